This is an optimization exercise on Yosys and OpenROAD, whose aim is small area, not a production implementation. RTL that was checked went through simulation tests only; none was proved equivalent to the original. The runs stand in the order in which they began. Some may have run side by side, so a run need not build on the results above it, and the first need not be the original design. Some runs may be left out. An edit can pass the tests and still lose a function that they never use. Function not checked in runs 4 and 5: the RTL went through the layout flow alone. The clock cells of runs 8 to 15 come from the design's own scripts or RTL, not from TritonCTS. The flow treats the clock pin as an ideal source. Dropping or thinning the clock tree relies on that and would not hold on a real chip. Power and IR drop assume default switching activity.

==> design.v <==
module contr_play_game(vga_clk,resetn,key_move,addr_x,addr_y,vga_r1,vga_g1,vga_b1);
parameter RESOLUTION = "160x120";
input vga_clk;
input resetn;
input key_move;
input [((RESOLUTION == "320x240") ? (8) : (7)):0] addr_x; 
input [((RESOLUTION == "320x240") ? (7) : (6)):0] addr_y;	
output [9:0] vga_r1;
output [9:0] vga_g1;
output [9:0] vga_b1;
reg [23:0] key_move_v;
reg move_sig;
reg[6:0] row_data_h0;
reg[6:0] row_data_l0;
reg[6:0] row_data_h1;
reg[6:0] row_data_l1;
reg[6:0] row_data_h2;
reg[6:0] row_data_l2;
reg[6:0] row_data_h3;
reg[6:0] row_data_l3;
reg [4:0] data_con;
reg up_sig0;
reg up_sig1;
reg up_sig2;
reg up_sig3;
reg en_sig;
reg [9:0] vga_r1r;
reg [9:0] vga_g1r;
reg [9:0] vga_b1r;
reg [9:0] vga_r1rr;
reg [9:0] vga_g1rr;
reg [9:0] vga_b1rr;
reg [7:0] targ_addr;
reg hit_sig0;
reg hit_sig1;
reg hit_sig2;
reg hit_sig3;
reg hit_sig;
always@(posedge vga_clk)
begin
  if(addr_x =='d1 && addr_y =='d0)
    data_con <= data_con +1'b1;
  else
    data_con <= data_con ;
  if(!resetn) begin
    data_con <= 5'd0;
  end
end
always@(posedge vga_clk)
begin
  if(addr_x =='d1 && addr_y =='d0 && data_con ==5'd30) 
     en_sig <= 1'b1;
  else
     en_sig <= 1'b0; 
  if(!resetn) begin
    en_sig <= 1'b0;
  end
end
always@(posedge vga_clk)
begin
   if(en_sig ==1'b1) begin
	  if(row_data_h0 ==7'd118 && up_sig0 ==1'b1)
	    up_sig0 <= 1'b0;
	  else if(row_data_h0 ==7'd10 & up_sig0 ==1'b0)
	    up_sig0 <= 1'b1;
	  else
	    up_sig0 <= up_sig0;
	end
	else
	  up_sig0 <= up_sig0;
  if(!resetn) begin
    up_sig0 <= 1'b0;
  end
end
always@(posedge vga_clk)
begin
   if(en_sig ==1'b1 && up_sig0 ==1'b1) begin
	  row_data_h0 <= row_data_h0 +1'b1;
	  row_data_l0 <= row_data_l0 +1'b1;
	end
	else if(en_sig ==1'b1 && up_sig0 ==1'b0) begin
	  row_data_h0 <= row_data_h0 -1'b1;
	  row_data_l0 <= row_data_l0 -1'b1;
	end
  if(!resetn) begin
    row_data_h0 <= 7'd9;
    row_data_l0 <= 7'd0;
  end
end
always@(posedge vga_clk)
begin
   if(en_sig ==1'b1) begin
	  if(row_data_h1 ==7'd118 && up_sig1 ==1'b1)
	    up_sig1 <= 1'b0;
	  else if(row_data_h1 ==7'd10 & up_sig1 ==1'b0)
	    up_sig1 <= 1'b1;
	  else
	    up_sig1 <= up_sig1;
	end
	else
	  up_sig1 <= up_sig1;
  if(!resetn) begin
    up_sig1 <= 1'b0;
  end
end
always@(posedge vga_clk)
begin
   if(en_sig ==1'b1 && up_sig1 ==1'b1) begin
	  row_data_h1 <= row_data_h1 +1'b1;
	  row_data_l1 <= row_data_l1 +1'b1;
	end
	else if(en_sig ==1'b1 && up_sig1 ==1'b0) begin
	  row_data_h1 <= row_data_h1 -1'b1;
	  row_data_l1 <= row_data_l1 -1'b1;
	end
  if(!resetn) begin
    row_data_h1 <= 7'd69;
    row_data_l1 <= 7'd60;
  end
end
always@(posedge vga_clk)
begin
   if(en_sig ==1'b1) begin
	  if(row_data_h2 ==7'd118 && up_sig2 ==1'b1)
	    up_sig2 <= 1'b0;
	  else if(row_data_h2 ==7'd10 & up_sig2 ==1'b0)
	    up_sig2 <= 1'b1;
	  else
	    up_sig2 <= up_sig2;
	end
	else
	  up_sig2 <= up_sig2;
  if(!resetn) begin
    up_sig2 <= 1'b0;
  end
end
always@(posedge vga_clk)
begin
   if(en_sig ==1'b1 && up_sig2 ==1'b1) begin
	  row_data_h2 <= row_data_h2 +1'b1;
	  row_data_l2 <= row_data_l2 +1'b1;
	end
	else if(en_sig ==1'b1 && up_sig2 ==1'b0) begin
	  row_data_h2 <= row_data_h2 -1'b1;
	  row_data_l2 <= row_data_l2 -1'b1;
	end
  if(!resetn) begin
    row_data_h2 <= 7'd49;
    row_data_l2 <= 7'd40;
  end
end
always@(posedge vga_clk)
begin
   if(en_sig ==1'b1) begin
	  if(row_data_h3 ==7'd118 && up_sig3 ==1'b1)
	    up_sig3 <= 1'b0;
	  else if(row_data_h3 ==7'd10 & up_sig3 ==1'b0)
	    up_sig3 <= 1'b1;
	  else
	    up_sig3 <= up_sig3;
	end
	else
	  up_sig3 <= up_sig3;
  if(!resetn) begin
    up_sig3 <= 1'b0;
  end
end
always@(posedge vga_clk)
begin
   if(en_sig ==1'b1 && up_sig3 ==1'b1) begin
	  row_data_h3 <= row_data_h3 +1'b1;
	  row_data_l3 <= row_data_l3 +1'b1;
	end
	else if(en_sig ==1'b1 && up_sig3 ==1'b0) begin
	  row_data_h3 <= row_data_h3 -1'b1;
	  row_data_l3 <= row_data_l3 -1'b1;
	end
  if(!resetn) begin
    row_data_h3 <= 7'd109;
    row_data_l3 <= 7'd100;
  end
end
reg col_sig;
always@(posedge vga_clk)
begin
  if(((addr_x >='d34 && addr_x <='d36) || (addr_x >='d69 && addr_x <='d71)) || 
    ((addr_x >='d99 && addr_x <='d101) || (addr_x >='d129 && addr_x <='d131)))
	   col_sig <= 1'b1;
  else 
      col_sig <= 1'b0;
  if(!resetn) begin
    col_sig <= 1'b0;
  end
end
always@(posedge vga_clk)
begin
  if(targ_addr >=8'd31 && targ_addr <=8'd36) begin
     if((row_data_h0 >=7'd58 && row_data_l0 <= 7'd58) ||(row_data_h0 >=7'd61 && row_data_l0 <=7'd61))
	    hit_sig0 <= 1'b1;
	  else
	    hit_sig0 <= 1'b0;
  end
  else
    hit_sig0 <= 1'b0;
  if(!resetn) begin
    hit_sig0 <= 1'b0;
  end
end
always@(posedge vga_clk)
begin
  if(targ_addr >=8'd66 && targ_addr <=8'd71) begin
     if((row_data_h1 >=7'd58 && row_data_l1 <= 7'd58) ||(row_data_h1 >=7'd61 && row_data_l1 <=7'd61))
	    hit_sig1 <= 1'b1;
	  else
	    hit_sig1 <= 1'b0;
  end
  else
    hit_sig1 <= 1'b0;
  if(!resetn) begin
    hit_sig1 <= 1'b0;
  end
end
always@(posedge vga_clk)
begin
  if(targ_addr >=8'd96 && targ_addr <=8'd101) begin
     if((row_data_h2 >=7'd58 && row_data_l2 <= 7'd58) ||(row_data_h2 >=7'd61 && row_data_l2 <=7'd61))
	    hit_sig2 <= 1'b1;
	  else
	    hit_sig2 <= 1'b0;
  end
  else
    hit_sig2 <= 1'b0;
  if(!resetn) begin
    hit_sig2 <= 1'b0;
  end
end
always@(posedge vga_clk)
begin
  if(targ_addr >=8'd126 && targ_addr <=8'd131) begin
     if((row_data_h3 >=7'd58 && row_data_l3 <= 7'd58) ||(row_data_h3 >=7'd61 && row_data_l3 <=7'd61))
	    hit_sig3 <= 1'b1;
	  else
	    hit_sig3 <= 1'b0;
  end
  else
    hit_sig3 <= 1'b0;
  if(!resetn) begin
    hit_sig3 <= 1'b0;
  end
end
always@(posedge vga_clk)
begin
  hit_sig <= (hit_sig0 | hit_sig1) | (hit_sig2 | hit_sig3);
  if(!resetn) begin
    hit_sig <= 1'b0;
  end
end
always@(posedge vga_clk)
begin
  if(col_sig) begin
    if((addr_y <=row_data_h0 && addr_y >=row_data_l0) || (addr_y <=row_data_h1 && addr_y >=row_data_l1) || 
	    (addr_y <=row_data_h2 && addr_y >=row_data_l2) || (addr_y <=row_data_h3 && addr_y >=row_data_l3) ) begin
	   vga_r1r <= 10'd1000;
		vga_g1r <= 10'd3;
		vga_b1r <= 10'd10;
	 end
    else begin
	   vga_r1r <= 10'd0;
		vga_g1r <= 10'd0;
		vga_b1r <= 10'd0;
	 end
  end
  if(!resetn) begin
    vga_r1r <= 10'd0;
    vga_g1r <= 10'd0;
    vga_b1r <= 10'd0;
  end
end
always@(posedge vga_clk)
begin
  key_move_v <={key_move_v[22:0],key_move};
  if(key_move_v ==24'h800000)
    move_sig <= 1'b1;
  else
    move_sig <= 1'b0;
  if(!resetn) begin
    key_move_v <= 24'hffffff;
    move_sig <= 1'b0;
  end
end
always@(posedge vga_clk)
begin
   if(!resetn)
	  targ_addr <= 8'd1;
	else if(hit_sig)
	  targ_addr <= 8'd1;
	else if(move_sig) begin
	  if(targ_addr >=8'd150)
	    targ_addr <= 8'd1;
	  else
	    targ_addr <= targ_addr +8'd4;
	end
end
always@(posedge vga_clk)
begin
  if(addr_y >='d58 && addr_y <='d61) begin
     if(addr_x >=targ_addr && addr_x <= targ_addr +8'd3) begin
	     vga_r1rr <= 10'd10;
		  vga_g1rr <= 10'd400;
		  vga_b1rr <= 10'd400;
     end	
	  else begin
	     vga_r1rr <= 10'd0;
		  vga_g1rr <= 10'd0;
		  vga_b1rr <= 10'd0;
     end	
  end
  if(!resetn) begin
    vga_r1rr <= 10'd0;
    vga_g1rr <= 10'd0;
    vga_b1rr <= 10'd0;
  end
end
assign vga_r1 = vga_r1r | vga_r1rr;
assign vga_g1 = vga_g1r | vga_g1rr;
assign vga_b1 = vga_b1r | vga_b1rr;
endmodule
==> run.sh <==
#!/bin/bash
# synth_recipe.tcl (not shown) runs the flow's synth.tcl, then flattens the netlist and writes it again
# the make line also repeats each setting of config.mk as NAME=value (left out here)
make -C /OpenROAD-flow-scripts/flow DESIGN_CONFIG=/design/flow/config.mk WORK_HOME=/design/flow/orfs CLKGATE_MAP_FILE= SYNTH_SCRIPT=/design/flow/synth_recipe.tcl finish
==> config.mk <==
export PLATFORM = sky130hd
export DESIGN_NAME = contr_play_game
export DESIGN_NICKNAME = contr_play_game
export VERILOG_FILES = /design/flow/design.v
export SDC_FILE = /design/flow/constraint.sdc
export NUM_CORES = 4
export LEC_CHECK = 0
export CAP_MARGIN = 20
export CORE_MARGIN = 2
export CORE_UTILIZATION = 40
export PLACE_DENSITY = 0.6
export SLEW_MARGIN = 20
==> constraint.sdc <==
create_clock -name core_clock -period 8.0 [get_ports {vga_clk}]
set_input_delay 1.6000 -clock core_clock [delete_from_list [all_inputs] [get_ports {vga_clk}]]
set_output_delay 1.6000 -clock core_clock [all_outputs]
set_load 0.01 [all_outputs]
==> impl_metrics.py, run 1 <==
metrics = {
    "sta": {
        "fmax_mhz": 290,
        "skew_ns": 0.0103,
        "setup-violations-final": 0,
        "drv_slew": 0,
        "holdWs_ns": 0.432,
        "period_minus_slack_ns": 3.45,
        "post-route-period-util": 0.431,
        "rsz0062_at_grt": "false",
        "worst_slack_ns": 4.55,
        "hold_violations": 0,
        "tightest_slew_ns": 0.725,
        "fin_setup_tns_ns": 0,
        "relSlewSlack": 0.516,
    },
    "worst_setup_path": {
        "timing.rr.end": "row_data_l3[6]",
        "crit_type": "input pin to flip-flop",
        "critical_path.reg2reg.startpoint": "en_sig",
        "cp-end-kind": "flip-flop",
        "cp.arrival_ns": 3.68,
        "crit_chain": "clkdlybuf4s50_1 > or4_1 > nor3_2 > and3_1 > a31o_2 > a21oi_1",
        "worst-r2r-setup-slack_ns": 4.56,
        "slowest_delay_ns": 0.68,
        "crit_required_ns": 8.23,
        "crit_path_top_delay_cell": "clkdlybuf4s50_1",
        "start_kind": "input pin",
        "reg2reg_depth": 8,
        "crit_fanout": 10,
    },
    "power": {
        "vdd_drop_max_uv": 126,
        "power.density_mw_per_mm2": 125,
        "p_leak_nw": 3.41,
    },
    "grt": {
        "grt_pass1_vias": 5949,
        "grt_pass1_wl_mm": 30.1,
        "grt_overflow_total": 0,
        "antenna_found_initial": 0,
        "grt_max_degree": 61,
        "track_usage": 0.172,
    },
    "floorplanning": {
        "initial_utilization": 0.409,
        "fp-row-count": 51,
        "coreArea_mm2": 0.0195,
        "die_area_mm2": 0.0210,
        "io_pins": 48,
        "die_h_um": 145,
        "die_x_um": 145,
    },
    "final_layout": {
        "diodes": 0,
        "final_util": 0.446,
        "drive_gt1_frac": 0.0317,
        "area_growth_syn_to_layout_pct": 9.10,
        "final_nets": 1084,
    },
    "clock_tree": {
        "cts_tree": "yes",
        "cts_sinks": 106,
        "numCtsBuffers": 9,
        "hold_buffers": 0,
        "cts.path.max_buffers": 2,
        "root_buffer": "clkbuf_16",
        "clock_latency_ns": 0.36,
        "clk_pin_slew_worst_paths_ns": 0.08,
        "post_cts_buffers": 0,
        "cts_resized": 0,
        "h-tree-depth": 3,
    },
    "route": {
        "detail_route.drc_violations": 0,
        "drt_wl_total_mm": 17.8,
        "antenna_left": 0,
        "via_count": 6417,
        "first_iter_violations": 300,
        "drtPass1Iterations": 4,
        "routedWlPerCell_um": 14.7,
        "viasPerCell": 5.30,
    },
    "yosys": {
        "synth_seq_area_share": 0.267,
        "synth_area_mm2": 0.00796,
        "ys_async_sr_fraction": 0,
        "ys_ff_latch": 106,
        "synth_edf_count": 0,
        "avgSynthCellArea_um2": 8.51,
        "ys_types": 58,
        "synth_cells": 935,
        "ys.flop_type": "dfxtp_1",
        "yosysWarnings": 1,
    },
    "hold_path": {
        "hp-start": "key_move_v[10]",
        "hold_depth": 1,
        "min_path_type": "flip-flop to flip-flop",
        "worstHoldEndpoint": "key_move_v[11]",
    },
    "placement": {
        "dp_slack_ns": 4.13,
        "gp_congestion": 0.831,
        "dpl.hpwl_mm": 13.1,
        "port_buffers": 34,
    },
    "status": {
        "status": "complete, no violations",
    },
    "run": {
        "max_cap_viol_count": 0,
    },
}
placed cells by master, fill, tap and decap left out, drive strengths merged, types with 4 or more instances in the layout:
master	n
a211oi	11
a21o	24
a21oi	53
a31oi	14
a41oi	5
buf	4
clkbuf	9
clkdlybuf4s50	33
clkinv	6
conb	13
dfxtp	106
fa	8
ha	118
inv	85
mux2i	26
nand2	59
nand2b	34
nand3	31
nand3b	10
nand4	27
nand4b	7
nor2	55
nor3	24
nor4	14
o211ai	14
o21ai	30
o21bai	7
o31ai	11
o32ai	4
or3	13
xnor2	39
xor2	6
where the power goes:
part	internal [W]	switching, W	total (W)
clock network	0.000227	0.000244	0.000471
logic	0.0000360	0.0000490	0.0000849
registers	0.000529	0.00000343	0.000533
worst max-delay path by stage:
stage,start,end,slack [ns]
2_1_floorplan,addr_y[4],data_con[4],5.12
3_3_place_gp,addr_y[4],data_con[3],4.14
3_5_place_dp,addr_y[4],data_con[3],4.13
4_1_cts,addr_y[4],data_con[3],4.51
5_1_grt,en_sig,row_data_h1[6],4.28
6_report,addr_y[4],data_con[3],4.55
per-layer routing:
metal	vias up	wire length, um	share of wire	global-route usage
met5	-	0	0	0
met4	0	161	0.0091	0.0294
met3	10	526	0.030	0.0321
met2	82	8120	0.46	0.284
met1	2969	8970	0.50	0.236
li1	3356	-	-	-
metrics by stage:
step | area, um^2 | instances | total power, W
after floorplan | 8000 | 947 | 0.000602
after global placement | 8360 | 1194 | 0.000630
after detailed placement | 8360 | 1194 | 0.000631
after CTS | 8680 | 1210 | 0.00110
after global routing | 8680 | 1210 | 0.00113
final | 8680 | 1210 | 0.00109
flip-flops by register name, indices dropped and copies added, names as in the netlist, 5 cells and up:
register and cells:
row_data_h3 7, targ_addr 7, data_con 5, row_data_l2 7, row_data_h0 7, row_data_h1 7, key_move_v 24, row_data_l0 7
row_data_l1 7, row_data_h2 7, row_data_l3 7
critical path: cells and delay by family:
family / cells / cell delay (ns)
AO/OA/AOI/OAI: 2 / 0.25
buffers and inverters: 1 / 0.68
AND/OR/NAND/NOR: 3 / 1.15
logic make-up after synthesis:
group,after synthesis,share of synthesized area
and+or+nand+nor,290,0.192
buffers and inverters,139,0.0821
AOI/OAI and AO/OA,200,0.168
xor gates and xnor gates,45,0.0495
muxes,28,0.0355
DFF,106,0.267
other,1,0.000471
adders and majority gates,126,0.206
final cells by class:
class                           instances  area [um^2]
Tap cell                              265          332
Timing Repair Buffer                   37          358
Multi-Input combinational cell        702         5230
Sequential cell                       106         2130
Clock buffer                            9          225
Inverter                               84          315
Fill cell                            1958        10800
Clock inverter                          7         98.8
cells in the mapped netlist, drive strengths merged, types with 3 or more instances:
cell     instances  share of area
clkbuf          16         0.0075
o2111ai          3         0.0033
nand3           31          0.019
o32ai            4         0.0044
ha             118           0.19
nand2b          34          0.027
o2111a           3         0.0042
nand2           59          0.028
o21bai           7         0.0066
mux2i           26          0.033
a2111o           3         0.0042
a31oi           14          0.011
xor2             6         0.0066
or3             13          0.010
a31o             3         0.0033
o311a            3         0.0038
a211oi          11          0.010
o211ai          14          0.013
or4              3         0.0028
nor2            55          0.026
a21oi           53          0.033
dfxtp          106           0.27
o31ai           11          0.010
fa               8          0.020
xnor2           39          0.043
nand4           27          0.023
nor3            24          0.016
nand4b           7         0.0077
buf             39          0.035
inv             84          0.040
a41oi            5         0.0055
a21o            24          0.023
nand3b          10         0.0094
o2bb2ai          3         0.0033
and2             3         0.0024
nor4b            3         0.0033
o21ai           30          0.019
nor4            14          0.011
==> run 2, diff against run 1 <==
==> design.v (replaced) <==
module contr_play_game(vga_clk,resetn,key_move,addr_x,addr_y,vga_r1,vga_g1,vga_b1);
parameter RESOLUTION = "160x120";
input vga_clk;
input resetn;
input key_move;
input [((RESOLUTION == "320x240") ? (8) : (7)):0] addr_x;
input [((RESOLUTION == "320x240") ? (7) : (6)):0] addr_y;
output [9:0] vga_r1;
output [9:0] vga_g1;
output [9:0] vga_b1;
reg [4:0] data_con;
reg en_sig;
wire frame_addr = (addr_x == 8'd1) && (addr_y == 7'd0);
always @(posedge vga_clk) begin
  if (!resetn) begin
    data_con <= 5'd0;
    en_sig <= 1'b0;
  end else begin
    if (frame_addr) data_con <= data_con + 1'b1;
    en_sig <= frame_addr && (data_con == 5'd30);
  end
end
reg [6:0] l0, l1, l2, l3;
reg up0, up1, up2, up3;
always @(posedge vga_clk) begin
  if (!resetn) begin
    l0 <= 7'd0;   up0 <= 1'b0;
    l1 <= 7'd60;  up1 <= 1'b0;
    l2 <= 7'd40;  up2 <= 1'b0;
    l3 <= 7'd100; up3 <= 1'b0;
  end else if (en_sig) begin
    l0 <= up0 ? l0 + 1'b1 : l0 - 1'b1;
    l1 <= up1 ? l1 + 1'b1 : l1 - 1'b1;
    l2 <= up2 ? l2 + 1'b1 : l2 - 1'b1;
    l3 <= up3 ? l3 + 1'b1 : l3 - 1'b1;
    if (up0 ? (l0 == 7'd109) : (l0 == 7'd1)) up0 <= ~up0;
    if (up1 ? (l1 == 7'd109) : (l1 == 7'd1)) up1 <= ~up1;
    if (up2 ? (l2 == 7'd109) : (l2 == 7'd1)) up2 <= ~up2;
    if (up3 ? (l3 == 7'd109) : (l3 == 7'd1)) up3 <= ~up3;
  end
end
reg col_sig;
always @(posedge vga_clk) begin
  if (!resetn) col_sig <= 1'b0;
  else col_sig <= (addr_x >= 8'd34 && addr_x <= 8'd36) || (addr_x >= 8'd69 && addr_x <= 8'd71) ||
                  (addr_x >= 8'd99 && addr_x <= 8'd101) || (addr_x >= 8'd129 && addr_x <= 8'd131);
end
wire [7:0] d0 = {1'b0, addr_y} - {1'b0, l0};
wire [7:0] d1 = {1'b0, addr_y} - {1'b0, l1};
wire [7:0] d2 = {1'b0, addr_y} - {1'b0, l2};
wire [7:0] d3 = {1'b0, addr_y} - {1'b0, l3};
wire in0 = (d0 <= 8'd9) && (l0 <= 7'd118);
wire in1 = (d1 <= 8'd9);
wire in2 = (d2 <= 8'd9);
wire in3 = (d3 <= 8'd9);
reg bar_on;
always @(posedge vga_clk) begin
  if (!resetn) bar_on <= 1'b0;
  else if (col_sig) bar_on <= in0 | in1 | in2 | in3;
end
reg [4:0] zc;
reg move_sig;
always @(posedge vga_clk) begin
  if (!resetn || key_move) zc <= 5'd0;
  else if (zc != 5'd24) zc <= zc + 1'b1;
  if (!resetn) move_sig <= 1'b0;
  else move_sig <= (zc == 5'd23);
end
reg [5:0] k;
reg hit_any, hit_sig;
always @(posedge vga_clk) begin
  if (!resetn || hit_sig) k <= 6'd0;
  else if (move_sig) k <= (k == 6'd38) ? 6'd0 : k + 1'b1;
end
wire cov0 = (l0 >= 7'd49) && (l0 <= 7'd61);
wire cov1 = (l1 >= 7'd49) && (l1 <= 7'd61);
wire cov2 = (l2 >= 7'd49) && (l2 <= 7'd61);
wire cov3 = (l3 >= 7'd49) && (l3 <= 7'd61);
always @(posedge vga_clk) begin
  if (!resetn) begin
    hit_any <= 1'b0;
    hit_sig <= 1'b0;
  end else begin
    hit_any <= ((k == 6'd8) && cov0) || ((k == 6'd17) && cov1) ||
               ((k == 6'd24 || k == 6'd25) && cov2) || ((k == 6'd32) && cov3);
    hit_sig <= hit_any;
  end
end
wire [7:0] xm1 = addr_x - 8'd1;
reg targ_on;
always @(posedge vga_clk) begin
  if (!resetn) targ_on <= 1'b0;
  else if (addr_y >= 7'd58 && addr_y <= 7'd61) targ_on <= (xm1[7:2] == k);
end
wire A = bar_on, B = targ_on;
assign vga_r1 = {A, A, A, A, A, 1'b0, A | B, 1'b0, B, 1'b0};
assign vga_g1 = {1'b0, B, B, 1'b0, 1'b0, B, 1'b0, 1'b0, A, A};
assign vga_b1 = {1'b0, B, B, 1'b0, 1'b0, B, A, 1'b0, A, 1'b0};
endmodule
==> run 2 against run 1 <==
Effect of this change: sequential power shrank 48%; critical path depth grew 3; clock skew grew 0.0020 ns; synthesized cell count shrank 36%; sequential share of layout area shrank 2.8 points; first-iteration DRC count shrank 11%; non-clock buffer count shrank 1; still clean on timing, DRC and antenna; power shrank 46%; maximum frequency shrank 14%.
==> impl_metrics.py, run 2 <==
metrics = {
    "final_layout": {
        "final_nets": 671,
        "final_common_cell": "dfxtp_1",
        "area_growth_syn_to_layout_pct": 9.42,
        "drive_gt1_frac": 0.0349,
        "layout_common_cells": "dfxtp_1, ha_1, o21ai_0",
        "final_util": 0.446,
        "diodes": 0,
        "instances_no_fill": 744,
        "stdcell_area_mm2": 0.00507,
    },
    "yosys": {
        "ys_async_sr_fraction": 0,
        "synth_edf_count": 0,
        "synth_cells": 594,
        "synth_commonest_cells": "dfxtp_1, ha_1, o21ai_0, inv_1, nand2_1",
        "ys_types": 56,
        "ys.flop_type": "dfxtp_1",
        "yosysWarnings": 1,
        "synth_most_common_cell": "dfxtp_1",
        "synth_seq_area_share": 0.238,
        "avgSynthCellArea_um2": 7.80,
        "yosys.area.top_type": "dfxtp_1",
        "ys_ff_latch": 55,
        "synth_top_area_frac": 0.238,
        "synth_area_mm2": 0.00464,
        "synth.area.top_cells": "dfxtp_1, ha_1, xnor2_1",
    },
    "placement": {
        "dp_slack_ns": 3.65,
        "dpl_cell_area_mm2": 0.00491,
        "dpl.cell_count": 736,
        "dpl.hpwl_mm": 7.72,
        "gp_congestion": 0.927,
        "port_buffers": 34,
    },
    "worst_setup_path": {
        "path_depth": 9,
        "start_kind": "input pin",
        "cp-end-kind": "flip-flop",
        "cp_num_buf_inv": 2,
        "crit_chain": "clkdlybuf4s50_1 > inv_1 > fa_1 > nor2b_4 > o21a_1 > o21ai_0 > a221o_1 > o311a_1 > a31oi_1",
        "crit_fanout": 10,
        "critical_path.reg2reg.startpoint": "l1[0]",
        "cp.arrival_ns": 4.27,
        "crit_required_ns": 8.25,
        "cp_top_family": "compound AO/OA/AOI/OAI gates",
        "worst-r2r-setup-slack_ns": 5.51,
        "crit_start": "addr_y[1]",
        "reg2reg_depth": 10,
        "crit_path_top_delay_cell": "clkdlybuf4s50_1",
        "slowest_delay_ns": 0.82,
        "crit_type": "input pin to flip-flop",
    },
    "clock_tree": {
        "numCtsBuffers": 5,
        "h-tree-depth": 2,
        "cts_sinks": 55,
        "root_buffer": "clkbuf_16",
        "cts_resized": 0,
        "clk_pin_slew_worst_paths_ns": 0.08,
        "hold_buffers": 0,
        "cts.path.max_buffers": 2,
        "clock_latency_ns": 0.31,
        "cts_tree": "yes",
        "post_cts_buffers": 0,
    },
    "floorplanning": {
        "initial_utilization": 0.408,
        "die_x_um": 112,
        "coreArea_mm2": 0.0114,
        "die_h_um": 112,
        "io_pins": 48,
        "fp-row-count": 39,
        "die_area_mm2": 0.0125,
    },
    "power": {
        "vdd_drop_max_uv": 187,
        "p_leak_nw": 1.98,
        "power.density_mw_per_mm2": 116,
    },
    "sta": {
        "hold_violations": 0,
        "period_minus_slack_ns": 4.02,
        "drv_slew": 0,
        "setup-violations-final": 0,
        "fin_setup_tns_ns": 0,
        "worst_slack_ns": 3.98,
        "post-route-period-util": 0.502,
        "relSlewSlack": 0.525,
        "tightest_slew_ns": 0.706,
        "fmax_mhz": 249,
        "rsz0062_at_grt": "false",
        "skew_ns": 0.0122,
    },
    "grt": {
        "track_usage": 0.172,
        "grt_pass1_wl_mm": 17.8,
        "grt_pass1_vias": 3833,
        "grt_max_degree": 47,
        "grt_overflow_total": 0,
        "antenna_found_initial": 0,
    },
    "route": {
        "viasPerCell": 5.36,
        "detail_route.drc_violations": 0,
        "drt_wl_total_mm": 10.5,
        "antenna_left": 0,
        "routedWlPerCell_um": 14.1,
        "via_count": 3988,
        "first_iter_violations": 268,
        "drtPass1Iterations": 4,
    },
    "hold_path": {
        "min_path_type": "flip-flop to flip-flop",
        "hold_depth": 1,
        "hp-start": "hit_any",
    },
    "run": {
        "max_cap_viol_count": 0,
    },
    "status": {
        "status": "complete, no violations",
    },
}
## run 2: cell types whose count changed after synthesis, sizes merged, moves of 19 or more
cell,delta
nand2b,-29
nand2,-19
ha,-69
dfxtp,-51
mux2i,-23
a21o,-21
nor2,-19
and2,+25
inv,-39
a21oi,-21
## run 2: layout make-up
cell class / instances / area, um^2
multi-input cells: 457 / 3110
clock inverters: 3 / 33.8
well taps: 143 / 179
clock buffers: 5 / 125
repair buffers: 36 / 355
inverters: 45 / 169
flip-flops and latches: 55 / 1100
fillers: 1126 / 6300
## run 2: where the power goes
group | internal, W | leakage (nW) | total, W | switching [W]
Sequential | 0.000274 | 0.444 | 0.000275 | 0.000000940
Combinational | 0.0000323 | 1.46 | 0.0000734 | 0.0000411
Clock | 0.000121 | 0.0772 | 0.000238 | 0.000117
Total | 0.000427 | 1.98 | 0.000586 | 0.000159
## run 2: cells by family after synthesis
| logic type | count (synthesis) | synth area share |
|---|---|---|
| and+or+nand+nor | 213 | 0.242 |
| AOI/OAI and AO/OA | 120 | 0.156 |
| buffers and inverters | 94 | 0.101 |
| DFF | 55 | 0.238 |
| adders and majority gates | 53 | 0.150 |
| xor gates and xnor gates | 51 | 0.0964 |
| muxes | 7 | 0.0162 |
| other | 1 | 0.000809 |
## run 2: per-layer routing
layer	wire, um	GRT usage	share of wire	up-vias
met5	0	0	0	-
met4	317	0.0741	0.030	0
met3	445	0.0463	0.042	24
met2	4820	0.284	0.46	88
met1	4910	0.212	0.47	1849
li1	-	-	-	2027
## run 2: stage by stage
stage | total power, W | hold slack [ns]
floorplan | 0.000334 | 0.406
detailed placement | 0.000354 | 0.429
CTS | 0.000596 | 0.444
global placement | 0.000352 | 0.420
finish | 0.000586 | 0.440
global route | 0.000615 | 0.457
## run 2: path summary, 6_finish.rpt
path / to
setup / recovery: bar_on
hold / removal: hit_sig
setup reg to reg: bar_on
hold reg to reg: hit_sig
==> run 3, diff against run 2 <==
==> flow/run.sh (new file) <==
#!/bin/bash
# Own layout flow: the standard synthesis, then an area-oriented re-mapping of the
# combinational logic between the (untouched) registers, then the standard ORFS layout.
set -euo pipefail
W=$(pwd)
R=$W/orfs/results/${FLOW_PLATFORM}/contr_play_game/base
LIB=$FLOW_HOME/platforms/sky130hd/lib/sky130_fd_sc_hd__tt_025C_1v80.lib

# 1. standard synthesis (unchanged)
bash standard.sh synth > $W/log_synth.txt 2>&1

# 2. re-map the logic for area; registers (dfxtp cells) are kept as black boxes
cp $R/1_2_yosys.v $W/std_synth.v
sed -e "s#@LIB@#$LIB#g" -e "s#@IN@#$W/std_synth.v#g" -e "s#@OUT@#$W/remapped.v#g" \
    -e "s#@ABC@#$W/flow/area.abc#g" $W/flow/remap.ys > $W/remap_run.ys
yosys -s $W/remap_run.ys > $W/log_remap.txt 2>&1
cp $W/remapped.v $R/1_2_yosys.v
rm -f $R/1_synth.odb $R/1_synth.sdc

# 3. standard layout on the re-mapped netlist
bash standard.sh \
  "BUFFER_PORTS_ARGS=-buffer_cell sky130_fd_sc_hd__buf_1" \
  finish > $W/log_layout.txt 2>&1
==> flow/area.abc (new file) <==
strash
&get -n
&deepsyn -T 30
&put
dch -f
amap
topo
dnsize
==> flow/remap.ys (new file) <==
read_liberty -ignore_miss_func @LIB@
read_verilog @IN@
hierarchy -top contr_play_game
setattr -mod -set blackbox 1 sky130_fd_sc_hd__dfxtp_1
flatten
hierarchy -top contr_play_game
read_liberty -lib -overwrite @LIB@
opt_clean
stat
abc -liberty @LIB@ -dont_use sky130_fd_sc_hd__probe_p_8 -dont_use sky130_fd_sc_hd__probec_p_8 -dont_use sky130_fd_sc_hd__lpflow_bleeder_1 -dont_use sky130_fd_sc_hd__lpflow_clkbufkapwr_1 -dont_use sky130_fd_sc_hd__lpflow_clkbufkapwr_16 -dont_use sky130_fd_sc_hd__lpflow_clkbufkapwr_2 -dont_use sky130_fd_sc_hd__lpflow_clkbufkapwr_4 -dont_use sky130_fd_sc_hd__lpflow_clkbufkapwr_8 -dont_use sky130_fd_sc_hd__lpflow_clkinvkapwr_1 -dont_use sky130_fd_sc_hd__lpflow_clkinvkapwr_16 -dont_use sky130_fd_sc_hd__lpflow_clkinvkapwr_2 -dont_use sky130_fd_sc_hd__lpflow_clkinvkapwr_4 -dont_use sky130_fd_sc_hd__lpflow_clkinvkapwr_8 -dont_use sky130_fd_sc_hd__lpflow_decapkapwr_12 -dont_use sky130_fd_sc_hd__lpflow_decapkapwr_3 -dont_use sky130_fd_sc_hd__lpflow_decapkapwr_4 -dont_use sky130_fd_sc_hd__lpflow_decapkapwr_6 -dont_use sky130_fd_sc_hd__lpflow_decapkapwr_8 -dont_use sky130_fd_sc_hd__lpflow_inputiso0n_1 -dont_use sky130_fd_sc_hd__lpflow_inputiso0p_1 -dont_use sky130_fd_sc_hd__lpflow_inputiso1n_1 -dont_use sky130_fd_sc_hd__lpflow_inputiso1p_1 -dont_use sky130_fd_sc_hd__lpflow_inputisolatch_1 -dont_use sky130_fd_sc_hd__lpflow_isobufsrc_1 -dont_use sky130_fd_sc_hd__lpflow_isobufsrc_16 -dont_use sky130_fd_sc_hd__lpflow_isobufsrc_2 -dont_use sky130_fd_sc_hd__lpflow_isobufsrc_4 -dont_use sky130_fd_sc_hd__lpflow_isobufsrc_8 -dont_use sky130_fd_sc_hd__lpflow_isobufsrckapwr_16 -dont_use sky130_fd_sc_hd__lpflow_lsbuf_lh_hl_isowell_tap_1 -dont_use sky130_fd_sc_hd__lpflow_lsbuf_lh_hl_isowell_tap_2 -dont_use sky130_fd_sc_hd__lpflow_lsbuf_lh_hl_isowell_tap_4 -dont_use sky130_fd_sc_hd__lpflow_lsbuf_lh_isowell_4 -dont_use sky130_fd_sc_hd__lpflow_lsbuf_lh_isowell_tap_1 -dont_use sky130_fd_sc_hd__lpflow_lsbuf_lh_isowell_tap_2 -dont_use sky130_fd_sc_hd__lpflow_lsbuf_lh_isowell_tap_4 -dont_use sky130_fd_sc_hd__fill_1 -dont_use sky130_fd_sc_hd__fill_2 -dont_use sky130_fd_sc_hd__fill_4 -dont_use sky130_fd_sc_hd__fill_8  -script @ABC@
opt_clean -purge
hilomap -singleton -hicell sky130_fd_sc_hd__conb_1 HI -locell sky130_fd_sc_hd__conb_1 LO
setundef -zero
splitnets
opt_clean -purge
insbuf -buf sky130_fd_sc_hd__buf_4 A X
check -assert
stat -liberty @LIB@
write_verilog -noattr -nohex -nodec @OUT@
==> standard.sh (new file) <==
#!/bin/bash
# synth_recipe.tcl (not shown) runs the flow's synth.tcl, then flattens the netlist and writes it again
# the make line also repeats each setting of config.mk as NAME=value (left out here)
make -C /OpenROAD-flow-scripts/flow DESIGN_CONFIG=/design/flow/config.mk WORK_HOME=/design/flow/orfs CLKGATE_MAP_FILE= SYNTH_SCRIPT=/design/flow/synth_recipe.tcl "${@:-finish}"
removed: run.sh
==> run 3 against run 2 <==
Effect of this change: sequential share of layout area increased by 9.1 points; register-to-register slack lost 0.30 ns; still clean; critical path depth up 2; critical path type unchanged.
==> impl_metrics.py, run 3 <==
metrics = {
    "clock_tree": {
        "numCtsBuffers": 5,
        "clk_pin_slew_worst_paths_ns": 0.11,
        "cts_resized": 0,
        "clock_latency_ns": 0.32,
        "hold_buffers": 0,
        "cts_tree": "yes",
        "h-tree-depth": 2,
        "cts.path.max_buffers": 2,
        "post_cts_buffers": 0,
        "cts_sinks": 55,
        "root_buffer": "clkbuf_8",
    },
    "power": {
        "vdd_drop_max_uv": 86.2,
        "p_leak_nw": 1.10,
        "power.density_mw_per_mm2": 144,
    },
    "floorplanning": {
        "initial_utilization": 0.412,
        "die_x_um": 95.8,
        "fp-row-count": 33,
        "io_pins": 48,
        "die_area_mm2": 0.00917,
        "die_h_um": 95.8,
        "coreArea_mm2": 0.00818,
    },
    "hold_path": {
        "min_path_type": "flip-flop to flip-flop",
    },
    "worst_setup_path": {
        "crit_required_ns": 8.26,
        "cp.arrival_ns": 3.73,
        "crit_fanout": 7,
        "start_kind": "input pin",
        "cp-end-kind": "flip-flop",
        "crit_path_top_delay_cell": "buf_1",
        "crit_chain": "buf_1 > clkinv_1 > nor2_1 > clkinv_1 > o21ai_0 > nor2_1 > o32ai_1 > o311ai_0 > a222oi_1 > nor3_1 > a31oi_1",
        "slowest_delay_ns": 0.31,
        "crit_type": "input pin to flip-flop",
    },
    "sta": {
        "period_minus_slack_ns": 3.47,
        "drv_slew": 0,
        "fin_setup_tns_ns": 0,
        "tightest_slew_ns": 0.910,
        "skew_ns": 0.0142,
        "hold_violations": 0,
        "rsz0062_at_grt": "false",
        "relSlewSlack": 0.386,
        "post-route-period-util": 0.434,
        "fmax_mhz": 288,
        "setup-violations-final": 0,
    },
    "yosys": {
        "synth_area_mm2": 0.00337,
        "avgSynthCellArea_um2": 6.86,
        "synth_cells": 491,
        "yosysWarnings": 1,
    },
    "final_layout": {
        "fillers": 852,
        "diodes": 0,
        "layout_common_cells": "nor2_1, clkinv_1, dfxtp_1",
        "final_nets": 533,
        "final_util": 0.437,
        "drive_gt1_frac": 0.0174,
        "area_growth_syn_to_layout_pct": 6.09,
        "final_common_cell": "nor2_1",
    },
    "grt": {
        "grt_max_degree": 38,
        "grt_pass1_vias": 3006,
        "track_usage": 0.191,
        "antenna_found_initial": 0,
        "grt_overflow_total": 0,
        "grt_pass1_wl_mm": 14.0,
    },
    "route": {
        "detail_route.drc_violations": 0,
        "antenna_left": 0,
        "drtPass1Iterations": 5,
        "viasPerCell": 5.54,
        "first_iter_violations": 227,
        "drt_wl_total_mm": 8.55,
        "via_count": 3440,
        "routedWlPerCell_um": 13.8,
    },
    "placement": {
        "gp_congestion": 0.908,
        "port_buffers": 34,
        "dpl.hpwl_mm": 6.46,
    },
    "status": {
        "status": "complete, no violations",
    },
    "run": {
        "max_cap_viol_count": 0,
    },
}
[run 3: worst max-delay path: cells and delay by family]
family | cells | cell delay [ns]
AND/OR/NAND/NOR | 3 | 0.43
buffers and inverters | 3 | 0.72
AO/OA/AOI/OAI | 5 | 0.98
[run 3: layout make-up]
cell class / instances / area (um^2) / share of cell area
Multi-Input combinational cell: 348 / 1830 / 0.512
Clock inverter: 3 / 50.0 / 0.0140
Tap cell: 105 / 131 / 0.0368
Timing Repair Buffer: 34 / 128 / 0.0357
Inverter: 71 / 267 / 0.0746
Clock buffer: 5 / 68.8 / 0.0193
Sequential cell: 55 / 1100 / 0.308
[run 3: path summary, 6_finish.rpt]
path,end,slack [ns],from,depth (start not counted)
min,move_sig,0.44,zc[3],1
max reg2reg,l3[6],5.21,en_sig,9
max,bar_on,4.53,addr_y[3],11
min reg2reg,move_sig,0.44,zc[3],1
[run 3: report_power, final]
part           leakage, nW  switching [W]  internal, W
clock network       0.0607       0.000100    0.0000967
registers            0.444     0.00000104     0.000275
logic                0.593      0.0000304    0.0000124
total                 1.10       0.000132     0.000384
[run 3: stage by stage]
| stage | cells | instance area (um^2) | power [W] | hold WS (ns) | setup slack [ns] |
|---|---|---|---|---|---|
| 2_1_floorplan | 503 | 3410 | 0.000314 | 0.406 | 4.83 |
| 3_5_place_dp | 613 | 3460 | 0.000324 | 0.428 | 3.98 |
| 6_report | 621 | 3570 | 0.000515 | 0.444 | 4.53 |
| 5_1_grt | 621 | 3570 | 0.000537 | 0.458 | 4.25 |
| 3_3_place_gp | 613 | 3460 | 0.000323 | 0.416 | 4.08 |
| 4_1_cts | 621 | 3570 | 0.000521 | 0.444 | 4.34 |
[run 3: routing by layer]
layer	wire length, um	GRT usage	vias to the layer above
li1	-	-	1780
met1	4070	0.253	1560
met2	3980	0.323	85
met3	335	0.0321	15
met4	153	0.0488	0
met5	0	0	-
==> run 4, diff against run 3 <==
--- a/design.v
+++ b/design.v
@@ -12,4 +12,5 @@
 reg en_sig;
 wire frame_addr = (addr_x == 8'd1) && (addr_y == 7'd0);
+wire dc_fb = data_con[4] ^ data_con[2] ^ (data_con[3:0] == 4'd0);
 always @(posedge vga_clk) begin
   if (!resetn) begin
@@ -17,21 +18,28 @@
     en_sig <= 1'b0;
   end else begin
-    if (frame_addr) data_con <= data_con + 1'b1;
-    en_sig <= frame_addr && (data_con == 5'd30);
+    if (frame_addr) data_con <= {data_con[3:0], dc_fb};
+    en_sig <= frame_addr && (data_con == 5'b01000);
   end
 end
-reg [6:0] l0, l1, l2, l3;
+reg b0;
+reg [5:0] u0, u1, u2, u3;
 reg up0, up1, up2, up3;
+wire [6:0] l0 = {u0, b0};
+wire [6:0] l1 = {u1, b0};
+wire [6:0] l2 = {u2, b0};
+wire [6:0] l3 = {u3, b0};
 always @(posedge vga_clk) begin
   if (!resetn) begin
-    l0 <= 7'd0;   up0 <= 1'b0;
-    l1 <= 7'd60;  up1 <= 1'b0;
-    l2 <= 7'd40;  up2 <= 1'b0;
-    l3 <= 7'd100; up3 <= 1'b0;
+    b0 <= 1'b0;
+    u0 <= 6'd0;  up0 <= 1'b0;
+    u1 <= 6'd30; up1 <= 1'b0;
+    u2 <= 6'd20; up2 <= 1'b0;
+    u3 <= 6'd50; up3 <= 1'b0;
   end else if (en_sig) begin
-    l0 <= up0 ? l0 + 1'b1 : l0 - 1'b1;
-    l1 <= up1 ? l1 + 1'b1 : l1 - 1'b1;
-    l2 <= up2 ? l2 + 1'b1 : l2 - 1'b1;
-    l3 <= up3 ? l3 + 1'b1 : l3 - 1'b1;
+    b0 <= ~b0;
+    u0 <= up0 ? u0 + b0 : u0 - !b0;
+    u1 <= up1 ? u1 + b0 : u1 - !b0;
+    u2 <= up2 ? u2 + b0 : u2 - !b0;
+    u3 <= up3 ? u3 + b0 : u3 - !b0;
     if (up0 ? (l0 == 7'd109) : (l0 == 7'd1)) up0 <= ~up0;
     if (up1 ? (l1 == 7'd109) : (l1 == 7'd1)) up1 <= ~up1;
@@ -61,9 +69,11 @@
 reg [4:0] zc;
 reg move_sig;
+wire [15:0] zc_tt = 16'b1000011011111001;
+wire zc_fb = zc_tt[{zc[4], zc[3], zc[1], zc[0]}];
 always @(posedge vga_clk) begin
   if (!resetn || key_move) zc <= 5'd0;
-  else if (zc != 5'd24) zc <= zc + 1'b1;
+  else zc <= {zc[3:0], zc_fb};
   if (!resetn) move_sig <= 1'b0;
-  else move_sig <= (zc == 5'd23);
+  else move_sig <= (zc == 5'b01111);
 end
 reg [5:0] k;
--- a/flow/run.sh
+++ b/flow/run.sh
@@ -21,3 +21,5 @@
 bash standard.sh \
   "BUFFER_PORTS_ARGS=-buffer_cell sky130_fd_sc_hd__buf_1" \
+  "SKIP_REPAIR_TIE_FANOUT=1" \
+  "CTS_ARGS=-sink_clustering_enable -repair_clock_nets -dont_use_dummy_load" \
   finish > $W/log_layout.txt 2>&1
==> flow/area.abc (replaced) <==
strash
&get -n
&deepsyn -T 60
&put
dch -f
amap
topo
dnsize
--- a/flow/remap.ys
+++ b/flow/remap.ys
@@ -4,4 +4,5 @@
 setattr -mod -set blackbox 1 sky130_fd_sc_hd__dfxtp_1
 flatten
+rename -hide w:*.*
 hierarchy -top contr_play_game
 read_liberty -lib -overwrite @LIB@
==> run 4 against run 3 <==
Effect of this change: highest routed layer unchanged; maximum frequency down 1.5%; combinational power about the same; critical endpoint is now up3; clock-buffer cell count unchanged; register-to-register slack worse by 0.74 ns.
==> impl_metrics.py, run 4 <==
metrics = {
    "sta": {
        "setup-violations-final": 0,
        "fin_setup_tns_ns": 0,
        "period_minus_slack_ns": 3.53,
        "hold_violations": 0,
        "relSlewSlack": 0.447,
        "post-route-period-util": 0.441,
        "rsz0062_at_grt": "false",
        "skew_ns": 0.0262,
        "fmax_mhz": 284,
        "drv_slew": 0,
        "tightest_slew_ns": 0.826,
    },
    "worst_setup_path": {
        "cp_top_family": "simple AND/OR/NAND/NOR gates",
        "cp.arrival_ns": 3.75,
        "critical_path.reg2reg.startpoint": "b0",
        "crit_type": "flip-flop to flip-flop",
        "reg2reg_depth": 12,
        "cp_num_buf_inv": 3,
        "start_kind": "flip-flop",
        "crit_required_ns": 8.23,
        "slowest_delay_ns": 0.73,
        "crit_path_top_delay_cell": "nor2_1",
        "crit_fanout": 10,
        "crit_chain": "clkinv_1 > nor2_1 > clkinv_1 > nor2_1 > o21ai_0 > nor2_1 > clkinv_1 > a211oi_1 > o21ai_0 > a21oi_1 > o21ai_0 > a21oi_1",
        "cp-end-kind": "flip-flop",
        "crit_start": "b0",
        "path_depth": 12,
    },
    "floorplanning": {
        "die_area_mm2": 0.00875,
        "die_h_um": 93.5,
        "io_pins": 48,
        "coreArea_mm2": 0.00777,
        "initial_utilization": 0.413,
        "die_x_um": 93.5,
        "fp-row-count": 32,
    },
    "power": {
        "vdd_drop_max_uv": 58.0,
        "p_leak_nw": 1.01,
        "power.density_mw_per_mm2": 132,
    },
    "clock_tree": {
        "post_cts_buffers": 0,
        "h-tree-depth": 2,
        "cts.path.max_buffers": 2,
        "hold_buffers": 0,
        "root_buffer": "clkbuf_8",
        "clock_latency_ns": 0.31,
        "clk_pin_slew_worst_paths_ns": 0.11,
        "numCtsBuffers": 5,
        "cts_tree": "yes",
        "cts_resized": 0,
        "cts_sinks": 52,
    },
    "yosys": {
        "synth_area_mm2": 0.00321,
        "synth_cells": 467,
        "yosysWarnings": 1,
        "avgSynthCellArea_um2": 6.87,
    },
    "grt": {
        "track_usage": 0.195,
        "grt_max_degree": 20,
        "grt_pass1_vias": 2848,
        "antenna_found_initial": 0,
        "grt_pass1_wl_mm": 13.6,
        "grt_overflow_total": 0,
    },
    "route": {
        "routedWlPerCell_um": 14.2,
        "detail_route.drc_violations": 0,
        "drtPass1Iterations": 5,
        "viasPerCell": 5.60,
        "antenna_left": 0,
        "drt_wl_total_mm": 8.26,
        "first_iter_violations": 193,
        "via_count": 3251,
    },
    "placement": {
        "port_buffers": 34,
        "gp_congestion": 0.899,
        "dpl_cell_area_mm2": 0.00326,
        "dpl.hpwl_mm": 6.29,
    },
    "status": {
        "status": "complete, no violations",
    },
    "final_layout": {
        "final_nets": 499,
        "layout_common_cells": "nor2_1, clkinv_1, dfxtp_1",
        "diodes": 0,
        "drive_gt1_frac": 0.0125,
        "stdcell_area_mm2": 0.00333,
        "final_common_cell": "nor2_1",
        "area_growth_syn_to_layout_pct": 3.78,
        "fillers": 822,
    },
    "run": {
        "max_cap_viol_count": 0,
    },
    "hold_path": {
        "min_path_type": "flip-flop to flip-flop",
        "hold_depth": 2,
        "hp-start": "zc[2]",
    },
}
[run 4: changes by cell type in the layout (fill, tap and decap cells not counted), sizes merged, moves of 5 or more]
cell,change
nor2,-21
conb,-12
a21oi,+12
o21ai,+8
clkinv,-5
[run 4: layout make-up]
class | instances | area, um^2 | area share
timing repair buffer | 35 | 135 | 0.0406
clock buffer | 5 | 68.8 | 0.0207
multi-input combinational | 322 | 1710 | 0.514
sequential | 52 | 1040 | 0.313
tap | 102 | 128 | 0.0383
inverter | 65 | 244 | 0.0733
[run 4: layer usage]
| layer | GRT usage | wire [um] | up-vias |
|---|---|---|---|
| li1 | - | - | 1683 |
| met1 | 0.271 | 4020 | 1481 |
| met2 | 0.319 | 3800 | 78 |
| met3 | 0.0274 | 346 | 9 |
| met4 | 0.0447 | 83 | 0 |
| met5 | 0 | 0 | - |
[run 4: power by group]
group | internal, W | switching (W)
Sequential | 0.000260 | 0.000000896
Combinational | 0.0000129 | 0.0000298
Clock | 0.0000567 | 0.0000781
Total | 0.000329 | 0.000109
[run 4: stage by stage]
step	std cells	utilization	worst slack, ns	hold slack, ns	power [W]
6_report	581	0.428	4.47	0.439	0.000438
5_1_grt	581	0.428	4.06	0.452	0.000461
4_1_cts	581	0.428	4.46	0.441	0.000447
3_5_place_dp	576	0.420	4.29	0.420	0.000309
3_3_place_gp	576	0.420	4.37	0.416	0.000308
2_1_floorplan	467	-	4.68	0.404	0.000298
[run 4: final timing paths]
path              slack [ns]  endpoint
hold reg to reg         0.44     zc[3]
setup / recovery        4.47       up3
hold / removal          0.44     zc[3]
setup reg to reg        4.47       up3
[run 4: worst reg2reg max path: cells and delay by family, from the launching register on]
kind                   cells  cell delay (ns)
buffers and inverters      3             0.94
AOI/OAI and AO/OA          6             1.04
DFF                        1             0.35
and+or+nand+nor            3             1.13
==> run 5, diff against run 4 <==
--- a/flow/run.sh
+++ b/flow/run.sh
@@ -22,4 +22,4 @@
   "BUFFER_PORTS_ARGS=-buffer_cell sky130_fd_sc_hd__buf_1" \
   "SKIP_REPAIR_TIE_FANOUT=1" \
-  "CTS_ARGS=-sink_clustering_enable -repair_clock_nets -dont_use_dummy_load" \
+  "CTS_ARGS=-sink_clustering_enable -repair_clock_nets -dont_use_dummy_load -sink_clustering_size 30 -buf_list {sky130_fd_sc_hd__clkbuf_4 sky130_fd_sc_hd__clkbuf_8} -root_buf sky130_fd_sc_hd__clkbuf_8" \
   finish > $W/log_layout.txt 2>&1
==> run 5 against run 4 <==
Effect of this change: critical endpoint unchanged; sequential power hardly changed; die area stayed put; clock power hardly changed; via count stayed put; highest routed layer unchanged; sequential share of layout area stayed put; sequential cell count stayed put; critical path type unchanged.
==> impl_metrics.py, run 5 <==
metrics = {
    "grt": {
        "grt_pass1_wl_mm": 13.6,
        "grt_overflow_total": 0,
        "grt_max_degree": 20,
        "antenna_found_initial": 0,
        "grt_pass1_vias": 2848,
        "track_usage": 0.195,
    },
    "clock_tree": {
        "root_buffer": "clkbuf_8",
        "cts_sinks": 52,
        "post_cts_buffers": 0,
        "cts_tree": "yes",
        "cts_resized": 0,
        "cts.path.max_buffers": 2,
        "hold_buffers": 0,
        "numCtsBuffers": 5,
        "clk_pin_slew_worst_paths_ns": 0.11,
        "clock_latency_ns": 0.31,
        "h-tree-depth": 2,
    },
    "power": {
        "power.density_mw_per_mm2": 132,
        "p_leak_nw": 1.01,
        "vdd_drop_max_uv": 58.0,
    },
    "floorplanning": {
        "coreArea_mm2": 0.00777,
        "die_x_um": 93.5,
        "io_pins": 48,
        "initial_utilization": 0.413,
        "die_h_um": 93.5,
        "fp-row-count": 32,
        "die_area_mm2": 0.00875,
    },
    "sta": {
        "drv_slew": 0,
        "period_minus_slack_ns": 3.53,
        "holdWs_ns": 0.439,
        "tightest_slew_ns": 0.826,
        "skew_ns": 0.0262,
        "fmax_mhz": 284,
        "setup-violations-final": 0,
        "post-route-period-util": 0.441,
        "fin_setup_tns_ns": 0,
        "rsz0062_at_grt": "false",
        "hold_violations": 0,
        "relSlewSlack": 0.447,
    },
    "route": {
        "via_count": 3251,
        "first_iter_violations": 193,
        "routedWlPerCell_um": 14.2,
        "detail_route.drc_violations": 0,
        "drtPass1Iterations": 5,
        "drt_wl_total_mm": 8.26,
        "antenna_left": 0,
        "viasPerCell": 5.60,
    },
    "final_layout": {
        "diodes": 0,
        "multi_input_area_mm2": 0.00171,
        "seq_area_mm2": 0.00104,
        "area_growth_syn_to_layout_pct": 3.78,
        "final_common_cell": "nor2_1",
        "fillers": 822,
        "layout_common_cells": "nor2_1, clkinv_1, dfxtp_1",
        "drive_gt1_frac": 0.0125,
        "final_nets": 499,
    },
    "worst_setup_path": {
        "crit_chain": "clkinv_1 > nor2_1 > clkinv_1 > nor2_1 > o21ai_0 > nor2_1 > clkinv_1 > a211oi_1 > o21ai_0 > a21oi_1 > o21ai_0 > a21oi_1",
        "start_kind": "flip-flop",
        "crit_type": "flip-flop to flip-flop",
        "crit_required_ns": 8.23,
        "crit_path_top_delay_cell": "nor2_1",
        "slowest_delay_ns": 0.73,
        "cp.arrival_ns": 3.75,
        "cp-end-kind": "flip-flop",
        "crit_fanout": 10,
    },
    "placement": {
        "port_buffers": 34,
        "dpl.hpwl_mm": 6.29,
        "gp_congestion": 0.899,
    },
    "yosys": {
        "synth_area_mm2": 0.00321,
        "yosysWarnings": 1,
        "avgSynthCellArea_um2": 6.87,
        "synth_cells": 467,
    },
    "hold_path": {
        "min_path_type": "flip-flop to flip-flop",
    },
    "run": {
        "max_cap_viol_count": 0,
    },
    "status": {
        "status": "complete, no violations",
    },
}
run 5: worst paths after layout:
check / startpoint / end / slack (ns) / depth (start not counted)
min reg2reg: zc[2] / zc[3] / 0.44 / 2
max: b0 / up3 / 4.47 / 12
min: zc[2] / zc[3] / 0.44 / 2
max reg2reg: b0 / up3 / 4.47 / 12
run 5: layer usage:
layer	global-route usage	vias up	share of wire
met1	0.271	1481	0.49
li1	-	1683	-
met2	0.319	78	0.46
met3	0.0274	9	0.042
met4	0.0447	0	0.010
met5	0	-	0
run 5: per-stage QoR:
step                 util  power [W]  cells  area [um^2]  setup slack, ns
global placement    0.420   0.000308    576         3260             4.37
floorplan               -   0.000298    467         3210             4.68
CTS                 0.428   0.000447    581         3330             4.46
finish              0.428   0.000438    581         3330             4.47
global route        0.428   0.000461    581         3330             4.06
detailed placement  0.420   0.000309    576         3260             4.29
run 5: area by class of cell:
class / count / area share
Multi-Input combinational cell: 322 / 0.514
Sequential cell: 52 / 0.313
Clock buffer: 5 / 0.0207
Timing Repair Buffer: 35 / 0.0406
Tap cell: 102 / 0.0383
Inverter: 65 / 0.0733
run 5: power by group:
group / internal, W / total [W] / switching, W
logic: 0.0000129 / 0.0000427 / 0.0000298
clock network: 0.0000567 / 0.000135 / 0.0000781
registers: 0.000260 / 0.000261 / 0.000000896
total: 0.000329 / 0.000438 / 0.000109
run 5: worst max-delay path, delay by kind of cell (launching register included):
kind | cells | cell delay [ns]
flip-flops | 1 | 0.35
buffers and inverters | 3 | 0.94
AO/OA/AOI/OAI | 6 | 1.04
AND/OR/NAND/NOR | 3 | 1.13
==> run 6, diff against run 5 <==
--- a/design.v
+++ b/design.v
@@ -42,8 +42,8 @@
     u2 <= up2 ? u2 + b0 : u2 - !b0;
     u3 <= up3 ? u3 + b0 : u3 - !b0;
-    if (up0 ? (l0 == 7'd109) : (l0 == 7'd1)) up0 <= ~up0;
-    if (up1 ? (l1 == 7'd109) : (l1 == 7'd1)) up1 <= ~up1;
-    if (up2 ? (l2 == 7'd109) : (l2 == 7'd1)) up2 <= ~up2;
-    if (up3 ? (l3 == 7'd109) : (l3 == 7'd1)) up3 <= ~up3;
+    if (b0 && (up0 ? (u0[5] & u0[4] & u0[2] & u0[1]) : (u0 == 6'd0))) up0 <= ~up0;
+    if (b0 && (up1 ? (u1[5] & u1[4] & u1[2] & u1[1]) : (u1 == 6'd0))) up1 <= ~up1;
+    if (b0 && (up2 ? (u2[5] & u2[4] & u2[2] & u2[1]) : (u2 == 6'd0))) up2 <= ~up2;
+    if (b0 && (up3 ? (u3[5] & u3[4] & u3[2] & u3[1]) : (u3 == 6'd0))) up3 <= ~up3;
   end
 end
@@ -81,5 +81,5 @@
 always @(posedge vga_clk) begin
   if (!resetn || hit_sig) k <= 6'd0;
-  else if (move_sig) k <= (k == 6'd38) ? 6'd0 : k + 1'b1;
+  else if (move_sig) k <= (k[5] & k[2] & k[1]) ? 6'd0 : k + 1'b1;   
 end
 wire cov0 = (l0 >= 7'd49) && (l0 <= 7'd61);
@@ -92,6 +92,8 @@
     hit_sig <= 1'b0;
   end else begin
-    hit_any <= ((k == 6'd8) && cov0) || ((k == 6'd17) && cov1) ||
-               ((k == 6'd24 || k == 6'd25) && cov2) || ((k == 6'd32) && cov3);
+    hit_any <= (k[3] & ~k[4] & (k[2:0] == 3'd0) & cov0) |
+               (k[4] & (k[3:1] == 3'd0) & k[0] & cov1) |
+               (k[4] & k[3] & (k[2:1] == 2'd0) & cov2) |
+               (k[5] & (k[2:0] == 3'd0) & cov3);
     hit_sig <= hit_any;
   end
--- a/flow/run.sh
+++ b/flow/run.sh
@@ -22,4 +22,4 @@
   "BUFFER_PORTS_ARGS=-buffer_cell sky130_fd_sc_hd__buf_1" \
   "SKIP_REPAIR_TIE_FANOUT=1" \
-  "CTS_ARGS=-sink_clustering_enable -repair_clock_nets -dont_use_dummy_load -sink_clustering_size 30 -buf_list {sky130_fd_sc_hd__clkbuf_4 sky130_fd_sc_hd__clkbuf_8} -root_buf sky130_fd_sc_hd__clkbuf_8" \
+  "CTS_ARGS=-sink_clustering_enable -repair_clock_nets -dont_use_dummy_load" \
   finish > $W/log_layout.txt 2>&1
==> flow/area.abc (replaced) <==
strash
&get -n
&deepsyn -T 120 -t
&put
dch -f
amap
topo
dnsize
==> run 6 against run 5 <==
Effect of this change: still clean; cell count fell by 2.6%; clock power barely moved; synthesized cell count down 3.2%; combinational power fell by 3%; global-route usage grew 0.14 points; worst hold slack better by 0.0053 ns; sequential power hardly changed; register-to-register slack improved by 1.2 ns; first-iteration DRC count is 19% lower; critical endpoint is now bar_on; largest cell class unchanged; highest routed layer unchanged.
==> impl_metrics.py, run 6 <==
metrics = {
    "final_layout": {
        "instances_no_fill": 566,
        "drive_gt1_frac": 0.0129,
        "multi_input_area_mm2": 0.00165,
        "diodes": 0,
        "layout_common_cells": "nor2_1, clkinv_1, dfxtp_1",
        "fillers": 815,
        "area_growth_syn_to_layout_pct": 3.84,
        "final_common_cell": "nor2_1",
        "final_nets": 484,
        "seq_area_mm2": 0.00104,
    },
    "floorplanning": {
        "initial_utilization": 0.411,
        "io_pins": 48,
        "die_x_um": 92.8,
        "fp-row-count": 32,
        "coreArea_mm2": 0.00769,
        "die_h_um": 92.8,
        "die_area_mm2": 0.00862,
    },
    "clock_tree": {
        "h-tree-depth": 2,
        "cts_sinks": 52,
        "cts.path.max_buffers": 2,
        "hold_buffers": 0,
        "cts_resized": 0,
        "numCtsBuffers": 5,
        "cts_tree": "yes",
        "clock_latency_ns": 0.31,
        "clk_pin_slew_worst_paths_ns": 0.11,
        "post_cts_buffers": 0,
        "root_buffer": "clkbuf_8",
    },
    "route": {
        "routedWlPerCell_um": 14.5,
        "viasPerCell": 5.65,
        "drtPass1Iterations": 4,
        "first_iter_violations": 157,
        "detail_route.drc_violations": 0,
        "antenna_left": 0,
        "via_count": 3200,
        "drt_wl_total_mm": 8.21,
    },
    "placement": {
        "dpl.cell_count": 561,
        "dpl.hpwl_mm": 6.32,
        "port_buffers": 34,
        "gp_congestion": 0.940,
    },
    "hold_path": {
        "min_path_type": "flip-flop to flip-flop",
        "hp-start": "zc[2]",
    },
    "sta": {
        "post-route-period-util": 0.422,
        "period_minus_slack_ns": 3.38,
        "fmax_mhz": 296,
        "relSlewSlack": 0.585,
        "fin_setup_tns_ns": 0,
        "rsz0062_at_grt": "false",
        "drv_slew": 0,
        "tightest_slew_ns": 0.623,
        "hold_violations": 0,
        "skew_ns": 0.0281,
        "setup-violations-final": 0,
    },
    "worst_setup_path": {
        "crit_chain": "buf_1 > clkinv_1 > nor2_1 > o21ai_0 > o221ai_1 > o211ai_1 > a2111o_1 > a31oi_1",
        "crit_fanout": 11,
        "crit_required_ns": 8.22,
        "slowest_delay_ns": 0.43,
        "crit_path_top_delay_cell": "a2111o_1",
        "crit_start": "addr_y[2]",
        "cp.arrival_ns": 3.60,
        "crit_type": "input pin to flip-flop",
        "critical_path.reg2reg.startpoint": "b0",
        "cp-end-kind": "flip-flop",
        "start_kind": "input pin",
    },
    "status": {
        "status": "complete, no violations",
    },
    "grt": {
        "grt_pass1_vias": 2893,
        "grt_overflow_total": 0,
        "grt_max_degree": 30,
        "antenna_found_initial": 0,
        "grt_pass1_wl_mm": 13.6,
        "track_usage": 0.196,
    },
    "power": {
        "power.density_mw_per_mm2": 133,
        "p_leak_nw": 0.986,
        "vdd_drop_max_uv": 76.5,
    },
    "run": {
        "max_cap_viol_count": 0,
    },
    "yosys": {
        "avgSynthCellArea_um2": 6.98,
        "yosysWarnings": 1,
        "synth_area_mm2": 0.00316,
        "synth_cells": 452,
    },
}
-- run 6: changes by cell type in the layout (fill, tap and decap cells not counted), sizes merged, moves of 4 or more --
cell    change
a21oi       -7
a22oi       +4
a31oi       +4
nor2       -11
o21ai       -5
o221ai      +5
o32ai       +4
or4         -4
-- run 6: final cells by class --
class                   instances  share of cell area
well taps                     102              0.0389
flip-flops and latches         52               0.318
inverters                      67              0.0767
clock buffers                   5              0.0210
multi-input cells             305               0.505
repair buffers                 35              0.0412
-- run 6: per-layer routing --
| metal | GRT usage | wire length [um] | up-vias |
|---|---|---|---|
| li1 | - | - | 1635 |
| met1 | 0.255 | 3720 | 1435 |
| met2 | 0.321 | 3880 | 114 |
| met3 | 0.0325 | 413 | 16 |
| met4 | 0.0821 | 201 | 0 |
| met5 | 0 | 0 | - |
-- run 6: critical path, delay by kind of cell --
family | cells | cell delay [ns]
buf+inv | 2 | 0.61
compound gates | 5 | 1.05
simple gates | 1 | 0.35
-- run 6: report_power, final --
group	total, W	internal (W)	switching (W)
logic	0.0000413	0.0000127	0.0000285
registers	0.000260	0.000259	0.000000499
clock network	0.000135	0.0000567	0.0000788
total	0.000437	0.000329	0.000108
-- run 6: final timing paths --
kind,end,slack (ns),cells past startpoint
hold / removal,zc[3],0.44,2
setup / recovery,bar_on,4.62,8
setup reg to reg,u0[5],5.65,8
hold reg to reg,zc[3],0.44,2
-- run 6: through the flow --
step	instance area, um^2	total power, W	setup WS, ns	hold WS (ns)	utilization
after floorplan	3160	0.000297	4.95	0.404	-
after global routing	3280	0.000459	4.41	0.474	0.426
after detailed placement	3210	0.000306	4.37	0.427	0.417
after CTS	3280	0.000443	4.67	0.445	0.426
after global placement	3210	0.000306	4.49	0.423	0.417
final	3280	0.000437	4.62	0.444	0.426
==> run 7, diff against run 6 <==
--- a/design.v
+++ b/design.v
@@ -54,12 +54,12 @@
                   (addr_x >= 8'd99 && addr_x <= 8'd101) || (addr_x >= 8'd129 && addr_x <= 8'd131);
 end
-wire [7:0] d0 = {1'b0, addr_y} - {1'b0, l0};
-wire [7:0] d1 = {1'b0, addr_y} - {1'b0, l1};
-wire [7:0] d2 = {1'b0, addr_y} - {1'b0, l2};
-wire [7:0] d3 = {1'b0, addr_y} - {1'b0, l3};
-wire in0 = (d0 <= 8'd9) && (l0 <= 7'd118);
-wire in1 = (d1 <= 8'd9);
-wire in2 = (d2 <= 8'd9);
-wire in3 = (d3 <= 8'd9);
+wire [6:0] yb = addr_y - b0;
+wire [3:0] zb = yb[6:3];
+wire [1:0] zo = yb[2:1];
+wire [3:0] zbm1 = zb - 1'b1;
+wire in0 = ((zb == u0[5:2] && zo >= u0[1:0]) || (zbm1 == u0[5:2] && zo <= u0[1:0])) && (l0 <= 7'd118);
+wire in1 = (zb == u1[5:2] && zo >= u1[1:0]) || (zbm1 == u1[5:2] && zo <= u1[1:0]);
+wire in2 = (zb == u2[5:2] && zo >= u2[1:0]) || (zbm1 == u2[5:2] && zo <= u2[1:0]);
+wire in3 = (zb == u3[5:2] && zo >= u3[1:0]) || (zbm1 == u3[5:2] && zo <= u3[1:0]);
 reg bar_on;
 always @(posedge vga_clk) begin
==> run 7 against run 6 <==
Effect of this change: largest power group unchanged; combinational power grew 1%; clock-buffer cell count unchanged; wire length shrank 0.23%; still clean; maximum frequency up 5.4%.
==> impl_metrics.py, run 7 <==
metrics = {
    "grt": {
        "grt_overflow_total": 0,
        "grt_pass1_vias": 2861,
        "grt_pass1_wl_mm": 13.4,
        "grt_max_degree": 30,
        "antenna_found_initial": 0,
        "track_usage": 0.191,
    },
    "placement": {
        "gp_congestion": 0.927,
        "dpl.hpwl_mm": 6.27,
        "port_buffers": 34,
        "dpl.cell_count": 563,
        "dpl_cell_area_mm2": 0.00322,
    },
    "clock_tree": {
        "clk_pin_slew_worst_paths_ns": 0.10,
        "clock_latency_ns": 0.31,
        "numCtsBuffers": 5,
        "post_cts_buffers": 0,
        "cts_tree": "yes",
        "cts.path.max_buffers": 2,
        "h-tree-depth": 2,
        "root_buffer": "clkbuf_8",
        "cts_sinks": 52,
        "hold_buffers": 0,
        "cts_resized": 0,
    },
    "floorplanning": {
        "coreArea_mm2": 0.00769,
        "die_x_um": 92.8,
        "die_area_mm2": 0.00862,
        "fp-row-count": 32,
        "io_pins": 48,
        "die_h_um": 92.8,
        "initial_utilization": 0.411,
    },
    "worst_setup_path": {
        "timing.rr.end": "u2[5]",
        "crit_fanout": 7,
        "cp_num_buf_inv": 2,
        "setup.worst_path.end": "bar_on",
        "slowest_delay_ns": 0.30,
        "start_kind": "input pin",
        "crit_type": "input pin to flip-flop",
        "path_depth": 9,
        "reg2reg_depth": 11,
        "cp-end-kind": "flip-flop",
        "crit_path_top_delay_cell": "buf_1",
        "crit_required_ns": 8.22,
        "worst-r2r-setup-slack_ns": 5.51,
        "cp_top_family": "compound AO/OA/AOI/OAI gates",
        "critical_path.reg2reg.startpoint": "b0",
        "crit_start": "addr_y[2]",
        "crit_chain": "buf_1 > clkinv_1 > nand2_1 > o22ai_1 > o21a_1 > o31a_1 > nor4_1 > nor3b_1 > a31oi_1",
        "cp.arrival_ns": 3.42,
    },
    "sta": {
        "skew_ns": 0.0199,
        "fmax_mhz": 312,
        "rsz0062_at_grt": "false",
        "hold_violations": 0,
        "relSlewSlack": 0.378,
        "fin_setup_tns_ns": 0,
        "period_minus_slack_ns": 3.21,
        "drv_slew": 0,
        "tightest_slew_ns": 0.921,
        "setup-violations-final": 0,
        "post-route-period-util": 0.401,
    },
    "final_layout": {
        "layout_common_cells": "nor2_1, clkinv_1, dfxtp_1",
        "stdcell_area_mm2": 0.00329,
        "instances_no_fill": 568,
        "area_growth_syn_to_layout_pct": 4.08,
        "diodes": 0,
        "final_nets": 486,
        "drive_gt1_frac": 0.0150,
        "final_common_cell": "nor2_1",
        "final_util": 0.427,
    },
    "route": {
        "first_iter_violations": 241,
        "viasPerCell": 5.65,
        "detail_route.drc_violations": 0,
        "drt_wl_total_mm": 8.19,
        "drtPass1Iterations": 5,
        "antenna_left": 0,
        "via_count": 3208,
        "routedWlPerCell_um": 14.4,
    },
    "status": {
        "status": "complete, no violations",
    },
    "yosys": {
        "synth_cells": 453,
        "yosysWarnings": 1,
        "synth_area_mm2": 0.00316,
        "avgSynthCellArea_um2": 6.97,
    },
    "power": {
        "p_leak_nw": 1.00,
        "p_total_w": 0.000439,
        "power.density_mw_per_mm2": 134,
        "vdd_drop_max_uv": 83.8,
    },
    "run": {
        "max_cap_viol_count": 0,
    },
    "hold_path": {
        "min_path_type": "flip-flop to flip-flop",
    },
}
-- run 7: metal layers --
metal  GRT usage  up-vias  share of wire  routed length [um]
met5           0        -              0                   0
met4      0.0588        0          0.022                 182
met3      0.0317       15          0.075                 618
met2       0.316      104           0.46                3780
met1       0.255     1461           0.44                3620
li1            -     1628              -                   -
-- run 7: worst min-delay path by stage --
stage | start | to | slack [ns] | cells after the start
floorplan | zc[2] | zc[3] | 0.40 | 2
global placement | hit_any | hit_sig | 0.42 | 1
detailed placement | zc[2] | zc[3] | 0.42 | 2
CTS | zc[2] | zc[3] | 0.44 | 2
global route | data_con[2] | en_sig | 0.46 | 1
finish | zc[2] | zc[3] | 0.43 | 2
-- run 7: worst register-to-register path: stages (launching register included) --
cell	delay (ns)
dfxtp_1	0.41
clkinv_1	0.26
nor2_1	0.15
buf_4	0.21
clkinv_1	0.31
nor2_1	0.16
o21ai_0	0.12
clkinv_1	0.11
o21ai_0	0.14
a211oi_1	0.31
nor2_1	0.07
a211oi_1	0.16
-- run 7: stage by stage --
stage	worst slack (ns)	hold slack, ns
floorplan	5.13	0.404
global placement	4.60	0.419
detailed placement	4.56	0.423
CTS	4.85	0.439
global route	4.71	0.457
finish	4.79	0.434
-- run 7: area by class of cell --
cell class	count	area [um^2]
inverter	72	270
clock buffer	5	68.8
fill	833	4400
sequential	52	1040
tap	102	128
timing repair buffer	36	143
multi-input combinational	301	1640
-- run 7: report_power, final --
part	leakage (nW)	total, W	internal (W)	switching, W
combinational	0.549	0.0000417	0.0000128	0.0000289
sequential	0.419	0.000260	0.000259	0.000000813
clock	0.0359	0.000137	0.0000567	0.0000802
total	1.00	0.000439	0.000329	0.000110
==> run 8, diff against run 7 <==
--- a/flow/run.sh
+++ b/flow/run.sh
@@ -18,8 +18,16 @@
 rm -f $R/1_synth.odb $R/1_synth.sdc
 
-# 3. standard layout on the re-mapped netlist
-bash standard.sh \
-  "BUFFER_PORTS_ARGS=-buffer_cell sky130_fd_sc_hd__buf_1" \
-  "SKIP_REPAIR_TIE_FANOUT=1" \
-  "CTS_ARGS=-sink_clustering_enable -repair_clock_nets -dont_use_dummy_load" \
-  finish > $W/log_layout.txt 2>&1
+# 3. standard layout on the re-mapped netlist up to clock tree synthesis
+VARS=("BUFFER_PORTS_ARGS=-buffer_cell sky130_fd_sc_hd__buf_1" "SKIP_REPAIR_TIE_FANOUT=1"
+      "CTS_ARGS=-sink_clustering_enable -repair_clock_nets -dont_use_dummy_load")
+bash standard.sh "${VARS[@]}" cts > $W/log_layout_cts.txt 2>&1
+
+# 4. replace the two-level clock tree by two clock buffers fed by the clock port
+ODB_IN=$R/4_cts.odb ODB_OUT=$R/4_cts_mod.odb SDC_IN=$R/4_cts.sdc LIB=$LIB \
+  PLATFORM_DIR=$FLOW_HOME/platforms/sky130hd NBUF=2 BUFCELL=sky130_fd_sc_hd__clkbuf_16 \
+  openroad -no_init -exit $W/flow/clk.tcl > $W/log_clk.txt 2>&1
+cp $R/4_cts_mod.odb $R/4_cts.odb
+touch $R/4_cts.sdc
+
+# 5. the rest of the standard layout
+bash standard.sh "${VARS[@]}" finish > $W/log_layout.txt 2>&1
==> flow/clk.tcl (new file) <==
# Rebuild the clock tree made by CTS as $::env(NBUF) buffers of type $::env(BUFCELL), each
# driving one cluster of the clock sinks straight from the clock port.
read_db $::env(ODB_IN)
read_liberty $::env(LIB)
read_sdc $::env(SDC_IN)
source $::env(PLATFORM_DIR)/setRC.tcl
set block [ord::get_db_block]
set db [ord::get_db]
set port_net [[$block findBTerm vga_clk] getNet]
set sinks {}
set bufs {}
proc walk {net} {
  global sinks bufs
  foreach it [$net getITerms] {
    if {[$it isOutputSignal]} { continue }
    set inst [$it getInst]
    set m [[$inst getMaster] getName]
    if {[string match "sky130_fd_sc_hd__clkbuf_*" $m] || [string match "sky130_fd_sc_hd__clkinv_*" $m]} {
      if {[lsearch $bufs $inst] < 0} {
        lappend bufs $inst
        walk [[$inst findITerm X] getNet]
      }
    } else {
      lappend sinks $it
    }
  }
}
walk $port_net
set n $::env(NBUF)
set pts {}
foreach it $sinks {
  set bb [[$it getInst] getBBox]
  lappend pts [list [expr {([$bb xMin] + [$bb xMax]) / 2.0}] [expr {([$bb yMin] + [$bb yMax]) / 2.0}]]
  $it disconnect
}
# k-means, seeded by sorting on x
set sorted [lsort -real -index 0 $pts]
set cs {}
for {set i 0} {$i < $n} {incr i} {
  lappend cs [lindex $sorted [expr {int(($i + 0.5) * [llength $sorted] / $n)}]]
}
for {set iter 0} {$iter < 50} {incr iter} {
  set asg {}
  foreach p $pts {
    set best 0; set bd 1e30
    for {set i 0} {$i < $n} {incr i} {
      set c [lindex $cs $i]
      set d [expr {abs([lindex $p 0] - [lindex $c 0]) + abs([lindex $p 1] - [lindex $c 1])}]
      if {$d < $bd} { set bd $d; set best $i }
    }
    lappend asg $best
  }
  set ncs {}
  for {set i 0} {$i < $n} {incr i} {
    set sx 0; set sy 0; set k 0
    foreach p $pts a $asg { if {$a == $i} { set sx [expr {$sx + [lindex $p 0]}]; set sy [expr {$sy + [lindex $p 1]}]; incr k } }
    if {$k > 0} { lappend ncs [list [expr {$sx / $k}] [expr {$sy / $k}]] } else { lappend ncs [lindex $cs $i] }
  }
  set cs $ncs
}
foreach inst $bufs {
  set onet [[$inst findITerm X] getNet]
  odb::dbInst_destroy $inst
  if {$onet != "NULL" && $onet != $port_net} { odb::dbNet_destroy $onet }
}
set master [$db findMaster $::env(BUFCELL)]
for {set i 0} {$i < $n} {incr i} {
  set buf [odb::dbInst_create $block $master clkbuf_leaf_${i}_vga_clk]
  set cnet [odb::dbNet_create $block clknet_leaf_${i}_vga_clk]
  $cnet setSigType CLOCK
  [$buf findITerm A] connect $port_net
  [$buf findITerm X] connect $cnet
  set k 0
  foreach it $sinks a $asg { if {$a == $i} { $it connect $cnet; incr k } }
  set c [lindex $cs $i]
  $buf setLocation [expr {int([lindex $c 0])}] [expr {int([lindex $c 1])}]
  $buf setPlacementStatus PLACED
  puts "buffer $i drives $k sinks"
}
detailed_placement
check_placement
estimate_parasitics -placement
set worst 0
foreach pin [get_pins -hierarchical */CLK] {
  set s [get_property $pin slew_max]
  if {$s > $worst} { set worst $s }
}
puts "worst estimated clock-pin slew $worst"
report_worst_slack -max
report_worst_slack -min
write_db $::env(ODB_OUT)
==> run 8 against run 7 <==
Effect of this change: utilization is 0.44 points lower; worst setup slack worse by 0.61 ns; synthesized area stayed put; clock skew is 0.0063 ns higher; wire length is 1.1% lower; sequential share of layout area is 0.33 points higher.
==> impl_metrics.py, run 8 <==
metrics = {
    "status": {
        "status": "complete, no violations",
    },
    "final_layout": {
        "layout_common_cells": "nor2_1, clkinv_1, dfxtp_1",
        "diodes": 0,
        "final_util": 0.423,
        "area_growth_syn_to_layout_pct": 3.01,
        "fillers": 834,
        "final_common_cell": "nor2_1",
        "final_nets": 489,
        "drive_gt1_frac": 0.00426,
    },
    "sta": {
        "hold_violations": 0,
        "drv_slew": 0,
        "tightest_slew_ns": 0.863,
        "rsz0062_at_grt": "false",
        "skew_ns": 0.0263,
        "post-route-period-util": 0.477,
        "worst_slack_ns": 4.18,
        "fin_setup_tns_ns": 0,
        "setup-violations-final": 0,
        "relSlewSlack": 0.421,
        "fmax_mhz": 262,
        "period_minus_slack_ns": 3.82,
    },
    "grt": {
        "track_usage": 0.194,
        "grt_pass1_vias": 2850,
        "grt_pass1_wl_mm": 13.6,
        "grt_overflow_total": 0,
        "grt_max_degree": 34,
        "antenna_found_initial": 0,
    },
    "clock_tree": {
        "post_cts_buffers": 0,
        "cts_resized": 0,
        "hold_buffers": 0,
        "cts_sinks": 52,
        "clk_pin_slew_worst_paths_ns": 0.12,
        "clock_latency_ns": 0.17,
    },
    "yosys": {
        "avgSynthCellArea_um2": 6.85,
        "synth_area_mm2": 0.00316,
        "synth_cells": 461,
        "yosysWarnings": 1,
    },
    "power": {
        "clkPwrFrac": 0.277,
        "p_leak_nw": 0.983,
        "combinationalPowerShare": 0.094,
        "p_total_w": 0.000413,
        "p_int_w": 0.000317,
        "sw_frac_of_total": 0.234,
        "p_seq_frac": 0.629,
        "power.density_mw_per_mm2": 127,
        "vdd_drop_max_uv": 105,
        "power.switching_w": 0.0000966,
    },
    "route": {
        "detail_route.drc_violations": 0,
        "routedWlPerCell_um": 14.2,
        "first_iter_violations": 170,
        "viasPerCell": 5.45,
        "antenna_left": 0,
        "drtPass1Iterations": 4,
        "via_count": 3113,
        "drt_wl_total_mm": 8.10,
    },
    "floorplanning": {
        "coreArea_mm2": 0.00769,
        "io_pins": 48,
        "die_x_um": 92.8,
        "initial_utilization": 0.411,
        "die_h_um": 92.8,
        "fp-row-count": 32,
        "die_area_mm2": 0.00862,
    },
    "worst_setup_path": {
        "crit_required_ns": 8.10,
        "critical_path.reg2reg.startpoint": "b0",
        "cp-end-kind": "flip-flop",
        "worst-r2r-setup-slack_ns": 5.32,
        "timing.rr.end": "bar_on",
        "crit_fanout": 28,
        "reg2reg_depth": 9,
        "cp.arrival_ns": 3.91,
        "start_kind": "input pin",
        "crit_type": "input pin to flip-flop",
    },
    "placement": {
        "gp_congestion": 0.899,
        "port_buffers": 34,
        "dpl.hpwl_mm": 6.21,
        "dp_slack_ns": 3.92,
    },
    "run": {
        "max_cap_viol_count": 0,
    },
    "hold_path": {
        "min_path_type": "flip-flop to flip-flop",
        "worstHoldEndpoint": "zc[3]",
        "hold_depth": 2,
        "hp-start": "zc[2]",
    },
}
-- run 8: worst max-delay path, stage by stage --
cell      delay, ns
buf_1          0.47
clkinv_1       0.89
a311o_1        0.69
a211oi_1       0.25
-- run 8: power groups by stage --
stage	combinational, W	sequential (W)	clock [W]
floorplan	0.0000296	0.000266	0
global placement	0.0000379	0.000266	0
detailed placement	0.0000384	0.000266	0
CTS	0.0000385	0.000260	0.000149
global route	0.0000431	0.000260	0.000132
finish	0.0000390	0.000260	0.000114
-- run 8: area by class of cell --
| type | count | area (um^2) | share of cell area |
|---|---|---|---|
| inverters | 74 | 278 | 0.0854 |
| multi-input cells | 307 | 1630 | 0.501 |
| flip-flops and latches | 52 | 1040 | 0.320 |
| plain buffers | 2 | 50.0 | 0.0154 |
| well taps | 102 | 128 | 0.0392 |
| repair buffers | 34 | 128 | 0.0392 |
-- run 8: per-layer routing --
metal / wire length, um / GRT usage / vias up / share of wire
li1: - / - / 1632 / -
met1: 3910 / 0.266 / 1402 / 0.48
met2: 3710 / 0.322 / 69 / 0.46
met3: 341 / 0.0244 / 10 / 0.042
met4: 141 / 0.0515 / 0 / 0.017
met5: 0 / 0 / - / 0
-- run 8: per-stage QoR --
step | hold slack (ns) | cells | cell area, um^2
after floorplan | 0.404 | 461 | 3160
after global placement | 0.411 | 569 | 3200
after detailed placement | 0.419 | 569 | 3200
after CTS | 0.433 | 574 | 3270
after global routing | 0.453 | 571 | 3250
final | 0.437 | 571 | 3250
-- run 8: how the worst max path moves through the flow --
stage,from,end,slack [ns],cells after the start
CTS,resetn,k[2],4.27,4
floorplan,addr_y[0],bar_on,4.95,8
finish,resetn,k[4],4.18,4
global route,resetn,k[4],3.96,4
global placement,resetn,k[0],4.05,4
detailed placement,resetn,k[2],3.92,4
==> run 9, diff against run 8 <==
--- a/flow/run.sh
+++ b/flow/run.sh
@@ -10,10 +10,28 @@
 bash standard.sh synth > $W/log_synth.txt 2>&1
 
-# 2. re-map the logic for area; registers (dfxtp cells) are kept as black boxes
+# 2. re-map the logic for area; registers (dfxtp cells) are kept as black boxes. ABC's
+# deepsyn is run with several random seeds in parallel and the smallest result is kept.
 cp $R/1_2_yosys.v $W/std_synth.v
-sed -e "s#@LIB@#$LIB#g" -e "s#@IN@#$W/std_synth.v#g" -e "s#@OUT@#$W/remapped.v#g" \
-    -e "s#@ABC@#$W/flow/area.abc#g" $W/flow/remap.ys > $W/remap_run.ys
-yosys -s $W/remap_run.ys > $W/log_remap.txt 2>&1
-cp $W/remapped.v $R/1_2_yosys.v
+remap() {
+  local s=$1
+  sed -e "s#@T@#${ABC_T:-90}#" -e "s#@S@#$s#" $W/flow/area.abc > $W/area_$s.abc
+  sed -e "s#@LIB@#$LIB#g" -e "s#@IN@#$W/std_synth.v#g" -e "s#@OUT@#$W/remapped_$s.v#g" \
+      -e "s#@ABC@#$W/area_$s.abc#g" $W/flow/remap.ys > $W/remap_run_$s.ys
+  yosys -s $W/remap_run_$s.ys > $W/log_remap_$s.txt 2>&1
+}
+for batch in "1 2 3 4" "5 6 7 8"; do
+  for s in $batch; do remap $s & done
+  wait
+done
+best=""; bestarea=""
+for s in 1 2 3 4 5 6 7 8; do
+  a=$(grep "Chip area" $W/log_remap_$s.txt | tail -1 | awk '{print $NF}')
+  echo "seed $s area $a" >> $W/log_remap_choice.txt
+  if [[ -n "$a" ]] && { [[ -z "$bestarea" ]] || awk "BEGIN{exit !($a < $bestarea)}"; }; then
+    best=$s; bestarea=$a
+  fi
+done
+echo "chosen seed $best area $bestarea" >> $W/log_remap_choice.txt
+cp $W/remapped_$best.v $R/1_2_yosys.v
 rm -f $R/1_synth.odb $R/1_synth.sdc
 
==> flow/area.abc (replaced) <==
strash
&get -n
&deepsyn -T @T@ -t -S @S@
&put
dch -f
amap
topo
dnsize
==> run 9 against run 8 <==
Effect of this change: synthesized area fell by 1.3%; via count rose by 0.77%; register-to-register slack got worse by 0.47 ns; sequential share of layout area rose by 0.41 points; cell count fell by 2.5%; combinational power rose by 7.9%; sequential power barely moved; largest power group unchanged; die area fell by 1.2%; wire length fell by 1.9%.
==> impl_metrics.py, run 9 <==
metrics = {
    "grt": {
        "grt_pass1_wl_mm": 13.1,
        "grt_overflow_total": 0,
        "grt_pass1_vias": 2766,
        "track_usage": 0.189,
        "antenna_found_initial": 0,
        "grt_max_degree": 32,
    },
    "sta": {
        "setup-violations-final": 0,
        "skew_ns": 0.0198,
        "fmax_mhz": 245,
        "post-route-period-util": 0.510,
        "hold_violations": 0,
        "drv_slew": 0,
        "fin_setup_tns_ns": 0,
        "rsz0062_at_grt": "false",
        "relSlewSlack": 0.315,
        "tightest_slew_ns": 1.01,
        "period_minus_slack_ns": 4.08,
    },
    "placement": {
        "dpl.cell_count": 555,
        "dpl.hpwl_mm": 6.10,
        "gp_congestion": 0.884,
        "port_buffers": 34,
    },
    "route": {
        "drt_wl_total_mm": 7.95,
        "detail_route.drc_violations": 0,
        "routedWlPerCell_um": 14.3,
        "via_count": 3137,
        "first_iter_violations": 212,
        "viasPerCell": 5.63,
        "drtPass1Iterations": 5,
        "antenna_left": 0,
    },
    "floorplanning": {
        "fp-row-count": 32,
        "io_pins": 48,
        "die_x_um": 92.3,
        "die_area_mm2": 0.00851,
        "coreArea_mm2": 0.00765,
        "die_h_um": 92.3,
        "initial_utilization": 0.407,
    },
    "run": {
        "max_cap_viol_count": 0,
    },
    "clock_tree": {
        "clk_pin_slew_worst_paths_ns": 0.11,
        "post_cts_buffers": 0,
        "cts_sinks": 52,
        "cts_resized": 0,
        "hold_buffers": 0,
        "clock_latency_ns": 0.17,
    },
    "worst_setup_path": {
        "start_kind": "input pin",
        "crit_type": "input pin to flip-flop",
        "crit_path_frequent_cell": "clkinv_1",
        "crit_fanout": 9,
        "slowest_delay_ns": 0.75,
        "crit_required_ns": 8.09,
        "crit_chain": "buf_1 > nor2_1 > nand2_1 > clkinv_1 > o21ai_0 > clkinv_1 > a22oi_1 > o311ai_0 > a222oi_1 > nor3_1 > a31oi_1",
        "worst-r2r-setup-slack_ns": 4.85,
        "cp.arrival_ns": 4.17,
        "cp-end-kind": "flip-flop",
        "crit_path_top_delay_cell": "o21ai_0",
    },
    "final_layout": {
        "layout_common_cells": "nor2_1, clkinv_1, dfxtp_1",
        "diodes": 0,
        "instances_no_fill": 557,
        "fillers": 812,
        "final_common_cell": "nor2_1",
        "area_growth_syn_to_layout_pct": 3.05,
        "multi_input_area_mm2": 0.00159,
        "drive_gt1_frac": 0.00440,
        "seq_area_mm2": 0.00104,
        "final_nets": 475,
    },
    "status": {
        "status": "complete, no violations",
    },
    "power": {
        "vdd_drop_max_uv": 151,
        "power.density_mw_per_mm2": 130,
        "p_leak_nw": 0.962,
    },
    "yosys": {
        "synth_cells": 447,
        "synth_area_mm2": 0.00312,
        "yosysWarnings": 1,
        "avgSynthCellArea_um2": 6.97,
    },
    "hold_path": {
        "min_path_type": "flip-flop to flip-flop",
    },
}
run 9: per-layer routing:
metal  up-vias  wire length (um)  global-route usage
met5         -                 0                   0
met4         0               123              0.0510
met3         9               331              0.0263
met2        80              3690               0.313
met1      1439              3800               0.257
li1       1609                 -                   -
run 9: critical path: cells and delay by family:
kind / cells / cell delay (ns)
AND/OR/NAND/NOR: 3 / 0.29
buffers and inverters: 3 / 0.55
AO/OA/AOI/OAI: 5 / 1.72
run 9: worst paths after layout:
path,cells after the start,end,start
setup / recovery,11,bar_on,addr_y[1]
setup reg to reg,12,bar_on,b0
hold reg to reg,1,en_sig,data_con[1]
hold / removal,1,en_sig,data_con[1]
run 9: metrics by stage:
step / cell area [um^2] / hold slack [ns] / worst slack [ns] / utilization / total power (W)
4_1_cts: 3230 / 0.434 / 4.11 / 0.422 / 0.000444
5_1_grt: 3210 / 0.462 / 3.53 / 0.420 / 0.000434
3_3_place_gp: 3160 / 0.420 / 3.99 / 0.413 / 0.000307
2_1_floorplan: 3120 / 0.404 / 4.48 / - / 0.000300
6_report: 3210 / 0.439 / 3.92 / 0.420 / 0.000417
3_5_place_dp: 3160 / 0.420 / 3.82 / 0.413 / 0.000308
run 9: cell type report:
type                            count  area share
Sequential cell                    52       0.324
Inverter                           73      0.0853
Buffer                              2      0.0156
Multi-Input combinational cell    294       0.495
Timing Repair Buffer               34      0.0398
Tap cell                          102      0.0398
run 9: power by group:
group | switching [W] | leakage [nW] | total [W] | internal [W]
Sequential | 0.00000106 | 0.419 | 0.000261 | 0.000260
Combinational | 0.0000293 | 0.518 | 0.0000421 | 0.0000128
Clock | 0.0000677 | 0.0246 | 0.000114 | 0.0000462
Total | 0.0000981 | 0.962 | 0.000417 | 0.000319
==> run 10, diff against run 9 <==
--- a/design.v
+++ b/design.v
@@ -23,29 +23,35 @@
 end
 reg b0;
-reg [5:0] u0, u1, u2, u3;
-reg up0, up1, up2, up3;
+reg [5:0] u0;
+reg up0;
+reg [6:0] ph;
+always @(posedge vga_clk) begin
+  if (!resetn) begin
+    b0 <= 1'b0;
+    u0 <= 6'd0;  up0 <= 1'b0;
+    ph <= 7'd80;
+  end else if (en_sig) begin
+    b0 <= ~b0;
+    u0 <= up0 ? u0 + b0 : u0 - !b0;
+    if (b0 && (up0 ? (u0[5] & u0[4] & u0[2] & u0[1]) : (u0 == 6'd0))) up0 <= ~up0;
+    if (b0) ph <= (ph == 7'd109) ? 7'd0 : ph + 1'b1;
+  end
+end
+wire [6:0] ph2 = (ph >= 7'd100) ? ph - 7'd100 : ph + 7'd10;
+wire [6:0] ph3 = (ph < 7'd20) ? ph + 7'd90 : ph - 7'd20;
+function [5:0] ufold; input [6:0] h; input b;
+  reg [6:0] f;
+  begin
+    f = 7'd110 - h - b;
+    ufold = (h <= 7'd54) ? h[5:0] : f[5:0];
+  end
+endfunction
+wire [5:0] u1 = ufold(ph, b0);
+wire [5:0] u2 = ufold(ph2, b0);
+wire [5:0] u3 = ufold(ph3, b0);
 wire [6:0] l0 = {u0, b0};
 wire [6:0] l1 = {u1, b0};
 wire [6:0] l2 = {u2, b0};
 wire [6:0] l3 = {u3, b0};
-always @(posedge vga_clk) begin
-  if (!resetn) begin
-    b0 <= 1'b0;
-    u0 <= 6'd0;  up0 <= 1'b0;
-    u1 <= 6'd30; up1 <= 1'b0;
-    u2 <= 6'd20; up2 <= 1'b0;
-    u3 <= 6'd50; up3 <= 1'b0;
-  end else if (en_sig) begin
-    b0 <= ~b0;
-    u0 <= up0 ? u0 + b0 : u0 - !b0;
-    u1 <= up1 ? u1 + b0 : u1 - !b0;
-    u2 <= up2 ? u2 + b0 : u2 - !b0;
-    u3 <= up3 ? u3 + b0 : u3 - !b0;
-    if (b0 && (up0 ? (u0[5] & u0[4] & u0[2] & u0[1]) : (u0 == 6'd0))) up0 <= ~up0;
-    if (b0 && (up1 ? (u1[5] & u1[4] & u1[2] & u1[1]) : (u1 == 6'd0))) up1 <= ~up1;
-    if (b0 && (up2 ? (u2[5] & u2[4] & u2[2] & u2[1]) : (u2 == 6'd0))) up2 <= ~up2;
-    if (b0 && (up3 ? (u3[5] & u3[4] & u3[2] & u3[1]) : (u3 == 6'd0))) up3 <= ~up3;
-  end
-end
 reg col_sig;
 always @(posedge vga_clk) begin
==> run 10 against run 9 <==
Effect of this change: clock skew is 0.017 ns lower; register-to-register slack worse by 0.79 ns; global-route usage is 2.5 points higher; utilization is 1.2 points higher; design area is 7.6% lower.
==> impl_metrics.py, run 10 <==
metrics = {
    "status": {
        "status": "complete, no violations",
    },
    "sta": {
        "skew_ns": 0.00321,
        "relSlewSlack": 0.369,
        "post-route-period-util": 0.515,
        "fin_setup_tns_ns": 0,
        "holdWs_ns": 0.436,
        "drv_slew": 0,
        "rsz0062_at_grt": "false",
        "setup-violations-final": 0,
        "hold_violations": 0,
        "fmax_mhz": 243,
        "tightest_slew_ns": 0.934,
        "period_minus_slack_ns": 4.12,
    },
    "power": {
        "power.density_mw_per_mm2": 111,
        "vdd_drop_max_uv": 128,
        "p_leak_nw": 0.931,
    },
    "route": {
        "drt_wl_total_mm": 8.11,
        "detail_route.drc_violations": 0,
        "via_count": 3071,
        "first_iter_violations": 191,
        "antenna_left": 0,
        "drtPass1Iterations": 5,
        "routedWlPerCell_um": 14.7,
        "viasPerCell": 5.56,
    },
    "final_layout": {
        "multi_input_area_mm2": 0.00165,
        "diodes": 0,
        "area_growth_syn_to_layout_pct": 3.04,
        "layout_common_cells": "nor2_1, clkinv_1, dfxtp_1",
        "drive_gt1_frac": 0.00439,
        "largest_register_ffs": 7,
        "final_nets": 476,
        "fillers": 741,
        "seq_area_um2": 761,
        "reg_top3": "ph (7), k (6), u0 (6)",
        "final_util": 0.432,
        "max_flop_register": "ph",
        "final_common_cell": "nor2_1",
    },
    "yosys": {
        "avgSynthCellArea_um2": 6.43,
        "yosysWarnings": 1,
        "synth_cells": 448,
        "synth_area_mm2": 0.00288,
    },
    "clock_tree": {
        "clock_latency_ns": 0.15,
        "cts_resized": 0,
        "post_cts_buffers": 0,
        "clk_pin_slew_worst_paths_ns": 0.08,
        "hold_buffers": 0,
        "cts_sinks": 38,
    },
    "placement": {
        "dpl.hpwl_mm": 6.55,
        "port_buffers": 34,
        "gp_congestion": 1.01,
    },
    "worst_setup_path": {
        "crit_type": "input pin to flip-flop",
        "cp-end-kind": "flip-flop",
        "cp.arrival_ns": 4.22,
        "timing.rr.end": "hit_any",
        "crit_fanout": 5,
        "setup.worst_path.end": "bar_on",
        "reg2reg_depth": 15,
        "worst-r2r-setup-slack_ns": 4.06,
        "critical_path.reg2reg.startpoint": "ph[6]",
        "start_kind": "input pin",
        "crit_start": "addr_y[0]",
        "crit_required_ns": 8.10,
    },
    "floorplanning": {
        "die_h_um": 88.8,
        "die_x_um": 88.8,
        "initial_utilization": 0.419,
        "die_area_mm2": 0.00789,
        "io_pins": 48,
        "fp-row-count": 30,
        "coreArea_mm2": 0.00687,
    },
    "grt": {
        "grt_overflow_total": 0,
        "antenna_found_initial": 0,
        "grt_pass1_vias": 2752,
        "grt_max_degree": 21,
        "grt_pass1_wl_mm": 13.2,
        "track_usage": 0.214,
    },
    "run": {
        "max_cap_viol_count": 0,
    },
    "hold_path": {
        "min_path_type": "flip-flop to flip-flop",
    },
}
## run 10: worst min path at each step
stage	from	end	slack, ns	depth (start not counted)
3_5_place_dp	data_con[4]	en_sig	0.42	1
3_3_place_gp	data_con[2]	en_sig	0.42	1
2_1_floorplan	zc[2]	zc[3]	0.40	2
4_1_cts	data_con[2]	en_sig	0.44	1
5_1_grt	zc[2]	zc[3]	0.47	2
6_report	data_con[4]	en_sig	0.44	1
## run 10: per-layer routing
layer | track usage | up-vias | routed length [um]
met5 | 0 | - | 0
met4 | 0.0785 | 0 | 289
met3 | 0.0252 | 23 | 498
met2 | 0.351 | 110 | 3680
met1 | 0.289 | 1365 | 3650
li1 | - | 1573 | -
## run 10: critical path: stages
cell	delay, ns
buf_1	0.08
nor2_1	0.11
nand2_1	0.09
nor2_1	0.16
clkinv_1	0.12
nor2_1	0.29
nor2_1	0.11
a21oi_1	0.28
nor2_1	0.07
a21oi_1	0.21
o311a_1	0.21
a21oi_1	0.05
a2111oi_0	0.36
o311ai_0	0.21
nand3_1	0.12
o211a_1	0.13
## run 10: stage by stage
stage          instance area [um^2]  total power, W  cells  setup slack, ns
2_1_floorplan                  2880        0.000230    448             4.23
3_3_place_gp                   2920        0.000238    550             3.85
3_5_place_dp                   2920        0.000238    550             3.77
4_1_cts                        2990        0.000358    555             4.07
5_1_grt                        2970        0.000347    552             3.38
6_report                       2970        0.000330    552             3.88
## run 10: final cells by class
type	count	share of cell area
multi-input cells	314	0.557
repair buffers	34	0.0430
well taps	96	0.0405
inverters	68	0.0860
flip-flops and latches	38	0.256
plain buffers	2	0.0169
## run 10: power breakdown
| part | internal (W) | total (W) | switching [W] | leakage [nW] |
|---|---|---|---|---|
| Combinational | 0.0000138 | 0.0000437 | 0.0000299 | 0.600 |
| Clock | 0.0000455 | 0.0000961 | 0.0000507 | 0.0246 |
| Sequential | 0.000190 | 0.000190 | 0.000000660 | 0.306 |
| Total | 0.000249 | 0.000330 | 0.0000812 | 0.931 |
==> run 11, diff against run 10 <==
--- a/design.v
+++ b/design.v
@@ -23,31 +23,31 @@
 end
 reg b0;
-reg [5:0] u0;
-reg up0;
+reg t0;
 reg [6:0] ph;
 always @(posedge vga_clk) begin
   if (!resetn) begin
     b0 <= 1'b0;
-    u0 <= 6'd0;  up0 <= 1'b0;
+    t0 <= 1'b1;
     ph <= 7'd80;
   end else if (en_sig) begin
     b0 <= ~b0;
-    u0 <= up0 ? u0 + b0 : u0 - !b0;
-    if (b0 && (up0 ? (u0[5] & u0[4] & u0[2] & u0[1]) : (u0 == 6'd0))) up0 <= ~up0;
     if (b0) ph <= (ph == 7'd109) ? 7'd0 : ph + 1'b1;
+    if (b0 && ph == 7'd88) t0 <= 1'b0;
   end
 end
+wire [6:0] ph0 = (ph >= 7'd34) ? ph - 7'd34 : ph + 7'd76;
 wire [6:0] ph2 = (ph >= 7'd100) ? ph - 7'd100 : ph + 7'd10;
 wire [6:0] ph3 = (ph < 7'd20) ? ph + 7'd90 : ph - 7'd20;
-function [5:0] ufold; input [6:0] h; input b;
+function [5:0] ufold; input [6:0] h; input b; input down;
   reg [6:0] f;
   begin
     f = 7'd110 - h - b;
-    ufold = (h <= 7'd54) ? h[5:0] : f[5:0];
+    ufold = (h <= 7'd54 && !down) ? h[5:0] : f[5:0];
   end
 endfunction
-wire [5:0] u1 = ufold(ph, b0);
-wire [5:0] u2 = ufold(ph2, b0);
-wire [5:0] u3 = ufold(ph3, b0);
+wire [5:0] u0 = ufold(ph0, b0, t0);
+wire [5:0] u1 = ufold(ph, b0, 1'b0);
+wire [5:0] u2 = ufold(ph2, b0, 1'b0);
+wire [5:0] u3 = ufold(ph3, b0, 1'b0);
 wire [6:0] l0 = {u0, b0};
 wire [6:0] l1 = {u1, b0};
==> run 11 against run 10 <==
Effect of this change: still clean; register-to-register slack hardly changed; cell count is 4.3% lower; worst setup slack better by 0.11 ns; critical endpoint unchanged; highest routed layer unchanged.
==> impl_metrics.py, run 11 <==
metrics = {
    "sta": {
        "holdWs_ns": 0.432,
        "rsz0062_at_grt": "false",
        "relSlewSlack": 0.504,
        "tightest_slew_ns": 0.736,
        "post-route-period-util": 0.501,
        "skew_ns": 0.0202,
        "hold_violations": 0,
        "setup-violations-final": 0,
        "worst_slack_ns": 3.99,
        "fin_setup_tns_ns": 0,
        "period_minus_slack_ns": 4.01,
        "drv_slew": 0,
        "fmax_mhz": 250,
    },
    "route": {
        "first_iter_violations": 429,
        "drtPass1Iterations": 6,
        "via_count": 3104,
        "viasPerCell": 5.88,
        "antenna_left": 0,
        "drt_wl_total_mm": 7.88,
        "routedWlPerCell_um": 14.9,
        "detail_route.drc_violations": 0,
    },
    "floorplanning": {
        "fp-row-count": 30,
        "die_area_mm2": 0.00755,
        "die_h_um": 86.9,
        "io_pins": 48,
        "die_x_um": 86.9,
        "coreArea_mm2": 0.00672,
        "initial_utilization": 0.409,
    },
    "worst_setup_path": {
        "crit_fanout": 5,
        "cp.arrival_ns": 4.08,
        "start_kind": "input pin",
        "cp-end-kind": "flip-flop",
        "reg2reg_depth": 18,
        "crit_required_ns": 8.08,
        "crit_type": "input pin to flip-flop",
    },
    "final_layout": {
        "seq_area_um2": 641,
        "final_nets": 468,
        "layout_common_cells": "nor2_1, clkinv_1, buf_1",
        "final_common_cell": "nor2_1",
        "stdcell_area_mm2": 0.00282,
        "multi_input_area_mm2": 0.00162,
        "drive_gt1_frac": 0.00446,
        "fillers": 748,
        "diodes": 0,
        "area_growth_syn_to_layout_pct": 2.46,
        "largest_register_ffs": 7,
        "max_flop_register": "ph",
        "reg_top3": "ph (7), k (6)",
    },
    "clock_tree": {
        "cts_resized": 0,
        "clk_pin_slew_worst_paths_ns": 0.08,
        "clock_latency_ns": 0.14,
        "post_cts_buffers": 0,
        "cts_sinks": 32,
        "hold_buffers": 0,
    },
    "run": {
        "max_cap_viol_count": 0,
    },
    "power": {
        "power.density_mw_per_mm2": 104,
        "p_total_w": 0.000293,
        "vdd_drop_max_uv": 140,
        "p_leak_nw": 0.901,
    },
    "grt": {
        "grt_pass1_wl_mm": 13.1,
        "antenna_found_initial": 0,
        "track_usage": 0.214,
        "grt_pass1_vias": 2768,
        "grt_max_degree": 21,
        "grt_overflow_total": 0,
    },
    "status": {
        "status": "complete, no violations",
    },
    "placement": {
        "dpl_cell_area_mm2": 0.00277,
        "dp_slack_ns": 3.85,
        "port_buffers": 34,
        "gp_congestion": 1.01,
        "dpl.hpwl_mm": 6.39,
    },
    "hold_path": {
        "min_path_type": "flip-flop to flip-flop",
        "hold_depth": 1,
    },
    "yosys": {
        "synth_area_mm2": 0.00275,
        "synth_cells": 440,
        "yosysWarnings": 1,
        "avgSynthCellArea_um2": 6.24,
    },
}
## run 11: power breakdown
part | switching (W) | internal (W) | total, W | leakage [nW]
logic | 0.0000327 | 0.0000150 | 0.0000477 | 0.618
clock network | 0.0000389 | 0.0000449 | 0.0000838 | 0.0246
registers | 0.000000993 | 0.000160 | 0.000161 | 0.258
## run 11: path summary, 6_finish.rpt
kind / start / slack, ns / end
worst max register to register: ph[3] / 4.06 / bar_on
worst max-delay path: addr_y[0] / 3.99 / bar_on
worst min register to register: zc[4] / 0.43 / move_sig
worst min-delay path: zc[4] / 0.43 / move_sig
## run 11: stage by stage
stage                     utilization  std cells
after global placement          0.412        526
after detailed placement        0.412        526
after floorplan                     -        440
final                           0.419        528
after CTS                       0.422        531
after global routing            0.419        528
## run 11: critical path, cell delays in order
cell	delay [ns]
buf_1	0.08
nor2_1	0.13
nand2_1	0.10
nor2_1	0.17
nor2_1	0.09
clkinv_1	0.07
nor2_1	0.05
o22ai_1	0.39
clkinv_1	0.27
a22oi_1	0.23
o2111ai_1	0.13
a221oi_1	0.23
a31oi_1	0.10
a2111o_1	0.31
a31oi_1	0.15
## run 11: layout make-up
cell class                      count  share of cell area
Buffer                              2              0.0178
Tap cell                           80              0.0356
Inverter                           75               0.100
Multi-Input combinational cell    305               0.574
Sequential cell                    32               0.228
Timing Repair Buffer               34              0.0453
## run 11: layer usage
layer / wire length (um) / global-route usage / part of all wire
met1: 3380 / 0.289 / 0.43
met2: 3540 / 0.347 / 0.45
met3: 630 / 0.0171 / 0.080
met4: 324 / 0.0966 / 0.041
met5: 0 / 0 / 0
==> run 12, diff against run 11 <==
--- a/design.v
+++ b/design.v
@@ -22,36 +22,28 @@
   end
 end
-reg b0;
+reg [7:0] p;
 reg t0;
-reg [6:0] ph;
 always @(posedge vga_clk) begin
   if (!resetn) begin
-    b0 <= 1'b0;
+    p <= 8'd160;
     t0 <= 1'b1;
-    ph <= 7'd80;
   end else if (en_sig) begin
-    b0 <= ~b0;
-    if (b0) ph <= (ph == 7'd109) ? 7'd0 : ph + 1'b1;
-    if (b0 && ph == 7'd88) t0 <= 1'b0;
+    p <= (p == 8'd219) ? 8'd0 : p + 1'b1;
+    if (p == 8'd177) t0 <= 1'b0;
   end
 end
-wire [6:0] ph0 = (ph >= 7'd34) ? ph - 7'd34 : ph + 7'd76;
-wire [6:0] ph2 = (ph >= 7'd100) ? ph - 7'd100 : ph + 7'd10;
-wire [6:0] ph3 = (ph < 7'd20) ? ph + 7'd90 : ph - 7'd20;
-function [5:0] ufold; input [6:0] h; input b; input down;
-  reg [6:0] f;
-  begin
-    f = 7'd110 - h - b;
-    ufold = (h <= 7'd54 && !down) ? h[5:0] : f[5:0];
-  end
+wire [8:0] xd = {1'b0, p} + 9'd128 - {2'b0, addr_y};
+wire [8:0] sd = {1'b0, p} + {2'b0, addr_y};
+function ins; input [8:0] v; input [8:0] lo, hi;
+  ins = (v >= lo) && (v <= hi);
 endfunction
-wire [5:0] u0 = ufold(ph0, b0, t0);
-wire [5:0] u1 = ufold(ph, b0, 1'b0);
-wire [5:0] u2 = ufold(ph2, b0, 1'b0);
-wire [5:0] u3 = ufold(ph3, b0, 1'b0);
-wire [6:0] l0 = {u0, b0};
-wire [6:0] l1 = {u1, b0};
-wire [6:0] l2 = {u2, b0};
-wire [6:0] l3 = {u3, b0};
+wire in1 = (p <= 8'd110) ? ins(xd, 9'd119, 9'd128) : ins(sd, 9'd220, 9'd229);
+wire in2 = (p <= 8'd90) ? ins(xd, 9'd99, 9'd108) :
+           (p >= 8'd200) ? ins(xd, 9'd319, 9'd328) : ins(sd, 9'd200, 9'd209);
+wire in3 = (p < 8'd40) ? ins(sd, 9'd40, 9'd49) :
+           (p <= 8'd150) ? ins(xd, 9'd159, 9'd168) : ins(sd, 9'd260, 9'd269);
+wire in0 = t0 ? ((p >= 8'd170 && ins(sd, 9'd288, 9'd297)) || (p == 8'd160 && addr_y <= 7'd9)) :
+           (p < 8'd68) ? ins(sd, 9'd68, 9'd77) :
+           (p <= 8'd178) ? ins(xd, 9'd187, 9'd196) : ins(sd, 9'd288, 9'd297);
 reg col_sig;
 always @(posedge vga_clk) begin
@@ -60,12 +52,4 @@
                   (addr_x >= 8'd99 && addr_x <= 8'd101) || (addr_x >= 8'd129 && addr_x <= 8'd131);
 end
-wire [6:0] yb = addr_y - b0;
-wire [3:0] zb = yb[6:3];
-wire [1:0] zo = yb[2:1];
-wire [3:0] zbm1 = zb - 1'b1;
-wire in0 = ((zb == u0[5:2] && zo >= u0[1:0]) || (zbm1 == u0[5:2] && zo <= u0[1:0])) && (l0 <= 7'd118);
-wire in1 = (zb == u1[5:2] && zo >= u1[1:0]) || (zbm1 == u1[5:2] && zo <= u1[1:0]);
-wire in2 = (zb == u2[5:2] && zo >= u2[1:0]) || (zbm1 == u2[5:2] && zo <= u2[1:0]);
-wire in3 = (zb == u3[5:2] && zo >= u3[1:0]) || (zbm1 == u3[5:2] && zo <= u3[1:0]);
 reg bar_on;
 always @(posedge vga_clk) begin
@@ -89,8 +73,8 @@
   else if (move_sig) k <= (k[5] & k[2] & k[1]) ? 6'd0 : k + 1'b1;   
 end
-wire cov0 = (l0 >= 7'd49) && (l0 <= 7'd61);
-wire cov1 = (l1 >= 7'd49) && (l1 <= 7'd61);
-wire cov2 = (l2 >= 7'd49) && (l2 <= 7'd61);
-wire cov3 = (l3 >= 7'd49) && (l3 <= 7'd61);
+wire cov0 = (p >= 8'd117 && p <= 8'd129) || (p >= 8'd7 && p <= 8'd19);
+wire cov1 = (p >= 8'd49 && p <= 8'd61) || (p >= 8'd159 && p <= 8'd171);
+wire cov2 = (p >= 8'd29 && p <= 8'd41) || (p >= 8'd139 && p <= 8'd151);
+wire cov3 = (p >= 8'd89 && p <= 8'd101) || (p >= 8'd199 && p <= 8'd211);
 always @(posedge vga_clk) begin
   if (!resetn) begin
--- a/flow/run.sh
+++ b/flow/run.sh
@@ -41,7 +41,7 @@
 bash standard.sh "${VARS[@]}" cts > $W/log_layout_cts.txt 2>&1
 
-# 4. replace the two-level clock tree by two clock buffers fed by the clock port
+# 4. replace the two-level clock tree by one clock buffer fed by the clock port
 ODB_IN=$R/4_cts.odb ODB_OUT=$R/4_cts_mod.odb SDC_IN=$R/4_cts.sdc LIB=$LIB \
-  PLATFORM_DIR=$FLOW_HOME/platforms/sky130hd NBUF=2 BUFCELL=sky130_fd_sc_hd__clkbuf_16 \
+  PLATFORM_DIR=$FLOW_HOME/platforms/sky130hd NBUF=1 BUFCELL=sky130_fd_sc_hd__clkbuf_16 \
   openroad -no_init -exit $W/flow/clk.tcl > $W/log_clk.txt 2>&1
 cp $R/4_cts_mod.odb $R/4_cts.odb
==> run 12 against run 11 <==
Effect of this change: sequential power is essentially flat; clock skew shrank 0.013 ns; synthesized cell count shrank 16%; clock power shrank 21%; utilization shrank 0.60 points; power shrank 5.6%; highest routed layer unchanged; first-iteration DRC count shrank 57%; largest cell class unchanged; sequential cell count is the same; worst setup slack lost 0.17 ns.
==> impl_metrics.py, run 12 <==
metrics = {
    "worst_setup_path": {
        "crit_fanout": 4,
        "crit_type": "input pin to flip-flop",
        "crit_start": "addr_y[1]",
        "cp-end-kind": "flip-flop",
        "critical_path.reg2reg.startpoint": "p[2]",
        "start_kind": "input pin",
        "cp.arrival_ns": 4.30,
        "crit_required_ns": 8.13,
    },
    "floorplanning": {
        "die_area_mm2": 0.00658,
        "initial_utilization": 0.407,
        "io_pins": 48,
        "coreArea_mm2": 0.00585,
        "die_h_um": 81.1,
        "die_x_um": 81.1,
        "fp-row-count": 28,
    },
    "power": {
        "vdd_drop_max_uv": 102,
        "p_leak_nw": 0.739,
        "power.switching_w": 0.0000766,
        "p_seq_frac": 0.581,
        "clkPwrFrac": 0.239,
        "power.density_mw_per_mm2": 114,
        "sw_frac_of_total": 0.277,
        "p_int_w": 0.000200,
        "combinationalPowerShare": 0.180,
        "p_total_w": 0.000277,
    },
    "final_layout": {
        "diodes": 0,
        "fillers": 641,
        "final_nets": 398,
        "reg_top3": "p (8), k (6)",
        "layout_common_cells": "nor2_1, clkinv_1, buf_1",
        "max_flop_register": "p",
        "area_growth_syn_to_layout_pct": 1.52,
        "stdcell_area_mm2": 0.00242,
        "drive_gt1_frac": 0.00265,
        "final_common_cell": "nor2_1",
        "largest_register_ffs": 8,
        "final_util": 0.413,
    },
    "sta": {
        "rsz0062_at_grt": "false",
        "drv_slew": 0,
        "fin_setup_tns_ns": 0,
        "tightest_slew_ns": 0.503,
        "worst_slack_ns": 3.82,
        "hold_violations": 0,
        "skew_ns": 0.00700,
        "fmax_mhz": 240,
        "relSlewSlack": 0.662,
        "period_minus_slack_ns": 4.18,
        "setup-violations-final": 0,
        "post-route-period-util": 0.522,
    },
    "route": {
        "drt_wl_total_mm": 6.15,
        "routedWlPerCell_um": 13.6,
        "antenna_left": 0,
        "viasPerCell": 5.45,
        "via_count": 2469,
        "drtPass1Iterations": 4,
        "detail_route.drc_violations": 0,
        "first_iter_violations": 183,
    },
    "yosys": {
        "avgSynthCellArea_um2": 6.41,
        "synth_cells": 371,
        "yosysWarnings": 1,
        "synth_area_mm2": 0.00238,
    },
    "grt": {
        "grt_max_degree": 33,
        "grt_pass1_wl_mm": 9.94,
        "antenna_found_initial": 0,
        "track_usage": 0.189,
        "grt_pass1_vias": 2167,
        "grt_overflow_total": 0,
    },
    "status": {
        "status": "complete, no violations",
    },
    "clock_tree": {
        "clk_pin_slew_worst_paths_ns": 0.12,
        "hold_buffers": 0,
        "cts_sinks": 32,
        "clock_latency_ns": 0.18,
        "cts_resized": 0,
        "post_cts_buffers": 0,
    },
    "placement": {
        "port_buffers": 34,
        "dpl.hpwl_mm": 5.07,
        "dpl_cell_area_mm2": 0.00239,
        "gp_congestion": 0.899,
        "dp_slack_ns": 3.69,
    },
    "run": {
        "max_cap_viol_count": 0,
    },
    "hold_path": {
        "hp-start": "data_con[2]",
        "min_path_type": "flip-flop to flip-flop",
    },
}
[run 12: final timing paths]
| check | to | slack [ns] | cells after the start |
|---|---|---|---|
| hold reg to reg | en_sig | 0.43 | 1 |
| hold / removal | en_sig | 0.43 | 1 |
| setup reg to reg | bar_on | 4.82 | 17 |
| setup / recovery | bar_on | 3.82 | 20 |
[run 12: power groups by stage]
stage	Sequential, W	Combinational (W)	Clock [W]
after floorplan	0.000164	0.0000412	0
after global placement	0.000164	0.0000488	0
after detailed placement	0.000164	0.0000492	0
after CTS	0.000161	0.0000495	0.000115
after global routing	0.000161	0.0000564	0.0000726
final	0.000161	0.0000498	0.0000661
[run 12: cell type report]
type / instances / area, um^2 / share of cell area
Inverter: 55 / 206 / 0.0854
Buffer: 1 / 25.0 / 0.0104
Tap cell: 75 / 93.8 / 0.0388
Timing Repair Buffer: 34 / 128 / 0.0528
Multi-Input combinational cell: 256 / 1320 / 0.547
Sequential cell: 32 / 641 / 0.265
[run 12: metal layers]
metal / GRT usage / share of wire
met4: 0.0407 / 0.020
met1: 0.262 / 0.48
met5: 0 / 0
met2: 0.321 / 0.45
met3: 0.0144 / 0.044
[run 12: critical path, stage by stage]
cell      delay (ns)
buf_1           0.14
clkinv_1        0.13
o22ai_1         0.21
clkinv_1        0.12
nand2_1         0.08
o21ai_0         0.10
nand2_1         0.08
o21ai_0         0.10
nand2_1         0.09
o21ai_0         0.10
nand2_1         0.09
o21ai_0         0.10
o21ai_0         0.32
clkinv_1        0.14
a221oi_1        0.25
a31oi_1         0.06
a21oi_1         0.15
a311oi_1        0.06
a31oi_1         0.17
o221a_1         0.19
[run 12: through the flow]
stage,hold slack [ns],std cells
4_1_cts,0.428,457
5_1_grt,0.456,453
3_3_place_gp,0.418,452
6_report,0.434,453
2_1_floorplan,0.404,371
3_5_place_dp,0.419,452
==> run 13, diff against run 12 <==
--- a/design.v
+++ b/design.v
@@ -78,8 +78,4 @@
 wire cov3 = (p >= 8'd89 && p <= 8'd101) || (p >= 8'd199 && p <= 8'd211);
 always @(posedge vga_clk) begin
-  if (!resetn) begin
-    hit_any <= 1'b0;
-    hit_sig <= 1'b0;
-  end else begin
     hit_any <= (k[3] & ~k[4] & (k[2:0] == 3'd0) & cov0) |
                (k[4] & (k[3:1] == 3'd0) & k[0] & cov1) |
@@ -87,11 +83,10 @@
                (k[5] & (k[2:0] == 3'd0) & cov3);
     hit_sig <= hit_any;
-  end
 end
-wire [7:0] xm1 = addr_x - 8'd1;
+wire [8:0] xk = {1'b0, addr_x} - {1'b0, k, 2'b00};
 reg targ_on;
 always @(posedge vga_clk) begin
   if (!resetn) targ_on <= 1'b0;
-  else if (addr_y >= 7'd58 && addr_y <= 7'd61) targ_on <= (xm1[7:2] == k);
+  else if (addr_y >= 7'd58 && addr_y <= 7'd61) targ_on <= (xk >= 9'd1) && (xk <= 9'd4);
 end
 wire A = bar_on, B = targ_on;
--- a/flow/run.sh
+++ b/flow/run.sh
@@ -11,26 +11,34 @@
 
 # 2. re-map the logic for area; registers (dfxtp cells) are kept as black boxes. ABC's
-# deepsyn is run with several random seeds in parallel and the smallest result is kept.
+# deepsyn is run with several random seeds in parallel and the smallest result is kept;
+# a second round starts again from that result.
 cp $R/1_2_yosys.v $W/std_synth.v
 remap() {
-  local s=$1
+  local s=$1 in=$2
   sed -e "s#@T@#${ABC_T:-90}#" -e "s#@S@#$s#" $W/flow/area.abc > $W/area_$s.abc
-  sed -e "s#@LIB@#$LIB#g" -e "s#@IN@#$W/std_synth.v#g" -e "s#@OUT@#$W/remapped_$s.v#g" \
+  sed -e "s#@LIB@#$LIB#g" -e "s#@IN@#$in#g" -e "s#@OUT@#$W/remapped_$s.v#g" \
       -e "s#@ABC@#$W/area_$s.abc#g" $W/flow/remap.ys > $W/remap_run_$s.ys
   yosys -s $W/remap_run_$s.ys > $W/log_remap_$s.txt 2>&1
 }
+pick() {
+  best=""; bestarea=""
+  for s in "$@"; do
+    a=$(grep "Chip area" $W/log_remap_$s.txt | tail -1 | awk '{print $NF}')
+    echo "seed $s area $a" >> $W/log_remap_choice.txt
+    if [[ -n "$a" ]] && { [[ -z "$bestarea" ]] || awk "BEGIN{exit !($a < $bestarea)}"; }; then
+      best=$s; bestarea=$a
+    fi
+  done
+  echo "chosen seed $best area $bestarea" >> $W/log_remap_choice.txt
+}
 for batch in "1 2 3 4" "5 6 7 8"; do
-  for s in $batch; do remap $s & done
+  for s in $batch; do remap $s $W/std_synth.v & done
   wait
 done
-best=""; bestarea=""
-for s in 1 2 3 4 5 6 7 8; do
-  a=$(grep "Chip area" $W/log_remap_$s.txt | tail -1 | awk '{print $NF}')
-  echo "seed $s area $a" >> $W/log_remap_choice.txt
-  if [[ -n "$a" ]] && { [[ -z "$bestarea" ]] || awk "BEGIN{exit !($a < $bestarea)}"; }; then
-    best=$s; bestarea=$a
-  fi
-done
-echo "chosen seed $best area $bestarea" >> $W/log_remap_choice.txt
+pick 1 2 3 4 5 6 7 8
+cp $W/remapped_$best.v $W/round1.v
+for s in 9 10 11 12; do remap $s $W/round1.v & done
+wait
+pick $best 9 10 11 12
 cp $W/remapped_$best.v $R/1_2_yosys.v
 rm -f $R/1_synth.odb $R/1_synth.sdc
==> run 13 against run 12 <==
Effect of this change: worst hold slack worse by 0.095 ns; register-to-register slack better by 0.23 ns; design area down 1.5%; combinational power down 4.4%; largest power group unchanged.
==> impl_metrics.py, run 13 <==
metrics = {
    "placement": {
        "dpl.hpwl_mm": 4.84,
        "dp_slack_ns": 4.00,
        "dpl.cell_count": 443,
        "gp_congestion": 0.872,
        "port_buffers": 34,
    },
    "final_layout": {
        "final_nets": 392,
        "diodes": 0,
        "instances_no_fill": 444,
        "final_common_cell": "nor2_1",
        "layout_common_cells": "nor2_1, clkinv_1, nand2_1",
        "area_growth_syn_to_layout_pct": 1.39,
        "largest_register_ffs": 8,
        "max_flop_register": "p",
        "reg_top3": "p (8), k (6)",
        "drive_gt1_frac": 0.00269,
        "fillers": 629,
    },
    "sta": {
        "drv_slew": 0,
        "fin_setup_tns_ns": 0,
        "setup-violations-final": 0,
        "fmax_mhz": 258,
        "hold_violations": 0,
        "rsz0062_at_grt": "false",
        "period_minus_slack_ns": 3.88,
        "post-route-period-util": 0.485,
        "relSlewSlack": 0.594,
        "skew_ns": 0.00449,
        "tightest_slew_ns": 0.593,
        "worst_slack_ns": 4.12,
    },
    "route": {
        "antenna_left": 0,
        "first_iter_violations": 182,
        "viasPerCell": 5.54,
        "drtPass1Iterations": 4,
        "routedWlPerCell_um": 13.4,
        "drt_wl_total_mm": 5.95,
        "via_count": 2459,
        "detail_route.drc_violations": 0,
    },
    "status": {
        "status": "complete, no violations",
    },
    "worst_setup_path": {
        "crit_chain": "buf_1 > clkinv_1 > a22oi_1 > a22oi_1 > o21ai_0 > clkinv_1 > o221ai_1 > nor3_1 > a21oi_1 > o31ai_1 > nand2_1 > a21oi_1 > nor2_1 > nor3_1",
        "crit_fanout": 7,
        "reg2reg_depth": 13,
        "timing.rr.end": "bar_on",
        "cp.arrival_ns": 3.94,
        "cp-end-kind": "flip-flop",
        "cp_num_buf_inv": 3,
        "cp_top_family": "compound AO/OA/AOI/OAI gates",
        "start_kind": "input pin",
        "worst-r2r-setup-slack_ns": 5.05,
        "slowest_delay_ns": 0.44,
        "crit_path_top_delay_cell": "a22oi_1",
        "crit_required_ns": 8.06,
        "crit_type": "input pin to flip-flop",
        "critical_path.reg2reg.startpoint": "p[2]",
    },
    "clock_tree": {
        "post_cts_buffers": 0,
        "cts_sinks": 32,
        "clock_latency_ns": 0.17,
        "clk_pin_slew_worst_paths_ns": 0.11,
        "hold_buffers": 0,
        "cts_resized": 0,
    },
    "floorplanning": {
        "die_x_um": 80.6,
        "coreArea_mm2": 0.00557,
        "die_h_um": 80.6,
        "initial_utilization": 0.421,
        "io_pins": 48,
        "fp-row-count": 27,
        "die_area_mm2": 0.00650,
    },
    "power": {
        "vdd_drop_max_uv": 99.3,
        "p_total_w": 0.000270,
        "power.density_mw_per_mm2": 114,
        "p_leak_nw": 0.728,
    },
    "grt": {
        "grt_pass1_vias": 2190,
        "grt_pass1_wl_mm": 9.92,
        "grt_max_degree": 33,
        "track_usage": 0.188,
        "antenna_found_initial": 0,
        "grt_overflow_total": 0,
    },
    "yosys": {
        "yosysWarnings": 1,
        "avgSynthCellArea_um2": 6.43,
        "synth_cells": 365,
        "synth_area_mm2": 0.00235,
    },
    "hold_path": {
        "hold_depth": 0,
        "worstHoldEndpoint": "hit_sig",
        "min_path_type": "flip-flop to flip-flop",
        "hp-start": "hit_any",
    },
    "run": {
        "max_cap_viol_count": 0,
    },
}
-- run 13: per-stage QoR --
step | instance area [um^2] | hold WS (ns) | utilization
2_1_floorplan | 2350 | 0.310 | -
3_3_place_gp | 2350 | 0.313 | 0.422
5_1_grt | 2380 | 0.358 | 0.427
3_5_place_dp | 2350 | 0.322 | 0.422
6_report | 2380 | 0.339 | 0.427
4_1_cts | 2420 | 0.333 | 0.435
-- run 13: area by class of cell --
type	instances	area, um^2	share of cell area
Buffer	1	25.0	0.0105
Inverter	53	199	0.0836
Sequential cell	32	641	0.269
Multi-Input combinational cell	252	1300	0.545
Tap cell	72	90.1	0.0379
Timing Repair Buffer	34	128	0.0536
-- run 13: power by group --
part | switching, W | internal, W
clock network | 0.0000382 | 0.0000233
logic | 0.0000322 | 0.0000154
registers | 0.00000100 | 0.000160
-- run 13: worst max-delay path by stage --
stage	cells past startpoint	slack, ns	startpoint	to
global placement	15	4.01	addr_y[2]	bar_on
detailed placement	15	4.00	addr_y[2]	bar_on
global route	16	3.80	addr_y[2]	bar_on
floorplan	15	4.47	addr_y[2]	bar_on
finish	14	4.12	addr_y[2]	bar_on
CTS	14	4.25	addr_y[2]	bar_on
-- run 13: worst register-to-register path, stage by stage, from the launching register on --
cell      delay (ns)
dfxtp_1         0.51
clkinv_1        0.25
a22oi_1         0.47
a22oi_1         0.15
o21ai_0         0.40
clkinv_1        0.20
o221ai_1        0.28
nor3_1          0.09
a21oi_1         0.14
o31ai_1         0.08
nand2_1         0.08
a21oi_1         0.06
nor2_1          0.09
nor3_1          0.04
-- run 13: metal layers --
| layer | share of wire | track usage | vias to the layer above |
|---|---|---|---|
| li1 | - | - | 1284 |
| met1 | 0.47 | 0.261 | 1108 |
| met2 | 0.47 | 0.321 | 63 |
| met3 | 0.053 | 0.0157 | 4 |
| met4 | 0.0042 | 0.0288 | 0 |
| met5 | 0 | 0 | - |
==> run 14, diff against run 13 <==
--- a/flow/run.sh
+++ b/flow/run.sh
@@ -16,5 +16,5 @@
 remap() {
   local s=$1 in=$2
-  sed -e "s#@T@#${ABC_T:-90}#" -e "s#@S@#$s#" $W/flow/area.abc > $W/area_$s.abc
+  sed -e "s#@T@#${ABC_T:-120}#" -e "s#@S@#$s#" $W/flow/area.abc > $W/area_$s.abc
   sed -e "s#@LIB@#$LIB#g" -e "s#@IN@#$in#g" -e "s#@OUT@#$W/remapped_$s.v#g" \
       -e "s#@ABC@#$W/area_$s.abc#g" $W/flow/remap.ys > $W/remap_run_$s.ys
@@ -32,13 +32,15 @@
   echo "chosen seed $best area $bestarea" >> $W/log_remap_choice.txt
 }
-for batch in "1 2 3 4" "5 6 7 8"; do
+for batch in "1 2 3 4" "5 6 7 8" "13 14 15 16"; do
   for s in $batch; do remap $s $W/std_synth.v & done
   wait
 done
-pick 1 2 3 4 5 6 7 8
-cp $W/remapped_$best.v $W/round1.v
-for s in 9 10 11 12; do remap $s $W/round1.v & done
-wait
-pick $best 9 10 11 12
+pick 1 2 3 4 5 6 7 8 13 14 15 16
+for round in "9 10 11 12" "17 18 19 20"; do
+  cp $W/remapped_$best.v $W/round_in.v
+  for s in $round; do remap $s $W/round_in.v & done
+  wait
+  pick $best $round
+done
 cp $W/remapped_$best.v $R/1_2_yosys.v
 rm -f $R/1_synth.odb $R/1_synth.sdc
==> run 14 against run 13 <==
Effect of this change: still clean; global-route usage is 0.28 points lower; sequential share of layout area rose by 0.33 points; critical path depth is the same; sequential cell count unchanged; design area decreased by 1.2%; clock power up 6.3%; critical endpoint unchanged; largest power group unchanged.
==> impl_metrics.py, run 14 <==
metrics = {
    "status": {
        "status": "complete, no violations",
    },
    "yosys": {
        "synth_area_mm2": 0.00232,
        "yosysWarnings": 1,
        "synth_cells": 355,
        "avgSynthCellArea_um2": 6.53,
    },
    "worst_setup_path": {
        "cp_top_family": "compound AO/OA/AOI/OAI gates",
        "cp_num_buf_inv": 4,
        "cp-end-kind": "flip-flop",
        "crit_path_frequent_cell": "clkinv_1",
        "crit_path_top_delay_cell": "or4_1",
        "slowest_delay_ns": 0.52,
        "cp.arrival_ns": 4.26,
        "crit_fanout": 6,
        "crit_required_ns": 8.11,
        "start_kind": "input pin",
        "crit_type": "input pin to flip-flop",
        "crit_chain": "buf_1 > clkinv_1 > o22ai_1 > o22ai_1 > o21ai_0 > clkinv_1 > nor2_1 > clkinv_1 > or4_1 > o31ai_1 > a21oi_1 > o211ai_1 > a311oi_1 > nor3_1",
    },
    "final_layout": {
        "layout_common_cells": "nor2_1, clkinv_1, nand2_1",
        "final_common_cell": "nor2_1",
        "max_flop_register": "p",
        "fillers": 594,
        "drive_gt1_frac": 0.00276,
        "final_util": 0.424,
        "area_growth_syn_to_layout_pct": 1.40,
        "diodes": 0,
        "final_nets": 382,
        "reg_top3": "p (8), k (6)",
        "largest_register_ffs": 8,
    },
    "sta": {
        "fin_setup_tns_ns": 0,
        "tightest_slew_ns": 0.561,
        "skew_ns": 0.00516,
        "drv_slew": 0,
        "worst_slack_ns": 3.84,
        "relSlewSlack": 0.623,
        "fmax_mhz": 241,
        "setup-violations-final": 0,
        "hold_violations": 0,
        "post-route-period-util": 0.520,
        "period_minus_slack_ns": 4.16,
        "rsz0062_at_grt": "false",
    },
    "placement": {
        "dp_slack_ns": 3.69,
        "dpl.hpwl_mm": 4.65,
        "port_buffers": 34,
        "gp_congestion": 0.863,
    },
    "floorplanning": {
        "fp-row-count": 27,
        "coreArea_mm2": 0.00554,
        "die_h_um": 80.1,
        "die_x_um": 80.1,
        "die_area_mm2": 0.00642,
        "io_pins": 48,
        "initial_utilization": 0.418,
    },
    "power": {
        "power.density_mw_per_mm2": 117,
        "p_leak_nw": 0.754,
        "vdd_drop_max_uv": 104,
    },
    "grt": {
        "track_usage": 0.185,
        "antenna_found_initial": 0,
        "grt_max_degree": 33,
        "grt_pass1_wl_mm": 9.76,
        "grt_overflow_total": 0,
        "grt_pass1_vias": 2177,
    },
    "route": {
        "drt_wl_total_mm": 5.79,
        "detail_route.drc_violations": 0,
        "antenna_left": 0,
        "routedWlPerCell_um": 13.3,
        "viasPerCell": 5.58,
        "drtPass1Iterations": 5,
        "via_count": 2422,
        "first_iter_violations": 176,
    },
    "clock_tree": {
        "cts_sinks": 32,
        "hold_buffers": 0,
        "post_cts_buffers": 0,
        "clock_latency_ns": 0.18,
        "cts_resized": 0,
        "clk_pin_slew_worst_paths_ns": 0.12,
    },
    "hold_path": {
        "min_path_type": "flip-flop to flip-flop",
    },
    "run": {
        "max_cap_viol_count": 0,
    },
}
[run 14: final timing paths]
check / start / end / slack [ns] / cells past startpoint
worst max register to register: p[1] / bar_on / 4.68 / 19
worst min register to register: hit_any / hit_sig / 0.34 / 0
worst max-delay path: addr_y[2] / bar_on / 3.84 / 14
worst min-delay path: hit_any / hit_sig / 0.34 / 0
[run 14: cell type report]
cell class / count / area (um^2) / area share
buffer: 1 / 25.0 / 0.0106
inverter: 48 / 180 / 0.0766
multi-input combinational: 247 / 1290 / 0.548
sequential: 32 / 641 / 0.272
tap: 72 / 90.1 / 0.0383
timing repair buffer: 34 / 128 / 0.0543
[run 14: power by group]
part           total [W]  switching (W)  internal, W  leakage (nW)
logic          0.0000473      0.0000325    0.0000148         0.484
registers       0.000161     0.00000107     0.000160         0.258
clock network  0.0000654      0.0000419    0.0000235        0.0123
total           0.000274      0.0000754     0.000199         0.754
[run 14: metal layers]
layer	wire length, um	share of wire	vias up	global-route usage
li1	-	-	1245	-
met1	2850	0.49	1079	0.260
met2	2540	0.44	90	0.314
met3	361	0.062	8	0.0157
met4	44	0.0076	0	0.0288
met5	0	0	-	0
[run 14: metrics by stage]
stage | hold slack (ns) | power, W | cells | instance area, um^2
global placement | 0.312 | 0.000211 | 433 | 2330
floorplan | 0.310 | 0.000205 | 355 | 2320
detailed placement | 0.316 | 0.000211 | 433 | 2330
finish | 0.342 | 0.000274 | 434 | 2350
global route | 0.355 | 0.000289 | 434 | 2350
CTS | 0.333 | 0.000322 | 438 | 2390
==> run 15, diff against run 14 <==
--- a/flow/run.sh
+++ b/flow/run.sh
@@ -37,5 +37,5 @@
 done
 pick 1 2 3 4 5 6 7 8 13 14 15 16
-for round in "9 10 11 12" "17 18 19 20"; do
+for round in "9 10 11 12" "17 18 19 20" "21 22 23 24" "25 26 27 28" "29 30 31 32"; do
   cp $W/remapped_$best.v $W/round_in.v
   for s in $round; do remap $s $W/round_in.v & done
==> run 15 against run 14 <==
Effect of this change: synthesized cell count rose by 3.1%; critical endpoint unchanged; worst setup slack improved by 0.29 ns; critical path type unchanged; design area rose by 1.1%; die area rose by 1.1%; global-route usage fell by 0.15 points.
==> impl_metrics.py, run 15 <==
metrics = {
    "sta": {
        "worst_slack_ns": 4.13,
        "hold_violations": 0,
        "fin_setup_tns_ns": 0,
        "drv_slew": 0,
        "setup-violations-final": 0,
        "post-route-period-util": 0.484,
        "skew_ns": 0.00393,
        "tightest_slew_ns": 0.918,
        "rsz0062_at_grt": "false",
        "period_minus_slack_ns": 3.87,
        "fmax_mhz": 258,
        "relSlewSlack": 0.380,
    },
    "route": {
        "viasPerCell": 5.40,
        "antenna_left": 0,
        "routedWlPerCell_um": 12.7,
        "detail_route.drc_violations": 0,
        "drtPass1Iterations": 5,
        "first_iter_violations": 86,
        "drt_wl_total_mm": 5.67,
        "via_count": 2401,
    },
    "final_layout": {
        "final_common_cell": "nor2_1",
        "diodes": 0,
        "final_nets": 393,
        "largest_register_ffs": 8,
        "layout_common_cells": "nor2_1, clkinv_1, nand2_1",
        "max_flop_register": "p",
        "area_growth_syn_to_layout_pct": 1.39,
        "reg_top3": "p (8), k (6)",
        "drive_gt1_frac": 0.00268,
    },
    "floorplanning": {
        "die_x_um": 80.6,
        "die_h_um": 80.6,
        "io_pins": 48,
        "die_area_mm2": 0.00649,
        "initial_utilization": 0.421,
        "coreArea_mm2": 0.00557,
        "fp-row-count": 27,
    },
    "hold_path": {
        "min_path_type": "flip-flop to flip-flop",
        "hold_depth": 0,
        "hp-start": "hit_any",
        "worstHoldEndpoint": "hit_sig",
    },
    "power": {
        "vdd_drop_max_uv": 107,
        "power.density_mw_per_mm2": 114,
        "p_leak_nw": 0.776,
    },
    "clock_tree": {
        "hold_buffers": 0,
        "cts_resized": 0,
        "clock_latency_ns": 0.17,
        "post_cts_buffers": 0,
        "cts_sinks": 32,
        "clk_pin_slew_worst_paths_ns": 0.11,
    },
    "yosys": {
        "avgSynthCellArea_um2": 6.41,
        "synth_cells": 366,
        "synth_area_mm2": 0.00234,
        "yosysWarnings": 1,
    },
    "placement": {
        "gp_congestion": 1.02,
        "dp_slack_ns": 3.97,
        "dpl.hpwl_mm": 4.73,
        "port_buffers": 34,
    },
    "worst_setup_path": {
        "cp.arrival_ns": 3.97,
        "worst-r2r-setup-slack_ns": 5.10,
        "critical_path.reg2reg.startpoint": "p[2]",
        "start_kind": "input pin",
        "reg2reg_depth": 11,
        "crit_type": "input pin to flip-flop",
        "crit_start": "addr_y[2]",
        "timing.rr.end": "bar_on",
        "cp-end-kind": "flip-flop",
        "crit_required_ns": 8.10,
        "crit_fanout": 7,
    },
    "grt": {
        "antenna_found_initial": 0,
        "grt_pass1_wl_mm": 9.59,
        "grt_pass1_vias": 2114,
        "track_usage": 0.183,
        "grt_overflow_total": 0,
        "grt_max_degree": 33,
    },
    "run": {
        "max_cap_viol_count": 0,
    },
    "status": {
        "status": "complete, no violations",
    },
}
run 15: worst max path at each step:
stage / end / slack, ns
final: bar_on / 4.13
after global routing: bar_on / 3.85
after CTS: bar_on / 4.25
after detailed placement: bar_on / 3.97
after global placement: bar_on / 4.05
after floorplan: bar_on / 4.42
run 15: routing by layer:
layer,vias up,wire (um),global-route usage
li1,1272,-,-
met1,1051,2680,0.254
met2,72,2560,0.305
met3,6,339,0.0202
met4,0,87,0.0424
met5,-,0,0
run 15: per-stage QoR:
stage                     total power, W  instance area, um^2  hold slack (ns)  instances   util
final                           0.000271                 2380            0.343        445  0.426
after global routing            0.000288                 2380            0.356        445  0.426
after CTS                       0.000320                 2420            0.335        449  0.434
after detailed placement        0.000212                 2350            0.316        444  0.422
after global placement          0.000212                 2350            0.312        444  0.422
after floorplan                 0.000205                 2340            0.310        366      -
run 15: report_power, final:
part | internal (W) | switching, W | leakage, nW
Clock | 0.0000233 | 0.0000384 | 0.0123
Sequential | 0.000160 | 0.000000840 | 0.258
Combinational | 0.0000163 | 0.0000320 | 0.506
run 15: cell type report:
type                            instances  area, um^2
Buffer                                  1        25.0
Fill cell                             607        3200
Sequential cell                        32         641
Tap cell                               72        90.1
Inverter                               49         184
Timing Repair Buffer                   34         128
Multi-Input combinational cell        257        1310
run 15: critical path: stages:
cell and delay [ns]:
buf_1 0.14, clkinv_1 0.12, o22ai_1 0.41, a22oi_1 0.18, o21ai_0 0.40, a22oi_1 0.16
or2_0 0.25, o32a_1 0.29, o21ai_0 0.08, nand3_1 0.10, o2111a_1 0.12, nor3_1 0.11

## port drivers added, routing unchanged
In the flow no input, the clock included, has a driving cell. The finished layouts below were timed again as built, in two steps. Step 1 (the two cells are an assumption about what drives the block):
set clk [get_ports {vga_clk}]
set_driving_cell -lib_cell sky130_fd_sc_hd__clkbuf_16 $clk
set_driving_cell -lib_cell sky130_fd_sc_hd__buf_2 [delete_from_list [all_inputs] $clk]
Step 2 adds t to the input delays and takes it off the output delays; t is the mean of the earliest and latest rising clock arrival at the registers after step 1. Input paths then give back, and output paths get back, about the clock's delay inside the block. Slacks: ideal ports / drivers / drivers and shift; pairs: ideal ports / drivers.
| run | t, ns | setup slack, ns | clock arrival spread, ns | worst slew at a driven data input, ns |
|---|---|---|---|---|
| run 1 | 0.401 | 4.548 / 4.561 / 4.168 | 0.010 / 0.011 | 0.06 |
| run 2 | 0.348 | 3.984 / 3.984 / 3.636 | 0.013 / 0.012 | 0.04 |
| run 3 | 0.349 | 4.526 / 4.535 / 4.186 | 0.015 / 0.016 | 0.03 |
| run 4 | 0.327 | 4.474 / 4.474 / 4.241 | 0.027 / 0.026 | 0.03 |
| run 5 | 0.327 | 4.474 / 4.474 / 4.241 | 0.027 / 0.026 | 0.03 |
| run 6 | 0.329 | 4.622 / 4.631 / 4.302 | 0.028 / 0.028 | 0.03 |
| run 7 | 0.330 | 4.795 / 4.807 / 4.478 | 0.021 / 0.021 | 0.04 |
| run 8 | 0.211 | 4.181 / 4.205 / 3.994 | 0.026 / 0.026 | 0.03 |
| run 9 | 0.211 | 3.922 / 3.948 / 3.737 | 0.020 / 0.020 | 0.04 |
| run 10 | 0.194 | 3.881 / 3.908 / 3.714 | 0.004 / 0.003 | 0.04 |
| run 11 | 0.179 | 3.993 / 4.017 / 3.838 | 0.021 / 0.020 | 0.03 |
| run 12 | 0.205 | 3.825 / 3.832 / 3.627 | 0.007 / 0.008 | 0.03 |
| run 13 | 0.196 | 4.124 / 4.122 / 3.927 | 0.005 / 0.005 | 0.03 |
| run 14 | 0.203 | 3.844 / 3.841 / 3.638 | 0.007 / 0.006 | 0.04 |
| run 15 | 0.199 | 4.129 / 4.138 / 3.939 | 0.004 / 0.004 | 0.04 |
After both steps setup and hold are still met in every run listed. The setup slack of run 1, which loses most, moves by +0.013 ns with the drivers and by -0.380 ns with both steps.
